This is an optimization exercise on Yosys and OpenROAD, whose aim is small area, not a production implementation.
Only simulation tests tie the RTL to the original design; equivalence was not proved.
Runs are listed by start time; runs that overlapped did not see each other's results, and the first one shown may already differ from the original design.
Not every run is shown, and edits may drop behaviour that the tests do not exercise.
The clock cells of runs 6 to 11 come from the design's own scripts or RTL, not from TritonCTS.
The clock port is modelled as an ideal driver, which makes a skipped or thinned clock tree look cheaper than it is; a real chip needs a root buffer or a tree.
No activity file was given, so power comes from the tool's default toggle rates.

**design/flow/design.v**
```verilog
module fifo
#(
    parameter int fifo_depth = 4,
    parameter int fifo_width = 32
)
(
    input logic                    clk,
    input logic                    reset,
    input logic                    push,
    input logic                    pop,
    input logic [fifo_width-1:0]   data_in,
    output logic                   fifo_full,
    output logic                   fifo_empty,
    output logic [fifo_width-1:0]  data_out
);
    logic [fifo_width-1:0] myfifo [fifo_depth-1:0];
    logic [2:0] wr_ptr;
    logic [2:0] rd_ptr;
    logic bit_comp;
    logic [fifo_width-1:0] register1;
    logic [fifo_width-1:0] register2;
    logic [fifo_width-1:0] register3;
    logic [fifo_width-1:0] register4;
    logic d_mux_out1;
    logic d_mux_out2;
    logic d_mux_out3;
    logic d_mux_out4;
    logic clr_wr;
    logic clr_rd;
    always_comb begin
        case (rd_ptr[1:0])
            2'd0: data_out = register1;
            2'd1: data_out = register2;
            2'd2: data_out = register3;
            2'd3: data_out = register4;
            default: data_out = '0;  
        endcase
    end
    always_comb begin
        case (wr_ptr[1:0])
            2'd0: {d_mux_out1, d_mux_out2, d_mux_out3, d_mux_out4} = {push && !fifo_full, 3'b0};
            2'd1: {d_mux_out1, d_mux_out2, d_mux_out3, d_mux_out4} = {1'b0, push && !fifo_full, 2'b0};
            2'd2: {d_mux_out1, d_mux_out2, d_mux_out3, d_mux_out4} = {2'b0, push && !fifo_full, 1'b0};
            2'd3: {d_mux_out1, d_mux_out2, d_mux_out3, d_mux_out4} = {3'b0, push && !fifo_full};
            default: {d_mux_out1, d_mux_out2, d_mux_out3, d_mux_out4} = 4'b0;  
        endcase
    end
    always_ff @(posedge clk or posedge reset) begin
        if (reset) begin
            register1 <= '0;
        end else if (d_mux_out1) begin
            register1 <= data_in;
        end
    end
    always_ff @(posedge clk or posedge reset) begin
        if (reset) begin
            register2 <= '0;
        end else if (d_mux_out2) begin
            register2 <= data_in;
        end
    end
    always_ff @(posedge clk or posedge reset) begin
        if (reset) begin
            register3 <= '0;
        end else if (d_mux_out3) begin
            register3 <= data_in;
        end
    end
    always_ff @(posedge clk or posedge reset) begin
        if (reset) begin
            register4 <= '0;
        end else if (d_mux_out4) begin
            register4 <= data_in;
        end
    end
    always_ff @(posedge clk or posedge reset) begin
        if (reset) begin
            wr_ptr <= '0;
        end else if (push && !fifo_full) begin
            wr_ptr <= wr_ptr + 1;
        end
    end
    always_ff @(posedge clk or posedge reset) begin
        if (reset) begin
            rd_ptr <= '0;
        end else if (pop && !fifo_empty) begin
            rd_ptr <= rd_ptr + 1;
        end    
    end
    always_comb begin
        bit_comp = wr_ptr[2] ^ rd_ptr[2];
    end
    always_comb begin
        fifo_full = bit_comp && (wr_ptr[1:0] == rd_ptr[1:0]);
        fifo_empty = !bit_comp && (wr_ptr[1:0] == rd_ptr[1:0]);
    end
endmodule
```
**design/flow/run.sh**
```bash
#!/bin/bash
# synth_recipe.tcl (not shown) runs the flow's synth.tcl, then flattens the netlist and writes it again
# the make line also repeats each setting of config.mk as NAME=value (left out here)
make -C /OpenROAD-flow-scripts/flow DESIGN_CONFIG=/design/flow/config.mk WORK_HOME=/design/flow/orfs CLKGATE_MAP_FILE= SYNTH_SCRIPT=/design/flow/synth_recipe.tcl finish
```
**design/flow/config.mk**
```make
export PLATFORM = sky130hd
export DESIGN_NAME = fifo
export DESIGN_NICKNAME = fifo
export VERILOG_FILES = /design/flow/design.v
export SDC_FILE = /design/flow/constraint.sdc
export NUM_CORES = 4
export LEC_CHECK = 0
export CAP_MARGIN = 20
export CORE_MARGIN = 2
export CORE_UTILIZATION = 40
export SLEW_MARGIN = 20
```
**design/flow/constraint.sdc**
```tcl
create_clock -name core_clock -period 5.0 [get_ports {clk}]
set_input_delay 1.0000 -clock core_clock [delete_from_list [all_inputs] [get_ports {clk}]]
set_output_delay 1.0000 -clock core_clock [all_outputs]
set_load 0.01 [all_outputs]
```
==> results of run 1 <==
## stage by stage
stage	instance area (um^2)	worst slack (ns)	hold slack [ns]
after CTS	7530	0.928	0.490
after global placement	6960	1.40	0.467
after detailed placement	6960	1.36	0.477
final	7530	0.959	0.486
after global routing	7530	0.743	0.499
after floorplan	6070	0.417	0.457
## path summary, 6_finish.rpt
check	from	to	slack, ns	cells past startpoint
worst max-delay path	rd_ptr[1]	data_out[21]	0.96	6
worst min-delay path	register4[31]	register4[31]	0.49	1
worst max register to register	wr_ptr[0]	register4[5]	2.39	4
worst min register to register	register4[31]	register4[31]	0.49	1
max in group asynchronous	reset	register1[7]	2.84	3
min in group asynchronous	reset	register1[21]	1.15	2
## registers in the layout, summed over array words and instances (netlist names)
name / cells
rd_ptr: 3
register1: 32
register2: 32
register3: 32
register4: 32
wr_ptr: 3
## cell families (layout without fill, tap and decap cells)
group,after synthesis,in the layout,share of synthesized area
xor+xnor,9,9,0.0142
simple gates,8,8,0.00577
buf+inv,63,146,0.0457
fa+ha+maj,8,8,0.0165
flops,134,134,0.552
mux,162,162,0.294
compound gates,41,41,0.0721
other cells,0,1,0
## power by group
part           total (W)  internal, W  switching (W)
clock            0.00119     0.000699       0.000487
sequential       0.00197      0.00165       0.000316
combinational    0.00261      0.00143        0.00118
total            0.00576      0.00378        0.00198
## synth_stat cells, types with 2 or more instances
library cell and number:
dfrtp_1 134, mux2_2 118, inv_1 37, a222oi_1 32
mux2i_1 32, clkbuf_1 12, mux2_1 12, ha_1 8
buf_2 6, xnor2_1 6, nand2_1 4, buf_4 3
buf_6 3, a31oi_2 2, buf_1 2, nor2_1 2
o31ai_1 2, xor2_1 2
## cell type report
cell class,instances,area (um^2),share of cell area
sequential,134,3350,0.445
multi-input combinational,228,2470,0.327
timing repair buffer,77,763,0.101
clock buffer,18,439,0.0583
tap,188,235,0.0312
inverter,37,144,0.0191
clock inverter,14,128,0.0169
antenna,1,2.50,0.000332
## routing by layer
| metal | vias up | wire [um] |
|---|---|---|
| met4 | 0 | 191 |
| met1 | 1948 | 5790 |
| met3 | 12 | 613 |
| met2 | 77 | 6840 |
| li1 | 1711 | - |
| met5 | - | 0 |
## critical path, delay by kind of cell, from the launching register on
family	cells	cell delay, ns
muxes	1	0.18
adders and majority gates	1	0.83
AOI/OAI and AO/OA	1	0.13
DFF	1	0.46
buffers and inverters	3	1.02
## layout by cell type (no fill, tap or decap), types with 7 or more instances in the layout
cell type	instances
clkbuf_16	17
inv_1	36
clkdlybuf4s50_1	69
a222oi_1	32
mux2_1	12
mux2_2	118
dfrtp_1	134
buf_4	7
mux2i_1	32
==> results.cfg, run 1 <==
[cts]
postCtsSetupBuffers = 0
cts.clk_slew.worst_paths_ns = 0.06
cts_root_buffer = clkbuf_16
cts.htree.levels = 4
cts_tree = yes
ctsHoldBuffers = 0
insertion_delay_ns = 0.42
clk_path_buf_depth = 2
cts-resized-gates = 0
cts_buffers = 17
cts_sinks = 134

[setup_path]
critPathLaunchType = flop
arrival_ns = 3.04
required_ns = 4.00
critPathSlowestCell = ha_1
critPathMaxStageDelay_ns = 0.83
cp_cell_sequence = inv_1 -> ha_1 -> buf_4 -> a222oi_1 -> mux2i_1 -> clkdlybuf4s50_1
critical_path_class = reg2out
worstPathMaxFanout = 22
end_kind = output pin

[sta]
setup_viol = 0
final-hold-violation-count = 0
clock_skew_ns = 0.00775
rsz0062_at_grt = false
slew_viol_final = 0
setup_tns_ns = 0
worst_slew_pin_slew_ns = 1.01
min_period_ns = 4.04
slew_headroom = 0.325
period_share = 0.808
fmax_mhz = 247

[routing]
viasPerCell = 5.38
drc = 0
wl_per_cell_um = 19.3
dr.pass1.iters = 6
vias = 3748
finalWirelength_um = 13400
detail-route-antenna-nets = 0
drt_iter0_markers = 242

[floorplanning]
die_w_um = 127
die_area_um2 = 16200
die_h_um = 127
floorplan.initialDensity = 0.404
rows = 45
boundaryPins = 70
placeableCoreArea_um2 = 15000

[finish]
final_cells = 697
fin_nets = 539
drive_above_1_share = 0.327
final_core_util = 0.501
fill_cells = 1297
area_growth_pct = 24.0

[global_route]
use_met3 = 0.0465
grt_util_met1 = 0.230
grt_pass1_wl_um = 22400
grt.total_usage = 0.181
grt_overflow = 0
busiest_layer = met2
antenna_found_initial = 1
grt_max_degree = 103
grt_pass1_vias = 4094
globalRouteMet2Util = 0.304

[min_path]
worstHoldPathType = reg2reg

[synthesis]
synth_fp_nets = 469
ys_seq_area_frac = 0.552
synth-edff-count = 0
synth_top_area_frac = 0.552
yosys.cell_types.count = 26
ys.flop_type = dfrtp_1
synth_warnings = 1
synth.avg_cell_area_um2 = 14.3
synth.ff_latch_count = 134
yosys.area.top_type = dfrtp_1
syn-cell-area_um2 = 6070
syn_inst = 425
async_reset_ff_frac = 1.00
yosys-top-cells-area = dfrtp_1 55%, mux2_2 22%, a222oi_1 5.3%

[placed_design]
placedCellCount = 664
globalplace.congestion = 0.762
dp_hpwl_um = 8360
portBuffers = 69

[power]
powerDensity_nw_per_um2 = 765
p_total_w = 0.00576
ir_drop_mv = 0.334
leakagePower_nw = 3.20

[job]
maxCapViolations = 0

[outcome]
status = no timing/DRC/antenna violations
==> run 2, diff against run 1 <==
==> design/flow/design.v (replaced) <==
module fifo
#(
    parameter int fifo_depth = 4,
    parameter int fifo_width = 32
)
(
    input logic                    clk,
    input logic                    reset,
    input logic                    push,
    input logic                    pop,
    input logic [fifo_width-1:0]   data_in,
    output logic                   fifo_full,
    output logic                   fifo_empty,
    output logic [fifo_width-1:0]  data_out
);
    logic [fifo_width-1:0] mem0, mem1, mem2, mem3;
    logic [1:0] sel;
    logic       empty_q;
    logic do_push, do_pop;
    assign fifo_empty = empty_q;
    assign fifo_full  = !empty_q && (sel == 2'd3);
    assign do_push = push && !fifo_full;
    assign do_pop  = pop && !empty_q;
    always_ff @(posedge clk) begin
        if (do_push) begin
            mem0 <= data_in;
            mem1 <= mem0;
            mem2 <= mem1;
            mem3 <= mem2;
        end
    end
    always_ff @(posedge clk or posedge reset) begin
        if (reset) begin
            sel     <= 2'd3;
            empty_q <= 1'b1;
        end else begin
            if (do_push && !do_pop) begin
                sel     <= sel + 2'd1;
                empty_q <= 1'b0;
            end else if (do_pop && !do_push) begin
                sel     <= sel - 2'd1;
                empty_q <= (sel == 2'd0);
            end
        end
    end
    always_comb begin
        case (sel)
            2'd0: data_out = mem0;
            2'd1: data_out = mem1;
            2'd2: data_out = mem2;
            default: data_out = mem3;
        endcase
    end
endmodule
==> run 2 against run 1 <==
Compared with the run above:
- count of clock-buffer cells in the layout rose by 5
- first-iteration DRC count rose by 29%
- utilization rose by 2.0 points
- critical path type unchanged
- design area fell by 17%
- register-to-register slack improved by 0.05 ns
- largest cell class unchanged
- critical endpoint is now data_out[13]
- combinational power fell by 48%
- synthesized cell count fell by 39%
- clock power fell by 9%
- cell count fell by 28%
- sequential cell count fell by 3
==> results.cfg, run 2 <==
[outcome]
status = no timing/DRC/antenna violations

[setup_path]
crit_path_start = sel[0]
r2r_start = sel[0]
worstPathMaxFanout = 28
critPathSlowestCell = ha_2
worst-path-stages = 4
reg2reg_depth = 4
end_kind = output pin
critPathLaunchType = flop
critPathMaxStageDelay_ns = 0.82
required_ns = 4.00
critical-path-top-delay-family = buffers and inverters
timing.critical_path.buf_inv = 2
arrival_ns = 2.88
cp_cell_sequence = ha_2 -> buf_4 -> mux2i_1 -> clkdlybuf4s50_1
critical_path_class = reg2out

[floorplanning]
rows = 40
die_w_um = 115
placeableCoreArea_um2 = 12000
die_h_um = 115
die_area_um2 = 13200
floorplan.initialDensity = 0.409
boundaryPins = 70

[sta]
rsz0062_at_grt = false
slew_viol_final = 0
final-hold-violation-count = 0
min_period_ns = 3.88
setup_tns_ns = 0
worst_slew_pin_slew_ns = 0.947
setup_viol = 0
clock_skew_ns = 0.00677
period_share = 0.775
fmax_mhz = 258
slew_headroom = 0.368

[global_route]
grt_pass1_vias = 2573
grt_overflow = 0
grt.total_usage = 0.147
grt_pass1_wl_um = 14300
grt_max_degree = 65
antenna_found_initial = 0

[cts]
cts-resized-gates = 0
cts_root_buffer = clkbuf_16
insertion_delay_ns = 0.41
ctsHoldBuffers = 0
clk_path_buf_depth = 2
cts_sinks = 131
cts_buffers = 17
postCtsSetupBuffers = 0
cts.htree.levels = 4
cts_tree = yes
cts.clk_slew.worst_paths_ns = 0.05

[routing]
top_layer = met4
finalWirelength_um = 8790
drc = 0
drt_iter0_markers = 312
met3_length_um = 684
wl_per_cell_um = 17.6
detail-route-antenna-nets = 0
wl_met1_um = 4050
viasPerCell = 5.20
dr_wl_met2_um = 3960
dr.pass1.iters = 7
vias = 2597

[min_path]
worstHoldPathType = reg2reg
min_path_cells = 0
holdCritStartpoint = mem1[2]

[finish]
layout_commonest_cell = edfxtp_1
diodes = 0
fill_cells = 1020
area_growth_pct = 27.4
drive_above_1_share = 0.0909
final_cell_mix = 128 x edfxtp_1, 69 x clkdlybuf4s50_1, 35 x inv_1, 32 x a222oi_1, 32 x mux2i_1
fin_nets = 380

[power]
powerDensity_nw_per_um2 = 654
p_total_w = 0.00409
leakagePower_nw = 2.24
ir_drop_mv = 0.256

[synthesis]
async_reset_ff_frac = 0.0229
yosys.area.top_type = edfxtp_1
synth.ff_latch_count = 131
synth-edff-count = 128
synth_warnings = 1
yosys.cell_types.count = 14
syn_inst = 259
synth.most_common_cell = edfxtp_1
synth_fp_nets = 300
ys_top_cells_by_count = 128 x edfxtp_1, 35 x inv_1, 32 x a222oi_1, 32 x mux2i_1, 10 x buf_2
yosys-top-cells-area = edfxtp_1 78%, a222oi_1 6.5%, mux2i_1 6.5%
ys.flop_type = edfxtp_1
synth.avg_cell_area_um2 = 19.0
synth_top_area_frac = 0.782
syn-cell-area_um2 = 4910
ys_seq_area_frac = 0.799

[job]
maxCapViolations = 0

[placed_design]
portBuffers = 69
globalplace.congestion = 0.725
dp_hpwl_um = 5120
[run 2: area by class of cell]
class                      count  area [um^2]  share of cell area
multi-input combinational     79          773               0.124
inverter                      35          131              0.0210
clock inverter                 9         63.8              0.0102
tap                          147          184              0.0294
sequential                   131         3920               0.627
clock buffer                  23          448              0.0716
timing repair buffer          75          736               0.118
[run 2: kinds of logic after synthesis]
family                     synth area share
and+or+nand+nor                     0.00662
DFF                                   0.799
xor gates and xnor gates            0.00357
adders and majority gates            0.0127
muxes                                0.0652
buffers and inverters                0.0461
AOI/OAI and AO/OA                    0.0672
[run 2: worst register-to-register path, delay by kind of cell (launching register included)]
kind                       cells  cell delay [ns]
and+or+nand+nor                2             0.43
buffers and inverters          1             0.36
adders and majority gates      1             0.82
DFF                            1             0.56
[run 2: worst paths after layout]
check                               endpoint  slack (ns)
worst max-delay path            data_out[13]        1.12
worst min-delay path                 mem2[2]        0.44
worst max register to register      mem2[29]        2.44
worst min register to register       mem2[2]        0.44
max in group asynchronous             sel[0]        4.00
min in group asynchronous             sel[1]        0.98
[run 2: layer usage]
metal,track usage,vias up
met5,0,-
li1,-,1200
met2,0.205,114
met1,0.210,1276
met4,0.0578,0
met3,0.0554,7
[run 2: report_power, final]
group / total, W / internal (W) / switching, W
Sequential: 0.00165 / 0.00154 / 0.000106
Clock: 0.00108 / 0.000671 / 0.000408
Combinational: 0.00137 / 0.000684 / 0.000684
Total: 0.00409 / 0.00290 / 0.00120
[run 2: per-stage QoR]
stage | hold WS, ns | std cells | util | setup WS, ns | cell area, um^2
detailed placement | 0.433 | 467 | 0.478 | 1.51 | 5750
CTS | 0.449 | 499 | 0.521 | 1.07 | 6260
floorplan | 0.426 | 259 | - | 1.19 | 4920
finish | 0.443 | 499 | 0.521 | 1.12 | 6260
global placement | 0.429 | 467 | 0.478 | 1.54 | 5750
global route | 0.460 | 499 | 0.521 | 0.934 | 6260
==> run 3, diff against run 2 <==
==> design/flow/flow/run.sh (new file) <==
#!/bin/bash
# Own layout flow: the standard synthesis and layout, with smaller
# cells for the port buffers and the clock tree, and no dummy clock loads.
set -euo pipefail
WORK=$(pwd)

bash standard.sh synth > "$WORK/make_synth.log" 2>&1

bash standard.sh \
  "BUFFER_PORTS_ARGS=-buffer_cell sky130_fd_sc_hd__buf_1" \
  "CTS_ARGS=-sink_clustering_enable -repair_clock_nets -dont_use_dummy_load -buf_list {sky130_fd_sc_hd__clkbuf_4 sky130_fd_sc_hd__clkbuf_2}" \
  finish > "$WORK/make_finish.log" 2>&1
==> design/flow/standard.sh (new file) <==
#!/bin/bash
# synth_recipe.tcl (not shown) runs the flow's synth.tcl, then flattens the netlist and writes it again
# the make line also repeats each setting of config.mk as NAME=value (left out here)
make -C /OpenROAD-flow-scripts/flow DESIGN_CONFIG=/design/flow/config.mk WORK_HOME=/design/flow/orfs CLKGATE_MAP_FILE= SYNTH_SCRIPT=/design/flow/synth_recipe.tcl "${@:-finish}"
removed: design/flow/run.sh
==> run 3 against run 2 <==
Compared with the run above:
- sequential power barely moved
- synthesized cell count did not move
- fmax rose by 11%
- area after synthesis did not move
- sequential cell count did not move
- via count fell by 2.3%
- first-iteration DRC count rose by 2.9%
- critical endpoint is now data_out[21]
==> results.cfg, run 3 <==
[min_path]
worstHoldPathType = reg2reg

[floorplanning]
rows = 40
boundaryPins = 70
floorplan.initialDensity = 0.409
die_h_um = 115
die_w_um = 115
die_area_um2 = 13200
placeableCoreArea_um2 = 12000

[routing]
drt_iter0_markers = 321
wl_per_cell_um = 18.3
detail-route-antenna-nets = 0
finalWirelength_um = 8830
viasPerCell = 5.25
drc = 0
dr.pass1.iters = 7
vias = 2538

[outcome]
status = no timing/DRC/antenna violations

[synthesis]
async_reset_ff_frac = 0.0229
syn_inst = 259
yosys-top-cells-area = edfxtp_1 78%, a222oi_1 6.5%, mux2i_1 6.5%
yosys.area.top_type = edfxtp_1
synth.avg_cell_area_um2 = 19.0
ys_seq_area_frac = 0.799
synth.ff_latch_count = 131
ys.flop_type = edfxtp_1
ys_top_cells_by_count = 128 x edfxtp_1, 35 x inv_1, 32 x a222oi_1, 32 x mux2i_1, 10 x buf_2
yosys.cell_types.count = 14
synth_warnings = 1
syn-cell-area_um2 = 4910
synth_top_area_frac = 0.782
synth-edff-count = 128
synth.most_common_cell = edfxtp_1
synth_fp_nets = 300

[setup_path]
critPathMaxStageDelay_ns = 0.58
required_ns = 4.00
arrival_ns = 2.48
worst-path-stages = 6
endpoint = data_out[21]
critical_path_class = reg2out
r2r_slack_ns = 2.12
timing.critical_path.buf_inv = 3
critPathLaunchType = flop
worstPathMaxFanout = 27
crit_path_start = sel[1]
reg2reg_depth = 7
r2r_start = sel[0]
cp_cell_sequence = inv_1 -> ha_1 -> buf_4 -> a222oi_1 -> mux2i_1 -> buf_1
critical-path-top-delay-family = flip-flops
end_kind = output pin
critPathSlowestCell = dfstp_2
r2r_end = empty_q

[global_route]
grt_overflow = 0
grt_pass1_wl_um = 13700
grt.total_usage = 0.142
antenna_found_initial = 1
grt_max_degree = 69
grt_pass1_vias = 2537

[power]
leakagePower_nw = 1.88
sw_frac_of_total = 0.347
powerDensity_nw_per_um2 = 585
ir_drop_mv = 0.206
p_clk_frac = 0.147
p_switching_w = 0.00111
internal-power_w = 0.00208
p_seq_frac = 0.516
combPwrFrac = 0.336

[sta]
setup_viol = 0
final-hold-violation-count = 0
rsz0062_at_grt = false
setup_tns_ns = 0
clock_skew_ns = 0.0290
period_share = 0.696
min_period_ns = 3.48
slew_headroom = 0.433
slew_viol_final = 0
fmax_mhz = 287
worst_slew_pin_slew_ns = 0.851

[cts]
cts_sinks = 131
cts_tree = yes
clk_path_buf_depth = 2
cts_buffers = 17
cts-resized-gates = 0
cts.htree.levels = 4
insertion_delay_ns = 0.52
cts.clk_slew.worst_paths_ns = 0.10
ctsHoldBuffers = 0
cts_root_buffer = clkbuf_4
postCtsSetupBuffers = 0

[finish]
design_area_um2 = 5440
fin_nets = 378
drive_above_1_share = 0.0806
final_cell_mix = 128 x edfxtp_1, 69 x buf_1, 35 x inv_1, 32 x a222oi_1, 32 x mux2i_1
layout_commonest_cell = edfxtp_1
final_core_util = 0.453
area_growth_pct = 10.8
final_cells = 483

[placed_design]
placedCellCount = 465
dp_hpwl_um = 4720
portBuffers = 69
globalplace.congestion = 0.663
dpl_cell_area_um2 = 5310

[job]
maxCapViolations = 0
run 3: cell counts after synthesis:
No cell type changed its count.
run 3: kinds of logic after synthesis:
logic type | synth area share
flops | 0.799
simple gates | 0.00662
mux | 0.0652
buf+inv | 0.0461
xor+xnor | 0.00357
compound gates | 0.0672
fa+ha+maj | 0.0127
run 3: through the flow:
step           power (W)  worst slack, ns  hold WS, ns
6_report         0.00319             1.52        0.428
5_1_grt          0.00339             1.39        0.441
4_1_cts          0.00325             1.49        0.428
3_5_place_dp     0.00277             2.06        0.435
3_3_place_gp     0.00273             1.80        0.429
2_1_floorplan    0.00240             1.19        0.426
run 3: worst min-delay path by stage:
stage,start,depth (start not counted),endpoint
final,mem0[21],0,mem1[21]
after global routing,mem0[21],0,mem1[21]
after CTS,mem0[21],0,mem1[21]
after detailed placement,mem0[20],0,mem1[20]
after global placement,mem1[23],0,mem2[23]
after floorplan,mem0[0],0,mem1[0]
run 3: final cells by class:
cell class                 count  area, um^2
antenna                        1        2.50
clock buffer                  17         128
fill                        1097        6570
inverter                      35         131
multi-input combinational     79         786
sequential                   131        3920
tap                          147         184
timing repair buffer          73         289
run 3: worst register-to-register path, cell delays in order (launching register included):
cell	delay, ns
dfstp_2	0.59
ha_4	0.60
nor2b_1	0.34
nor2b_4	0.06
buf_4	0.36
ha_1	0.50
nand2b_1	0.16
o21ai_0	0.19
run 3: per-layer routing:
layer / wire [um] / track usage / vias to the layer above
li1: - / - / 1179
met1: 4090 / 0.198 / 1249
met2: 3980 / 0.200 / 103
met3: 660 / 0.0548 / 7
met4: 108 / 0.0627 / 0
met5: 0 / 0 / -
run 3: power by group through the flow:
| stage | Sequential, W | Combinational [W] | Clock [W] |
|---|---|---|---|
| detailed placement | 0.00167 | 0.00110 | 0 |
| global route | 0.00168 | 0.00117 | 0.000538 |
| floorplan | 0.00164 | 0.000764 | 0 |
| CTS | 0.00165 | 0.00110 | 0.000496 |
| global placement | 0.00165 | 0.00109 | 0 |
| finish | 0.00164 | 0.00107 | 0.000470 |
==> run 4, diff against run 3 <==
==> design/flow/design.v (replaced) <==
module fifo
#(
    parameter int fifo_depth = 4,
    parameter int fifo_width = 32
)
(
    input logic                    clk,
    input logic                    reset,
    input logic                    push,
    input logic                    pop,
    input logic [fifo_width-1:0]   data_in,
    output logic                   fifo_full,
    output logic                   fifo_empty,
    output logic [fifo_width-1:0]  data_out
);
    logic [fifo_width-1:0] mem0, mem1, mem2, mem3;
    logic [1:0] nsel;
    logic       nonempty;
    logic [3:0] rsel;
    logic do_push, do_pop;
    assign fifo_empty = !nonempty;
    assign fifo_full  = nonempty && (nsel == 2'd0);
    assign do_push = push && !fifo_full;
    assign do_pop  = pop && nonempty;
    always_ff @(posedge clk) begin
        if (do_push) begin
            mem0 <= data_in;
            mem1 <= mem0;
            mem2 <= mem1;
            mem3 <= mem2;
        end
    end
    always_ff @(posedge clk or posedge reset) begin
        if (reset) begin
            nsel     <= 2'd0;
            nonempty <= 1'b0;
        end else begin
            if (do_push && !do_pop) begin
                nsel     <= nsel - 2'd1;
                nonempty <= 1'b1;
            end else if (do_pop && !do_push) begin
                nsel     <= nsel + 2'd1;
                nonempty <= (nsel != 2'd3);
            end
        end
    end
    assign rsel[0] = (nsel == 2'd3);
    assign rsel[1] = (nsel == 2'd2);
    assign rsel[2] = (nsel == 2'd1);
    assign rsel[3] = (nsel == 2'd0);
    for (genvar i = 0; i < fifo_width; i++) begin : g_rd
        fifo_rdbit u_rd (
            .sel(rsel),
            .d({mem3[i], mem2[i], mem1[i], mem0[i]}),
            .q(data_out[i])
        );
    end
endmodule
module fifo_rdbit (
    input  logic [3:0] sel,
    input  logic [3:0] d,
    output logic       q
);
    logic n3, n1;
    fifo_aoi3  u_a (.s(sel[2:0]), .d(d[2:0]), .y(n3));
    fifo_nand2 u_b (.a(sel[3]), .b(d[3]), .y(n1));
    fifo_nand2 u_c (.a(n3), .b(n1), .y(q));
endmodule
module fifo_aoi3 (
    input  logic [2:0] s,
    input  logic [2:0] d,
    output logic       y
);
    assign y = ~|(s & d);
endmodule
module fifo_nand2 (
    input  logic a,
    input  logic b,
    output logic y
);
    assign y = ~(a & b);
endmodule
--- a/design/flow/config.mk
+++ b/design/flow/config.mk
@@ -9,3 +9,5 @@
 export CORE_MARGIN = 2
 export CORE_UTILIZATION = 40
 export SLEW_MARGIN = 20
+export SYNTH_HIERARCHICAL = 1
+export SYNTH_MINIMUM_KEEP_SIZE = 0
==> run 4 against run 3 <==
Compared with the run above:
- still clean
- register-to-register slack gained 0.08 ns
- count of clock-buffer cells in the layout is the same
- utilization grew 0.97 points
- combinational power is essentially flat
- non-clock buffer count grew 1
- clock skew shrank 0.010 ns
- routed wire length shrank 5.1%
==> results.cfg, run 4 <==
[outcome]
status = no timing/DRC/antenna violations

[routing]
drt_iter0_markers = 300
dr.pass1.iters = 7
detail-route-antenna-nets = 0
drc = 0
wl_per_cell_um = 17.4
vias = 2503
finalWirelength_um = 8390
viasPerCell = 5.18

[sta]
period_share = 0.661
clock_skew_ns = 0.0189
slew_headroom = 0.527
fmax_mhz = 302
final-hold-violation-count = 0
setup_tns_ns = 0
rsz0062_at_grt = false
slew_viol_final = 0
worst_slew_pin_slew_ns = 0.710
setup_viol = 0
min_period_ns = 3.31

[global_route]
grt.total_usage = 0.142
antenna_found_initial = 0
grt_pass1_vias = 2552
grt_overflow = 0
grt_max_degree = 131
grt_pass1_wl_um = 13400

[synthesis]
ys_top_cells_by_count = 128 x edfxtp_1, 67 x nand2_1, 32 x a222oi_1
synth-edff-count = 128
yosys.area.top_type = edfxtp_1
async_reset_ff_frac = 0.0229
synth_fp_nets = 291
syn_inst = 249
syn-cell-area_um2 = 4640
ys_seq_area_frac = 0.845
synth.most_common_cell = edfxtp_1
synth_warnings = 7
synth.avg_cell_area_um2 = 18.6
yosys-top-cells-area = edfxtp_1 83%, a222oi_1 6.9%, nand2_1 5.4%
yosys.cell_types.count = 14
ys.flop_type = edfxtp_1
synth_top_area_frac = 0.828
synth.ff_latch_count = 131

[finish]
final_cell_mix = 128 x edfxtp_1, 69 x buf_1, 67 x nand2_1, 32 x a222oi_1, 17 x clkbuf_4
fill_cells = 1020
layout_commonest_cell = edfxtp_1
drive_above_1_share = 0.0706
area_growth_pct = 13.4
design_area_um2 = 5260
fin_nets = 384
diodes = 0

[floorplanning]
die_area_um2 = 12500
placeableCoreArea_um2 = 11400
floorplan.initialDensity = 0.408
rows = 39
die_w_um = 112
boundaryPins = 70
die_h_um = 112

[setup_path]
cp_cell_sequence = ha_1 -> buf_4 -> a222oi_1 -> nand2_1 -> buf_1
critical_path_class = reg2out
timing.critical_path.buf_inv = 2
required_ns = 4.00
critPathSlowestCell = dfrtp_1
worstPathMaxFanout = 20
critPathMaxStageDelay_ns = 0.43
critical-path-top-delay-family = buffers and inverters
critPathLaunchType = flop
reg2reg_depth = 9
arrival_ns = 2.31
r2r_start = nsel[0]
r2r_slack_ns = 2.20
end_kind = output pin
r2r_end = nsel[0]

[cts]
postCtsSetupBuffers = 0
cts_sinks = 131
insertion_delay_ns = 0.50
cts-resized-gates = 0
ctsHoldBuffers = 0
cts_buffers = 17
cts_tree = yes
cts_root_buffer = clkbuf_4
clk_path_buf_depth = 2
cts.htree.levels = 4
cts.clk_slew.worst_paths_ns = 0.09

[power]
ir_drop_mv = 0.236
leakagePower_nw = 1.81
powerDensity_nw_per_um2 = 616

[placed_design]
portBuffers = 69
dpl_cell_area_um2 = 5130
globalplace.congestion = 0.727
dp_hpwl_um = 4920

[min_path]
worstHoldPathType = in2async

[job]
maxCapViolations = 0
==> run 4: changes by cell type after synthesis, sizes merged, moves of 3 or more <==
cell,delta
inv,-31
buf,-14
dfrtp,+3
dfstp,-3
mux2i,-32
nand2,+65
==> run 4: cells by family (layout without fill, tap and decap cells) <==
group	Yosys count	count (layout)	synth area share
xor gates and xnor gates	1	1	0.00189
adders and majority gates	6	6	0.0162
DFF	131	131	0.845
buffers and inverters	4	95	0.00324
AOI/OAI and AO/OA	35	35	0.0736
and+or+nand+nor	72	72	0.0604
==> run 4: per-module statistics from Yosys (local to each module, per instance), excerpt <==
| module | area [um^2] | cells inside | flops+latches |
|---|---|---|---|
| fifo | 4080 | 153 | 131 |
| fifo_aoi3 | 10.0 | 1 | 0 |
| fifo_nand2 | 3.75 | 1 | 0 |
==> run 4: stage by stage <==
stage | std cells | total power, W | hold slack (ns) | utilization | worst slack [ns]
after floorplan | 249 | 0.00240 | 0.425 | - | 0.868
after global placement | 466 | 0.00281 | 0.428 | 0.452 | 2.20
after detailed placement | 466 | 0.00284 | 0.435 | 0.452 | 2.11
after CTS | 483 | 0.00331 | 0.292 | 0.463 | 1.61
after global routing | 483 | 0.00348 | 0.289 | 0.463 | 1.48
final | 483 | 0.00324 | 0.342 | 0.463 | 1.69
==> run 4: worst max path at each step <==
stage / from / cells after the start / slack, ns / endpoint
global placement: nsel[0] / 9 / 2.20 / nsel[0]
CTS: nsel[0] / 5 / 1.61 / data_out[24]
finish: nsel[0] / 5 / 1.69 / data_out[24]
detailed placement: nsel[0] / 9 / 2.11 / nsel[0]
floorplan: nsel[0] / 7 / 0.87 / nsel[0]
global route: nsel[0] / 6 / 1.48 / data_out[18]
==> run 4: per-layer routing <==
| layer | wire length, um | global-route usage | share of wire | vias up |
|---|---|---|---|---|
| li1 | - | - | - | 1199 |
| met1 | 3580 | 0.189 | 0.43 | 1209 |
| met2 | 4130 | 0.213 | 0.49 | 91 |
| met3 | 600 | 0.0533 | 0.072 | 4 |
| met4 | 73 | 0.0593 | 0.0087 | 0 |
| met5 | 0 | 0 | 0 | - |
==> run 4: power by group <==
group / switching (W) / internal (W)
clock network: 0.000303 / 0.000155
registers: 0.000121 / 0.00162
logic: 0.000704 / 0.000339
total: 0.00113 / 0.00211
==> run 4: final cells by class <==
| type | count | area [um^2] | share of cell area |
|---|---|---|---|
| clock buffer | 17 | 128 | 0.0243 |
| inverter | 4 | 15.0 | 0.00285 |
| multi-input combinational | 114 | 713 | 0.136 |
| sequential | 131 | 3920 | 0.745 |
| tap | 143 | 179 | 0.0340 |
| timing repair buffer | 74 | 309 | 0.0587 |
==> run 5, diff against run 4 <==
--- a/design/flow/design.v
+++ b/design/flow/design.v
@@ -30,18 +30,17 @@
             mem3 <= mem2;
         end
     end
+    logic chg, up;
+    assign chg = do_push ^ do_pop;
+    assign up  = do_pop;
     always_ff @(posedge clk or posedge reset) begin
         if (reset) begin
             nsel     <= 2'd0;
             nonempty <= 1'b0;
-        end else begin
-            if (do_push && !do_pop) begin
-                nsel     <= nsel - 2'd1;
-                nonempty <= 1'b1;
-            end else if (do_pop && !do_push) begin
-                nsel     <= nsel + 2'd1;
-                nonempty <= (nsel != 2'd3);
-            end
+        end else if (chg) begin
+            nsel[0]  <= !nsel[0];
+            nsel[1]  <= nsel[1] ^ (up ~^ nsel[0]);
+            nonempty <= !(up && nsel == 2'd3);
         end
     end
     assign rsel[0] = (nsel == 2'd3);
==> run 5 against run 4 <==
Compared with the run above:
- design area down 0.67%
- sequential share of layout area up 0.50 points
- worst setup slack worse by 0.14 ns
- sequential cell count unchanged
- global-route usage up 0.20 points
- non-clock buffer count down 2
- critical endpoint is now data_out[3]
- largest power group unchanged
==> results.cfg, run 5 <==
[routing]
drt_iter0_markers = 445
finalWirelength_um = 8590
drc = 0
vias = 2600
dr.pass1.iters = 6
detail-route-antenna-nets = 0
wl_per_cell_um = 17.8
viasPerCell = 5.39

[floorplanning]
floorplan.initialDensity = 0.408
placeableCoreArea_um2 = 11400
die_area_um2 = 12500
boundaryPins = 70
die_h_um = 112
rows = 39
die_w_um = 112

[finish]
fill_cells = 1024
layout_commonest_cell = edfxtp_1
area_growth_pct = 12.8
drive_above_1_share = 0.0767
final_cell_mix = 128 x edfxtp_1, 69 x buf_1, 65 x nand2_1, 32 x a222oi_1, 17 x clkbuf_4
diodes = 0
fin_nets = 377

[cts]
clk_path_buf_depth = 2
cts-resized-gates = 0
cts_tree = yes
cts.clk_slew.worst_paths_ns = 0.11
cts.htree.levels = 4
ctsHoldBuffers = 0
insertion_delay_ns = 0.48
cts_sinks = 131
cts_root_buffer = clkbuf_4
postCtsSetupBuffers = 0
cts_buffers = 17

[global_route]
grt_pass1_wl_um = 13800
antenna_found_initial = 0
grt.total_usage = 0.144
grt_pass1_vias = 2577
grt_overflow = 0
grt_max_degree = 69

[synthesis]
yosys-top-cells-area = edfxtp_1 83%, a222oi_1 6.9%, nand2_1 5.3%
syn_inst = 252
synth.ff_latch_count = 131
synth-edff-count = 128
yosys.cell_types.count = 22
yosys.area.top_type = edfxtp_1
ys.flop_type = edfxtp_1
ys_seq_area_frac = 0.846
synth_fp_nets = 288
syn-cell-area_um2 = 4630
synth_top_area_frac = 0.829
ys_top_cells_by_count = 128 x edfxtp_1, 65 x nand2_1, 32 x a222oi_1
synth.avg_cell_area_um2 = 18.4
synth.most_common_cell = edfxtp_1
async_reset_ff_frac = 0.0229
synth_warnings = 7

[placed_design]
dp_hpwl_um = 4820
globalplace.congestion = 0.685
portBuffers = 69

[power]
p_clk_frac = 0.147
p_seq_frac = 0.552
internal-power_w = 0.00204
combPwrFrac = 0.302
leakagePower_nw = 1.76
p_switching_w = 0.00109
sw_frac_of_total = 0.348
powerDensity_nw_per_um2 = 600
ir_drop_mv = 0.527

[sta]
rsz0062_at_grt = false
holdWs_ns = 0.344
setup_tns_ns = 0
setup_viol = 0
slew_viol_final = 0
period_share = 0.690
worst_slew_pin_slew_ns = 0.922
slew_headroom = 0.384
final-hold-violation-count = 0
clock_skew_ns = 0.0334
fmax_mhz = 290
min_period_ns = 3.45

[setup_path]
required_ns = 4.00
critPathLaunchType = flop
r2r_end = mem3[11]
end_kind = output pin
reg2reg_depth = 3
r2r_start = nsel[1]
critical_path_class = reg2out
arrival_ns = 2.45
worstPathMaxFanout = 32
r2r_slack_ns = 2.98

[job]
maxCapViolations = 0

[min_path]
worstHoldPathType = in2async

[outcome]
status = no timing/DRC/antenna violations
==> run 5: cell count changes in the layout (fill, tap and decap cells not counted), moves of 2 or more <==
cell,change
nor2_4,+2
o211ai_1,+2
a21oi_1,+2
nand2_1,-2
ha_1,-6
==> run 5: worst max path at each step <==
stage,slack (ns),end,startpoint,cells past startpoint
after floorplan,0.23,mem0[0],push,1
after global placement,2.16,data_out[16],nsel[0],5
after detailed placement,2.10,data_out[19],nsel[0],5
after CTS,1.53,data_out[19],nsel[0],5
after global routing,1.34,data_out[3],nsel[0],5
final,1.55,data_out[3],nsel[0],5
==> run 5: through the flow <==
stage / setup WS (ns) / area, um^2 / cells / power, W / utilization
after floorplan: 0.225 / 4640 / 252 / 0.00234 / -
after global placement: 2.16 / 5100 / 465 / 0.00269 / 0.449
after detailed placement: 2.10 / 5100 / 465 / 0.00272 / 0.449
after CTS: 1.53 / 5230 / 482 / 0.00318 / 0.460
after global routing: 1.34 / 5230 / 482 / 0.00336 / 0.460
final: 1.55 / 5230 / 482 / 0.00313 / 0.460
==> run 5: worst max-delay path: stages, from the launching register on <==
cell and delay, ns:
dfrtp_1 0.54, inv_1 0.16, nor2_4 0.72, a222oi_1 0.20, nand2_1 0.16, buf_1 0.18
==> run 5: cell type report <==
cell class,instances,area (um^2),area share
Tap cell,143,179,0.0342
Multi-Input combinational cell,115,706,0.135
Timing Repair Buffer,72,282,0.0539
Clock buffer,17,128,0.0244
Inverter,4,15.0,0.00287
Sequential cell,131,3920,0.750
==> run 5: per-layer routing <==
metal,vias up,track usage,share of wire
li1,1203,-,-
met1,1271,0.214,0.46
met2,121,0.201,0.45
met3,5,0.0555,0.084
met4,0,0.0370,0.0069
met5,-,0,0
==> run 5: logic make-up (layout without fill, tap and decap cells) <==
kind of cell / count (synthesis) / in the layout / synth area share
compound gates: 40 / 40 / 0.0807
xor+xnor: 1 / 1 / 0.00189
buf+inv: 6 / 93 / 0.00729
flops: 131 / 131 / 0.846
simple gates: 74 / 74 / 0.0645
==> run 5: per-module statistics from Yosys, one instance, submodules excluded, excerpt <==
module / flip-flops and latches / cells inside / area, um^2
fifo: 131 / 156 / 4070
fifo_aoi3: 0 / 1 / 10.0
fifo_nand2: 0 / 1 / 3.75
==> run 5: power by group through the flow <==
stage,clock (W),sequential [W],combinational (W)
after floorplan,0,0.00172,0.000620
final,0.000459,0.00173,0.000946
after global routing,0.000534,0.00176,0.00106
after CTS,0.000482,0.00173,0.000969
after detailed placement,0,0.00175,0.000966
after global placement,0,0.00173,0.000960
==> run 6, diff against run 5 <==
==> design/flow/flow/run.sh (replaced) <==
#!/bin/bash
# Own layout flow: the standard synthesis and layout, with the smallest
# buffer on the ports and a hand-built clock tree (flow/mcts.tcl) in place
# of TritonCTS.
set -euo pipefail
WORK=$(pwd)

bash standard.sh synth > "$WORK/make_synth.log" 2>&1

export MCTS_LEAVES=${MCTS_LEAVES:-4}
export MCTS_LEAF_CELL=${MCTS_LEAF_CELL:-sky130_fd_sc_hd__clkbuf_16}
export MCTS_ROOT_CELL=${MCTS_ROOT_CELL:-}
bash standard.sh \
  "BUFFER_PORTS_ARGS=-buffer_cell sky130_fd_sc_hd__buf_1" \
  "PRE_CTS_TCL=$WORK/flow/mcts.tcl" \
  finish > "$WORK/make_finish.log" 2>&1
==> design/flow/flow/mcts.tcl (new file) <==
proc mcts_split {items k} {
  # items: list of {iterm x y}; split into k groups of near-equal size
  if {$k <= 1 || [llength $items] < 2} { return [list $items] }
  set xs [lmap i $items {lindex $i 1}]; set ys [lmap i $items {lindex $i 2}]
  set w [expr {[tcl::mathfunc::max {*}$xs] - [tcl::mathfunc::min {*}$xs]}]
  set h [expr {[tcl::mathfunc::max {*}$ys] - [tcl::mathfunc::min {*}$ys]}]
  set ix [expr {$w >= $h ? 1 : 2}]
  set s [lsort -integer -index $ix $items]
  set k1 [expr {$k / 2}]
  set m [expr {int(round([llength $s] * double($k1) / $k))}]
  return [concat [mcts_split [lrange $s 0 [expr {$m-1}]] $k1] \
                 [mcts_split [lrange $s $m end] [expr {$k-$k1}]]]
}

proc manual_cts {clkname depth leafcell rootcell} {
  set db [ord::get_db]
  set block [ord::get_db_block]
  set net [[$block findBTerm $clkname] getNet]
  set items {}
  foreach it [$net getITerms] {
    set inst [$it getInst]
    set loc [$inst getLocation]
    set m [$inst getMaster]
    set cx [expr {[lindex $loc 0] + [$m getWidth]/2}]
    set cy [expr {[lindex $loc 1] + [$m getHeight]/2}]
    lappend items [list $it $cx $cy]
  }
  set groups [mcts_split $items $depth]
  set srcnet $net
  if {$rootcell ne ""} {
    # root buffer at the centre of all sinks
    set xs [lmap i $items {lindex $i 1}]; set ys [lmap i $items {lindex $i 2}]
    set rx [expr {int(([tcl::mathfunc::max {*}$xs] + [tcl::mathfunc::min {*}$xs])/2)}]
    set ry [expr {int(([tcl::mathfunc::max {*}$ys] + [tcl::mathfunc::min {*}$ys])/2)}]
    set rb [odb::dbInst_create $block [$db findMaster $rootcell] "clkbuf_root"]
    $rb setLocation $rx $ry
    $rb setPlacementStatus PLACED
    set rnet [odb::dbNet_create $block "clknet_root"]
    $rnet setSigType CLOCK
    [$rb findITerm A] connect $net
    [$rb findITerm X] connect $rnet
    set srcnet $rnet
  }
  set n 0
  foreach g $groups {
    set xs [lmap i $g {lindex $i 1}]; set ys [lmap i $g {lindex $i 2}]
    set gx [expr {int(([tcl::mathfunc::max {*}$xs] + [tcl::mathfunc::min {*}$xs])/2)}]
    set gy [expr {int(([tcl::mathfunc::max {*}$ys] + [tcl::mathfunc::min {*}$ys])/2)}]
    set b [odb::dbInst_create $block [$db findMaster $leafcell] "clkbuf_leaf_$n"]
    $b setLocation $gx $gy
    $b setPlacementStatus PLACED
    set nn [odb::dbNet_create $block "clknet_leaf_$n"]
    $nn setSigType CLOCK
    [$b findITerm A] connect $srcnet
    [$b findITerm X] connect $nn
    foreach i $g {
      set it [lindex $i 0]
      $it disconnect
      $it connect $nn
    }
    incr n
  }
  puts "manual_cts: [llength $groups] leaf buffers ($leafcell), root $rootcell"
}

# This file is sourced inside a proc, so its settings are set as globals.
# The clock port's name, from the SDC.
set ::mcts_clk_port [get_full_name [lindex [get_property [lindex [all_clocks] 0] sources] 0]]
set ::mcts_leaves $::env(MCTS_LEAVES)
set ::mcts_leaf_cell $::env(MCTS_LEAF_CELL)
set ::mcts_root_cell [expr {[info exists ::env(MCTS_ROOT_CELL)] ? $::env(MCTS_ROOT_CELL) : ""}]

rename ::clock_tree_synthesis ::tritoncts_clock_tree_synthesis
proc ::clock_tree_synthesis {args} {
  manual_cts $::mcts_clk_port $::mcts_leaves $::mcts_leaf_cell $::mcts_root_cell
  set_propagated_clock [all_clocks]
}
==> run 6 against run 5 <==
Compared with the run above:
- still clean on timing, DRC and antenna
- utilization is 0.24 points lower
- via count shrank 3.8%
- die area is the same
- global-route usage fell by 1.4 points
- critical endpoint unchanged
- largest cell class unchanged
- largest power group unchanged
==> results.cfg, run 6 <==
[synthesis]
synth_fp_nets = 288
syn_inst = 252
yosys.area.top_type = edfxtp_1
synth.ff_latch_count = 131
yosys.cell_types.count = 22
ys_seq_area_frac = 0.846
synth.avg_cell_area_um2 = 18.4
async_reset_ff_frac = 0.0229
synth_warnings = 7
synth_top_area_frac = 0.829
ys_top_cells_by_count = 128 x edfxtp_1, 65 x nand2_1, 32 x a222oi_1
syn-cell-area_um2 = 4630
synth-edff-count = 128
ys.flop_type = edfxtp_1
synth.most_common_cell = edfxtp_1
yosys-top-cells-area = edfxtp_1 83%, a222oi_1 6.9%, nand2_1 5.3%

[sta]
min_period_ns = 3.14
slew_viol_final = 0
worst_slew_pin_slew_ns = 0.928
slew_headroom = 0.380
fmax_mhz = 319
rsz0062_at_grt = false
period_share = 0.628
final-hold-violation-count = 0
clock_skew_ns = 0.00720
holdWs_ns = 0.461
setup_viol = 0
setup_tns_ns = 0

[global_route]
grt_pass1_vias = 2453
grt_max_degree = 69
antenna_found_initial = 0
grt_pass1_wl_um = 13400
grt_overflow = 0
grt.total_usage = 0.130

[cts]
cts.clk_slew.worst_paths_ns = 0.12
cts-resized-gates = 0
ctsHoldBuffers = 0
postCtsSetupBuffers = 0
insertion_delay_ns = 0.17

[setup_path]
required_ns = 4.00
crit_path_start = nsel[0]
cp_cell_sequence = inv_1 -> nor2_4 -> a222oi_1 -> nand2_1 -> buf_1
critPathMaxStageDelay_ns = 0.72
critical_path_class = reg2out
end_kind = output pin
worstPathMaxFanout = 32
critPathLaunchType = flop
arrival_ns = 2.14
r2r_end = mem2[14]
reg2reg_depth = 3
r2r_start = nsel[1]
r2r_slack_ns = 3.00
critPathSlowestCell = nor2_4

[routing]
finalWirelength_um = 8410
met3_length_um = 762
drt_iter0_markers = 401
wl_met1_um = 3820
dr_wl_met2_um = 3780
dr.pass1.iters = 9
viasPerCell = 5.33
wl_per_cell_um = 17.9
top_layer = met4
vias = 2502
detail-route-antenna-nets = 0
drc = 0

[finish]
diodes = 0
final_cell_mix = 128 x edfxtp_1, 69 x buf_1, 65 x nand2_1, 32 x a222oi_1
layout_commonest_cell = edfxtp_1
final_core_util = 0.457
drive_above_1_share = 0.0399
fin_nets = 364
area_growth_pct = 12.2

[floorplanning]
die_h_um = 112
placeableCoreArea_um2 = 11400
floorplan.initialDensity = 0.408
die_w_um = 112
boundaryPins = 70
rows = 39
die_area_um2 = 12500

[power]
leakagePower_nw = 1.73
powerDensity_nw_per_um2 = 592
ir_drop_mv = 0.523

[placed_design]
dp_hpwl_um = 4820
globalplace.congestion = 0.685
portBuffers = 69

[job]
maxCapViolations = 0

[outcome]
status = no timing/DRC/antenna violations

[min_path]
worstHoldPathType = reg2reg
min_path_cells = 0
holdCritStartpoint = mem1[11]
whs_endpoint = mem2[11]
==> run 6: worst max path at each step <==
| stage | endpoint | slack (ns) | cells after the start |
|---|---|---|---|
| 2_1_floorplan | mem0[0] | 0.23 | 1 |
| 3_3_place_gp | data_out[16] | 2.16 | 5 |
| 3_5_place_dp | data_out[19] | 2.10 | 5 |
| 4_1_cts | data_out[19] | 1.88 | 5 |
| 5_1_grt | data_out[3] | 1.70 | 5 |
| 6_report | data_out[3] | 1.86 | 5 |
==> run 6: cell type report <==
class                      instances  area, um^2
fill                            1012        6170
sequential                       131        3920
multi-input combinational        115         706
timing repair buffer              72         282
tap                              143         179
buffer                             4         100
inverter                           4        15.0
==> run 6: metrics by stage <==
| stage | area [um^2] | cells | worst slack, ns | power (W) |
|---|---|---|---|---|
| after floorplan | 4640 | 252 | 0.225 | 0.00234 |
| after global placement | 5100 | 465 | 2.16 | 0.00269 |
| after detailed placement | 5100 | 465 | 2.10 | 0.00272 |
| after CTS | 5200 | 469 | 1.88 | 0.00312 |
| after global routing | 5200 | 469 | 1.70 | 0.00328 |
| final | 5200 | 469 | 1.86 | 0.00308 |
==> run 6: critical path, delay by kind of cell, from the launching register on <==
family	cells	cell delay [ns]
compound gates	1	0.20
flops	1	0.54
buf+inv	2	0.33
simple gates	2	0.88
==> run 6: cell families (layout without fill, tap and decap cells) <==
family,Yosys count,in the layout,share of synthesized area
compound gates,40,40,0.0807
xor+xnor,1,1,0.00189
buf+inv,6,80,0.00729
flops,131,131,0.846
simple gates,74,74,0.0645
==> run 6: modules after synthesis (local to each module, per instance), excerpt <==
module	flip-flops and latches	copies in the design	cells
fifo_nand2	0	64	1
fifo	131	1	156
fifo_aoi3	0	32	1
==> run 6: per-layer routing <==
| layer | global-route usage | up-vias |
|---|---|---|
| met4 | 0.00741 | 0 |
| met3 | 0.0196 | 2 |
| li1 | - | 1178 |
| met5 | 0 | - |
| met1 | 0.213 | 1201 |
| met2 | 0.194 | 121 |
==> run 6: report_power, final <==
part / switching (W) / total [W] / internal [W] / leakage (nW)
sequential: 0.000132 / 0.00173 / 0.00160 / 1.25
clock: 0.000252 / 0.000401 / 0.000150 / 0.0493
combinational: 0.000658 / 0.000947 / 0.000289 / 0.433
total: 0.00104 / 0.00308 / 0.00204 / 1.73
==> run 7, diff against run 6 <==
--- a/design/flow/flow/run.sh
+++ b/design/flow/flow/run.sh
@@ -1,7 +1,8 @@
 #!/bin/bash
 # Own layout flow: the standard synthesis and layout, with the smallest
 # buffer on the ports and a hand-built clock tree (flow/mcts.tcl) in place
-# of TritonCTS.
+# of TritonCTS, and smaller drive strengths where the loads allow
+# (flow/downsize.tcl).
 set -euo pipefail
 WORK=$(pwd)
 
@@ -13,4 +14,5 @@
 bash standard.sh \
   "BUFFER_PORTS_ARGS=-buffer_cell sky130_fd_sc_hd__buf_1" \
   "PRE_CTS_TCL=$WORK/flow/mcts.tcl" \
+  "POST_CTS_TCL=$WORK/flow/downsize.tcl" \
   finish > "$WORK/make_finish.log" 2>&1
==> design/flow/flow/downsize.tcl (new file) <==
# Sourced as POST_CTS_TCL: after CTS and its timing repair, downsize
# combinational cells: for each instance, try the smaller cells of
# the same function (smallest first) and keep the first that leaves no
# max-slew, max-capacitance or max-fanout violation and keeps setup and hold
# slack at or above the given floors. Registers are left as they are.
proc ds_violations {} {
  set n 0
  incr n [sta::max_slew_violation_count]
  incr n [sta::max_capacitance_violation_count]
  return $n
}

proc downsize_cells {setup_floor hold_floor} {
  estimate_parasitics -placement
  set saved 0.0
  set changed 0
  foreach inst [get_cells *] {
    set cell [get_property $inst ref_name]
    if {[regexp {tap|fill|decap} $cell]} { continue }
    set lc [get_lib_cells */$cell]
    if {[regexp {__(e?df|sdf|sedf|dl)} $cell]} { continue }
    if {[string match "*clkbuf*" $cell] || [string match "*tap*" $cell] || [string match "*fill*" $cell]} { continue }
    # the same function in other drive strengths: same name but the suffix
    set fam [regsub {_[0-9]+$} $cell ""]
    set equivs [get_lib_cells */${fam}_*]
    set area0 [get_property $lc area]
    set cands {}
    foreach e $equivs {
      set a [get_property $e area]
      if {![regexp "^${fam}_\[0-9\]+\$" [get_name $e]]} { continue }
      if {$a < $area0 && ![regexp {lpflow|probe} [get_name $e]]} { lappend cands [list $e $a] }
    }
    if {$cands eq ""} { continue }
    set cands [lsort -real -index 1 $cands]
    set base_viol [ds_violations]
    foreach c $cands {
      set e [lindex $c 0]
      replace_cell $inst [get_name $e]
      set ok 1
      if {[ds_violations] > $base_viol} { set ok 0 }
      if {$ok && [sta::worst_slack_cmd max] < $setup_floor} { set ok 0 }
      if {$ok && [sta::worst_slack_cmd min] < $hold_floor} { set ok 0 }
      if {$ok} {
        set saved [expr {$saved + $area0 - [lindex $c 1]}]
        incr changed
        puts "downsize: [get_full_name $inst] $cell -> [get_name $e]"
        break
      }
      replace_cell $inst $cell
    }
  }
  puts "downsize: $changed cells, [format %.2f $saved] um2 saved"
}

downsize_cells 0.3e-9 0.05e-9
==> run 7 against run 6 <==
Compared with the run above:
- first-iteration DRC count shrank 7.2%
- area after synthesis unchanged
- combinational power decreased by 0.5%
- largest power group unchanged
==> results.cfg, run 7 <==
[outcome]
status = no timing/DRC/antenna violations

[floorplanning]
placeableCoreArea_um2 = 11400
boundaryPins = 70
die_area_um2 = 12500
rows = 39
die_w_um = 112
die_h_um = 112
floorplan.initialDensity = 0.408

[finish]
diodes = 0
drive_above_1_share = 0.0337
fin_nets = 364
area_growth_pct = 12.0
final_cell_mix = 128 x edfxtp_1, 69 x buf_1, 65 x nand2_1, 32 x a222oi_1
design_area_um2 = 5190
layout_commonest_cell = edfxtp_1

[synthesis]
synth.ff_latch_count = 131
synth.avg_cell_area_um2 = 18.4
async_reset_ff_frac = 0.0229
yosys.cell_types.count = 22
ys_top_cells_by_count = 128 x edfxtp_1, 65 x nand2_1, 32 x a222oi_1
synth_top_area_frac = 0.829
synth_fp_nets = 288
yosys.area.top_type = edfxtp_1
syn-cell-area_um2 = 4630
syn_inst = 252
synth_warnings = 7
synth.most_common_cell = edfxtp_1
yosys-top-cells-area = edfxtp_1 83%, a222oi_1 6.9%, nand2_1 5.3%
synth-edff-count = 128
ys_seq_area_frac = 0.846
ys.flop_type = edfxtp_1

[global_route]
globalRouteMet2Util = 0.195
busiest_layer = met1
use_met3 = 0.0196
grt_overflow = 0
grt_pass1_vias = 2459
antenna_found_initial = 0
grt_util_met1 = 0.213
grt.total_usage = 0.130
grt_max_degree = 69
grt_pass1_wl_um = 13400

[power]
powerDensity_nw_per_um2 = 593
ir_drop_mv = 0.522
p_total_w = 0.00308
leakagePower_nw = 1.72

[setup_path]
timing.critical_path.buf_inv = 2
arrival_ns = 2.16
cp_cell_sequence = inv_1 -> nor2_4 -> a222oi_1 -> nand2_1 -> buf_1
critPathMaxStageDelay_ns = 0.75
critPathSlowestCell = nor2_4
end_kind = output pin
critPathLaunchType = flop
critical-path-top-delay-family = simple AND/OR/NAND/NOR gates
critical_path_class = reg2out
worstPathMaxFanout = 32
required_ns = 4.00

[sta]
min_period_ns = 3.16
worst_slew_pin_slew_ns = 0.954
slew_headroom = 0.362
fmax_mhz = 316
setup_viol = 0
clock_skew_ns = 0.00744
setup_tns_ns = 0
period_share = 0.633
rsz0062_at_grt = false
final-hold-violation-count = 0
slew_viol_final = 0

[placed_design]
dpl_cell_area_um2 = 5100
globalplace.congestion = 0.685
dp_hpwl_um = 4820
portBuffers = 69

[cts]
insertion_delay_ns = 0.17
cts.clk_slew.worst_paths_ns = 0.12

[routing]
drt_iter0_markers = 372
wl_per_cell_um = 18.0
drc = 0
dr.pass1.iters = 8
detail-route-antenna-nets = 0
viasPerCell = 5.40
vias = 2532
finalWirelength_um = 8440

[job]
maxCapViolations = 0

[min_path]
worstHoldPathType = reg2reg
[run 7: cell counts after synthesis]
No cell type changed its count.
[run 7: worst paths after layout]
kind | slack [ns] | end | depth (start not counted) | startpoint
setup reg to reg | 2.96 | mem1[20] | 3 | nsel[1]
max in group asynchronous | 4.21 | nonempty | 2 | reset
setup / recovery | 1.84 | data_out[3] | 5 | nsel[0]
min in group asynchronous | 0.65 | nsel[1] | 2 | reset
hold / removal | 0.46 | mem2[11] | 0 | mem1[11]
hold reg to reg | 0.46 | mem2[11] | 0 | mem1[11]
[run 7: stage by stage]
| step | setup WS (ns) | cells | hold slack, ns | utilization |
|---|---|---|---|---|
| floorplan | 0.225 | 252 | 0.425 | - |
| global placement | 2.16 | 465 | 0.429 | 0.449 |
| detailed placement | 2.10 | 465 | 0.433 | 0.449 |
| global route | 1.70 | 469 | 0.471 | 0.456 |
| finish | 1.84 | 469 | 0.461 | 0.456 |
[run 7: cell type report]
| cell class | count | area (um^2) |
|---|---|---|
| flip-flops and latches | 131 | 3920 |
| inverters | 4 | 15.0 |
| multi-input cells | 115 | 697 |
| repair buffers | 72 | 279 |
| well taps | 143 | 179 |
| plain buffers | 4 | 100 |
| fillers | 1014 | 6180 |
[run 7: logic make-up after synthesis]
kind of cell | share of synthesized area
simple gates | 0.0645
flops | 0.846
compound gates | 0.0807
xor+xnor | 0.00189
buf+inv | 0.00729
[run 7: Yosys stat by module (local to each module, per instance), excerpt]
module / flops+latches / times used / area, um^2
fifo: 131 / 1 / 4070
fifo_nand2: 0 / 64 / 3.75
fifo_aoi3: 0 / 32 / 10.0
[run 7: where the power goes]
part	internal, W	switching, W	total, W
registers	0.00160	0.000132	0.00173
clock network	0.000150	0.000256	0.000405
logic	0.000285	0.000657	0.000942
total	0.00203	0.00105	0.00308
[run 7: per-layer routing]
| layer | vias up | routed length [um] | share of wire |
|---|---|---|---|
| met4 | 0 | 48 | 0.0057 |
| met1 | 1226 | 3920 | 0.46 |
| met2 | 127 | 3730 | 0.44 |
| met5 | - | 0 | 0 |
| met3 | 2 | 742 | 0.088 |
| li1 | 1177 | - | - |
==> run 8, diff against run 7 <==
--- a/design/flow/design.v
+++ b/design/flow/design.v
@@ -17,10 +17,16 @@
     logic [1:0] nsel;
     logic       nonempty;
     logic [3:0] rsel;
-    logic do_push, do_pop;
+    logic do_push, do_pop, do_push_n;
+    logic chg, up;
+    fifo_and2  u_rsel0 (.a(nsel[1]),  .b(nsel[0]),  .y(rsel[0]));
+    fifo_and2b u_rsel1 (.a_n(nsel[0]), .b(nsel[1]), .y(rsel[1]));
+    fifo_and2b u_rsel2 (.a_n(nsel[1]), .b(nsel[0]), .y(rsel[2]));
+    fifo_nor2  u_rsel3 (.a(nsel[1]),  .b(nsel[0]),  .y(rsel[3]));
     assign fifo_empty = !nonempty;
-    assign fifo_full  = nonempty && (nsel == 2'd0);
-    assign do_push = push && !fifo_full;
+    assign fifo_full  = nonempty && rsel[3];
+    assign do_push_n = !push || fifo_full;
+    fifo_inv u_push (.a(do_push_n), .y(do_push));
     assign do_pop  = pop && nonempty;
     always_ff @(posedge clk) begin
         if (do_push) begin
@@ -30,7 +36,6 @@
             mem3 <= mem2;
         end
     end
-    logic chg, up;
     assign chg = do_push ^ do_pop;
     assign up  = do_pop;
     always_ff @(posedge clk or posedge reset) begin
@@ -40,13 +45,9 @@
         end else if (chg) begin
             nsel[0]  <= !nsel[0];
             nsel[1]  <= nsel[1] ^ (up ~^ nsel[0]);
-            nonempty <= !(up && nsel == 2'd3);
+            nonempty <= !(up && rsel[0]);
         end
     end
-    assign rsel[0] = (nsel == 2'd3);
-    assign rsel[1] = (nsel == 2'd2);
-    assign rsel[2] = (nsel == 2'd1);
-    assign rsel[3] = (nsel == 2'd0);
     for (genvar i = 0; i < fifo_width; i++) begin : g_rd
         fifo_rdbit u_rd (
             .sel(rsel),
@@ -79,3 +80,30 @@
 );
     assign y = ~(a & b);
 endmodule
+module fifo_and2 (
+    input  logic a,
+    input  logic b,
+    output logic y
+);
+    assign y = a & b;
+endmodule
+module fifo_and2b (
+    input  logic a_n,
+    input  logic b,
+    output logic y
+);
+    assign y = !a_n & b;
+endmodule
+module fifo_nor2 (
+    input  logic a,
+    input  logic b,
+    output logic y
+);
+    assign y = !(a | b);
+endmodule
+module fifo_inv (
+    input  logic a,
+    output logic y
+);
+    assign y = !a;
+endmodule
==> run 8 against run 7 <==
Compared with the run above:
- via count shrank 3.9%
- combinational power grew 5.7%
- clock skew grew 0.0038 ns
- die area shrank 0.57%
- utilization grew 0.17 points
- still clean
- register-to-register slack lost 1.1 ns
- critical path depth is the same
- first-iteration DRC count shrank 13%
- synthesized cell count shrank 2.8%
- design area is essentially flat
- sequential share of layout area is essentially flat
==> results.cfg, run 8 <==
[setup_path]
required_ns = 4.00
end_kind = output pin
worstPathMaxFanout = 19
critical_path_class = reg2out
arrival_ns = 2.69
critPathLaunchType = flop
r2r_slack_ns = 1.90

[finish]
seqCellArea_um2 = 3920
layout_commonest_cell = edfxtp_1
fin_nets = 359
final_cell_mix = 128 x edfxtp_1, 70 x buf_1, 66 x nand2_1, 32 x a222oi_1, 4 x clkbuf_16
area_growth_pct = 12.6
fill_cells = 999
diodes = 0
drive_above_1_share = 0.0312
final_cells = 464
multi_input_area_um2 = 679

[routing]
viasPerCell = 5.24
wl_per_cell_um = 16.9
vias = 2432
drc = 0
finalWirelength_um = 7860
detail-route-antenna-nets = 0
dr.pass1.iters = 5
drt_iter0_markers = 324

[synthesis]
ys_top_cells_by_count = 128 x edfxtp_1, 66 x nand2_1, 32 x a222oi_1
ys.flop_type = edfxtp_1
synth.area.mux_share = 0
synth_compound_area_frac = 0.0744
synth.most_common_cell = edfxtp_1
synth.avg_cell_area_um2 = 18.8
yosys.area.top_type = edfxtp_1
synth.ff_latch_count = 131
synth_top_family_by_area = compound AO/OA/AOI/OAI gates
synth_fp_nets = 281
yosys-top-cells-area = edfxtp_1 83%, a222oi_1 7.0%, nand2_1 5.4%
async_reset_ff_frac = 0.0229
syn-cell-area_um2 = 4610
yosys.area_share.simple = 0.0668
synth_top_area_frac = 0.834
synth-adder-area-share = 0
synth-edff-count = 128
yosys.cell_types.count = 15
syn_inst = 245
synth_xor_xnor_area_share = 0.00570
ys_seq_area_frac = 0.851
synth_warnings = 7

[global_route]
grt_max_degree = 86
grt_overflow = 0
grt_pass1_vias = 2301
antenna_found_initial = 0
grt.total_usage = 0.121
grt_pass1_wl_um = 12500

[sta]
clock_skew_ns = 0.0113
setup_tns_ns = 0
period_share = 0.738
worst_slew_pin_slew_ns = 1.03
rsz0062_at_grt = false
slew_viol_final = 0
setup_viol = 0
fmax_mhz = 271
holdWs_ns = 0.462
min_period_ns = 3.69
slew_headroom = 0.315
final-hold-violation-count = 0

[outcome]
status = no timing/DRC/antenna violations

[power]
sw_frac_of_total = 0.336
leakagePower_nw = 1.74
p_switching_w = 0.00104
powerDensity_nw_per_um2 = 599
p_clk_frac = 0.127
combPwrFrac = 0.321
p_seq_frac = 0.552
p_total_w = 0.00310
internal-power_w = 0.00206
ir_drop_mv = 0.271

[floorplanning]
placeableCoreArea_um2 = 11300
die_area_um2 = 12400
die_w_um = 111
die_h_um = 111
rows = 39
floorplan.initialDensity = 0.407
boundaryPins = 70

[cts]
cts.clk_slew.worst_paths_ns = 0.12
insertion_delay_ns = 0.17

[placed_design]
placedCellCount = 459
globalplace.congestion = 0.703
portBuffers = 69
dp_hpwl_um = 4600

[job]
maxCapViolations = 0

[min_path]
worstHoldPathType = reg2reg
==> run 8: modules after synthesis (local to each module, per instance), a selection <==
module	cells inside	area, um^2	flops+latches
fifo	144	4010	131
fifo_nand2	1	3.75	0
fifo_nor2	1	3.75	0
fifo_and2	1	6.26	0
fifo_and2b	1	13.8	0
fifo_aoi3	1	10.0	0
fifo_inv	1	3.75	0
==> run 8: final cells by class <==
class / instances / share of cell area
Buffer: 4 / 0.0193
Tap cell: 143 / 0.0345
Timing Repair Buffer: 72 / 0.0569
Sequential cell: 131 / 0.756
Inverter: 3 / 0.00265
Multi-Input combinational cell: 111 / 0.131
==> run 8: worst paths after layout <==
kind                          from      endpoint  depth (start not counted)
max in group asynchronous    reset      nonempty                          2
min                        mem1[1]       mem2[1]                          0
min reg2reg                mem1[1]       mem2[1]                          0
max                        nsel[0]  data_out[30]                          5
max reg2reg                nsel[0]      mem2[24]                          6
min in group asynchronous    reset       nsel[0]                          2
==> run 8: cells by family (layout without fill, tap and decap cells) <==
group / after synthesis / count (layout)
AOI/OAI and AO/OA: 35 / 35
xor gates and xnor gates: 3 / 3
buffers and inverters: 3 / 79
DFF: 131 / 131
and+or+nand+nor: 73 / 73
==> run 8: power by group through the flow <==
stage	Combinational (W)	Clock, W	Sequential, W
detailed placement	0.00101	0	0.00174
floorplan	0.000645	0	0.00172
finish	0.000996	0.000395	0.00171
global route	0.00112	0.000446	0.00175
global placement	0.00101	0	0.00173
==> run 8: metrics by stage <==
step	utilization	area (um^2)	setup WS [ns]
after floorplan	-	4610	0.480
after global placement	0.448	5070	2.03
after detailed placement	0.448	5070	1.99
after global routing	0.458	5190	1.05
final	0.458	5190	1.31
==> run 8: critical path, stage by stage, from the launching register on <==
cell and delay [ns]:
dfrtp_1 0.54, and2_1 0.61, buf_1 0.76, a222oi_1 0.29, nand2_1 0.14, buf_1 0.16
==> run 8: routing by layer <==
layer / track usage / wire length [um]
met1: 0.202 / 3850
met2: 0.178 / 3500
met3: 0.0153 / 450
met4: 0.00741 / 61
met5: 0 / 0
==> run 9, diff against run 8 <==
--- a/design/flow/flow/downsize.tcl
+++ b/design/flow/flow/downsize.tcl
@@ -1,8 +1,10 @@
 # Sourced as POST_CTS_TCL: after CTS and its timing repair, downsize
 # combinational cells: for each instance, try the smaller cells of
 # the same function (smallest first) and keep the first that leaves no
-# max-slew, max-capacitance or max-fanout violation and keeps setup and hold
-# slack at or above the given floors. Registers are left as they are.
+# max-slew or max-capacitance violation, keeps the worst slew and load at
+# least the given headroom below their limits (or no closer than before),
+# and keeps setup and hold slack at or above the given floors. Registers
+# and clock buffers are left as they are.
 proc ds_violations {} {
   set n 0
   incr n [sta::max_slew_violation_count]
@@ -10,7 +12,12 @@
   return $n
 }
 
-proc downsize_cells {setup_floor hold_floor} {
+# Worst ratio of slack to limit over the max-slew and max-capacitance checks.
+proc ds_headroom {} {
+  return [expr {min([sta::max_slew_check_slack_limit], [sta::max_capacitance_check_slack_limit])}]
+}
+
+proc downsize_cells {setup_floor hold_floor headroom} {
   estimate_parasitics -placement
   set saved 0.0
   set changed 0
@@ -19,7 +26,7 @@
     if {[regexp {tap|fill|decap} $cell]} { continue }
     set lc [get_lib_cells */$cell]
     if {[regexp {__(e?df|sdf|sedf|dl)} $cell]} { continue }
-    if {[string match "*clkbuf*" $cell] || [string match "*tap*" $cell] || [string match "*fill*" $cell]} { continue }
+    if {[string match "*clkbuf*" $cell]} { continue }
     # the same function in other drive strengths: same name but the suffix
     set fam [regsub {_[0-9]+$} $cell ""]
     set equivs [get_lib_cells */${fam}_*]
@@ -33,11 +40,13 @@
     if {$cands eq ""} { continue }
     set cands [lsort -real -index 1 $cands]
     set base_viol [ds_violations]
+    set base_room [expr {min($headroom, [ds_headroom])}]
     foreach c $cands {
       set e [lindex $c 0]
       replace_cell $inst [get_name $e]
       set ok 1
       if {[ds_violations] > $base_viol} { set ok 0 }
+      if {$ok && [ds_headroom] < $base_room} { set ok 0 }
       if {$ok && [sta::worst_slack_cmd max] < $setup_floor} { set ok 0 }
       if {$ok && [sta::worst_slack_cmd min] < $hold_floor} { set ok 0 }
       if {$ok} {
@@ -52,4 +61,4 @@
   puts "downsize: $changed cells, [format %.2f $saved] um2 saved"
 }
 
-downsize_cells 0.3e-9 0.05e-9
+downsize_cells 0.3e-9 0.05e-9 0.3
==> run 9 against run 8 <==
Compared with the run above:
- still clean
- clock power is 1% higher
- power down 0.12%
- routed wire length rose by 0.62%
- critical path depth unchanged
- clock skew down 0.0019 ns
- sequential cell count stayed put
- fmax shrank 0.32%
- first-iteration DRC count down 2.8%
- via count decreased by 1.3%
- worst setup slack worse by 0.012 ns
- critical endpoint unchanged
- largest power group unchanged
==> results.cfg, run 9 <==
[global_route]
grt.total_usage = 0.121
antenna_found_initial = 0
grt_pass1_vias = 2301
grt_pass1_wl_um = 12500
grt_max_degree = 86
grt_overflow = 0

[sta]
clock_skew_ns = 0.00938
period_share = 0.740
min_period_ns = 3.70
worst_slack_ns = 1.30
fmax_mhz = 270
slew_headroom = 0.311
holdWs_ns = 0.463
rsz0062_at_grt = false
setup_tns_ns = 0
final-hold-violation-count = 0
worst_slew_pin_slew_ns = 1.03
setup_viol = 0
slew_viol_final = 0

[finish]
seqCellArea_um2 = 3920
fin_nets = 358
diodes = 0
final_cell_mix = 128 x edfxtp_1, 70 x buf_1, 66 x nand2_1, 32 x a222oi_1, 4 x clkbuf_16
area_growth_pct = 12.0
multi_input_area_um2 = 679
drive_above_1_share = 0.0281
fill_cells = 1003
layout_commonest_cell = edfxtp_1

[cts]
insertion_delay_ns = 0.17
cts.clk_slew.worst_paths_ns = 0.12

[setup_path]
worstPathMaxFanout = 19
critPathLaunchType = flop
crit_path_start = nsel[0]
r2r_start = nsel[0]
end_kind = output pin
arrival_ns = 2.70
required_ns = 4.00
critical_path_class = reg2out

[power]
ir_drop_mv = 0.388
p_total_w = 0.00310
leakagePower_nw = 1.72
powerDensity_nw_per_um2 = 601

[floorplanning]
boundaryPins = 70
die_w_um = 111
placeableCoreArea_um2 = 11300
die_h_um = 111
rows = 39
floorplan.initialDensity = 0.407
die_area_um2 = 12400

[routing]
drt_iter0_markers = 315
viasPerCell = 5.18
dr.pass1.iters = 7
detail-route-antenna-nets = 0
finalWirelength_um = 7910
vias = 2400
wl_per_cell_um = 17.1
drc = 0

[synthesis]
async_reset_ff_frac = 0.0229
syn_inst = 245
yosys-top-cells-area = edfxtp_1 83%, a222oi_1 7.0%, nand2_1 5.4%
synth.ff_latch_count = 131
synth_fp_nets = 281
ys_seq_area_frac = 0.851
yosys.area.top_type = edfxtp_1
synth-edff-count = 128
ys_top_cells_by_count = 128 x edfxtp_1, 66 x nand2_1, 32 x a222oi_1
syn-cell-area_um2 = 4610
synth_warnings = 7
synth.most_common_cell = edfxtp_1
synth.avg_cell_area_um2 = 18.8
ys.flop_type = edfxtp_1
synth_top_area_frac = 0.834
yosys.cell_types.count = 15

[placed_design]
dp_hpwl_um = 4600
globalplace.congestion = 0.703
place_ws_ns = 1.99
portBuffers = 69

[job]
maxCapViolations = 0

[min_path]
holdCritStartpoint = mem1[25]
worstHoldPathType = reg2reg

[outcome]
status = no timing/DRC/antenna violations
==> run 9: cell counts after synthesis <==
No cell type changed its count.
==> run 9: cell families (layout without fill, tap and decap cells) <==
group,after synthesis,after routing,synth area share
compound gates,35,35,0.0744
simple gates,73,73,0.0668
flops,131,131,0.851
xor+xnor,3,3,0.00570
buf+inv,3,78,0.00244
==> run 9: cell type report <==
class | count | share of cell area
Sequential cell | 131 | 0.759
Buffer | 4 | 0.0194
Timing Repair Buffer | 71 | 0.0524
Tap cell | 143 | 0.0347
Multi-Input combinational cell | 111 | 0.132
Inverter | 3 | 0.00267
==> run 9: modules after synthesis, one instance, submodules excluded, excerpt <==
| module | cell area [um^2] | times used | cells inside |
|---|---|---|---|
| fifo | 4010 | 1 | 144 |
| fifo_nor2 | 3.75 | 1 | 1 |
| fifo_and2 | 6.26 | 1 | 1 |
| fifo_nand2 | 3.75 | 64 | 1 |
| fifo_aoi3 | 10.0 | 32 | 1 |
| fifo_inv | 3.75 | 1 | 1 |
| fifo_and2b | 13.8 | 2 | 1 |
==> run 9: metrics by stage <==
step,utilization,cells,instance area (um^2)
after floorplan,-,245,4610
after global placement,0.448,459,5070
after detailed placement,0.448,459,5070
after global routing,0.456,463,5160
final,0.456,463,5160
==> run 9: final timing paths <==
kind / end / slack [ns] / cells past startpoint
max: data_out[30] / 1.30 / 5
min in group asynchronous: nsel[0] / 0.65 / 2
max reg2reg: mem3[25] / 2.00 / 5
min: mem2[25] / 0.46 / 0
max in group asynchronous: nonempty / 4.22 / 2
min reg2reg: mem2[25] / 0.46 / 0
==> run 9: power breakdown <==
group | switching (W) | internal (W) | leakage, nW
clock | 0.000251 | 0.000150 | 0.0493
sequential | 0.000130 | 0.00159 | 1.26
combinational | 0.000668 | 0.000316 | 0.411
total | 0.00105 | 0.00205 | 1.72
==> run 9: per-layer routing <==
layer  track usage  part of all wire  vias up  routed length [um]
met5             0                 0        -                   0
met3        0.0153             0.062        4                 488
met1         0.202              0.49     1167                3860
li1              -                 -     1152                   -
met2         0.178              0.44       77                3510
met4       0.00741            0.0077        0                  61
==> run 9: worst max-delay path, cell delays in order, from the launching register on <==
cell	delay, ns
dfrtp_1	0.54
and2_1	0.62
buf_1	0.78
a222oi_1	0.29
nand2_1	0.14
buf_1	0.16
==> run 10, diff against run 9 <==
==> design/flow/design.v (replaced) <==
module fifo
#(
    parameter int fifo_depth = 4,
    parameter int fifo_width = 32
)
(
    input logic                    clk,
    input logic                    reset,
    input logic                    push,
    input logic                    pop,
    input logic [fifo_width-1:0]   data_in,
    output logic                   fifo_full,
    output logic                   fifo_empty,
    output logic [fifo_width-1:0]  data_out
);
    logic [fifo_width-1:0] mem0, mem1, mem2, mem3;
    logic [1:0] nsel;
    logic       nonempty;
    logic [3:0] rsel_n;
    logic do_push, do_pop, do_push_n;
    logic chg, up;
    fifo_nand2  u_rsel0 (.a(nsel[1]),   .b(nsel[0]), .y(rsel_n[0]));
    fifo_nand2b u_rsel1 (.a_n(nsel[0]), .b(nsel[1]), .y(rsel_n[1]));
    fifo_nand2b u_rsel2 (.a_n(nsel[1]), .b(nsel[0]), .y(rsel_n[2]));
    fifo_or2    u_rsel3 (.a(nsel[1]),   .b(nsel[0]), .y(rsel_n[3]));
    assign fifo_empty = !nonempty;
    assign fifo_full  = nonempty && !rsel_n[3];
    assign do_push_n = !push || fifo_full;
    fifo_inv u_push (.a(do_push_n), .y(do_push));
    assign do_pop  = pop && nonempty;
    always_ff @(posedge clk) begin
        if (do_push) begin
            mem0 <= data_in;
            mem1 <= mem0;
            mem2 <= mem1;
            mem3 <= mem2;
        end
    end
    assign chg = do_push ^ do_pop;
    assign up  = do_pop;
    always_ff @(posedge clk or posedge reset) begin
        if (reset) begin
            nsel     <= 2'd0;
            nonempty <= 1'b0;
        end else if (chg) begin
            nsel[0]  <= !nsel[0];
            nsel[1]  <= nsel[1] ^ (up ~^ nsel[0]);
            nonempty <= !(up && !rsel_n[0]);
        end
    end
    for (genvar i = 0; i < fifo_width; i++) begin : g_rd
        fifo_rdbit u_rd (
            .sel_n(rsel_n),
            .d({mem3[i], mem2[i], mem1[i], mem0[i]}),
            .q(data_out[i])
        );
    end
endmodule
module fifo_rdbit (
    input  logic [3:0] sel_n,
    input  logic [3:0] d,
    output logic       q
);
    logic y01, y23;
    fifo_oai22 u_a (.a1(d[0]), .a2(sel_n[0]), .b1(d[1]), .b2(sel_n[1]), .y(y01));
    fifo_oai22 u_b (.a1(d[2]), .a2(sel_n[2]), .b1(d[3]), .b2(sel_n[3]), .y(y23));
    fifo_nor2  u_c (.a(y01), .b(y23), .y(q));
endmodule
module fifo_oai22 (
    input  logic a1,
    input  logic a2,
    input  logic b1,
    input  logic b2,
    output logic y
);
    assign y = !((a1 | a2) & (b1 | b2));
endmodule
module fifo_nor2 (
    input  logic a,
    input  logic b,
    output logic y
);
    assign y = !(a | b);
endmodule
module fifo_nand2 (
    input  logic a,
    input  logic b,
    output logic y
);
    assign y = !(a & b);
endmodule
module fifo_nand2b (
    input  logic a_n,
    input  logic b,
    output logic y
);
    assign y = a_n | !b;
endmodule
module fifo_or2 (
    input  logic a,
    input  logic b,
    output logic y
);
    assign y = a | b;
endmodule
module fifo_inv (
    input  logic a,
    output logic y
);
    assign y = !a;
endmodule
==> run 10 against run 9 <==
Compared with the run above:
- still clean on timing, DRC and antenna
- area after synthesis fell by 1.2%
- register-to-register slack got worse by 0.31 ns
- die area fell by 1.2%
- synthesized cell count did not move
- sequential power barely moved
- first-iteration DRC count fell by 73%
- global-route usage rose by 0.097 points
- critical path type is now reg2reg
==> results.cfg, run 10 <==
[outcome]
status = no timing/DRC/antenna violations

[setup_path]
critPathSlowestCell = clkinv_2
r2r_end = mem2[8]
critPathMaxStageDelay_ns = 0.78
endpoint = mem2[8]
reg2reg_depth = 4
r2r_start = nsel[0]
critPathLaunchType = flop
r2r_slack_ns = 1.69
required_ns = 4.82
end_kind = flop
arrival_ns = 3.13
cp_cell_sequence = or2_2 -> o21ai_1 -> clkinv_2 -> buf_4
worstPathMaxFanout = 73
critical_path_class = reg2reg
crit_path_start = nsel[0]

[power]
ir_drop_mv = 0.231
p_seq_frac = 0.554
p_clk_frac = 0.128
sw_frac_of_total = 0.339
powerDensity_nw_per_um2 = 608
leakagePower_nw = 1.61
internal-power_w = 0.00205
p_switching_w = 0.00105
combPwrFrac = 0.318

[finish]
fill_cells = 979
area_growth_pct = 12.0
diodes = 0
final_core_util = 0.464
drive_above_1_share = 0.0344
final_cell_mix = 128 x edfxtp_1, 69 x buf_1, 64 x o22ai_1, 33 x nor2_1, 4 x clkbuf_16
fin_nets = 358
layout_commonest_cell = edfxtp_1

[min_path]
worstHoldPathType = reg2reg

[job]
maxCapViolations = 0

[floorplanning]
die_area_um2 = 12200
boundaryPins = 70
floorplan.initialDensity = 0.414
die_w_um = 111
die_h_um = 111
rows = 38
placeableCoreArea_um2 = 11000

[sta]
setup_tns_ns = 0
final-hold-violation-count = 0
worst_slew_pin_slew_ns = 0.996
min_period_ns = 3.31
setup_viol = 0
worst_slack_ns = 1.69
slew_headroom = 0.336
rsz0062_at_grt = false
clock_skew_ns = 0.0121
fmax_mhz = 302
holdWs_ns = 0.463
period_share = 0.662
slew_viol_final = 0

[synthesis]
ys_seq_area_frac = 0.861
yosys-top-cells-area = edfxtp_1 84%, o22ai_1 8.8%, nor2_1 2.7%
yosys.area.top_type = edfxtp_1
yosys.cell_types.count = 16
synth_top_area_frac = 0.845
synth-edff-count = 128
synth.ff_latch_count = 131
synth_warnings = 7
async_reset_ff_frac = 0.0229
ys.flop_type = edfxtp_1
synth.avg_cell_area_um2 = 18.6
ys_top_cells_by_count = 128 x edfxtp_1, 64 x o22ai_1, 33 x nor2_1
syn-cell-area_um2 = 4550
synth_fp_nets = 281
synth.most_common_cell = edfxtp_1
syn_inst = 245

[placed_design]
globalplace.congestion = 0.721
dp_hpwl_um = 4770
portBuffers = 69
place_ws_ns = 2.24

[routing]
vias = 2398
drc = 0
finalWirelength_um = 7990
detail-route-antenna-nets = 0
dr.pass1.iters = 6
wl_per_cell_um = 17.4
viasPerCell = 5.21
drt_iter0_markers = 85

[cts]
cts.clk_slew.worst_paths_ns = 0.12
insertion_delay_ns = 0.18

[global_route]
grt_overflow = 0
grt_max_degree = 74
grt_pass1_vias = 2414
antenna_found_initial = 0
grt.total_usage = 0.121
grt_pass1_wl_um = 12600
==> run 10: cell types whose count changed after synthesis, sizes merged <==
cell / delta
a222oi: -32
nand2b: +2
nor2: +32
o22ai: +64
o21ai: +1
nor2b: -2
or2: +1
nand2: -64
and2: -2
==> run 10: worst max-delay path, delay by kind of cell (launching register included) <==
| family | cells | cell delay [ns] |
|---|---|---|
| compound gates | 1 | 0.28 |
| buf+inv | 2 | 1.49 |
| flops | 1 | 0.47 |
| simple gates | 1 | 0.63 |
==> run 10: worst min path at each step <==
stage | startpoint | slack, ns | cells after the start | end
after floorplan | mem1[0] | 0.43 | 0 | mem2[0]
final | mem1[29] | 0.46 | 0 | mem2[29]
after global placement | mem2[23] | 0.43 | 0 | mem3[23]
after detailed placement | mem1[29] | 0.43 | 0 | mem2[29]
after global routing | mem1[29] | 0.47 | 0 | mem2[29]
==> run 10: kinds of logic after synthesis <==
group	share of synthesized area
AO/OA/AOI/OAI	0.0940
XOR/XNOR	0.00578
buffers and inverters	0.00247
flip-flops	0.861
AND/OR/NAND/NOR	0.0366
==> run 10: area by class of cell <==
| class | instances | area (um^2) | area share |
|---|---|---|---|
| Buffer | 4 | 100 | 0.0196 |
| Inverter | 3 | 12.5 | 0.00245 |
| Timing Repair Buffer | 71 | 272 | 0.0533 |
| Tap cell | 140 | 175 | 0.0344 |
| Sequential cell | 131 | 3920 | 0.769 |
| Multi-Input combinational cell | 111 | 621 | 0.122 |
==> run 10: per-module statistics from Yosys (local to each module, per instance), a selection <==
module | cells | flip-flops and latches | copies in the design
fifo | 144 | 131 | 1
fifo_inv | 1 | 0 | 1
fifo_or2 | 1 | 0 | 1
fifo_nand2b | 1 | 0 | 2
fifo_nand2 | 1 | 0 | 1
fifo_nor2 | 1 | 0 | 32
fifo_oai22 | 1 | 0 | 64
==> run 10: metal layers <==
layer,vias to the layer above,wire length (um),part of all wire,GRT usage
met5,-,0,0,0
met4,0,70,0.0088,0.00917
met3,7,356,0.045,0.0159
met2,50,3740,0.47,0.197
met1,1187,3820,0.48,0.186
li1,1154,-,-,-
==> run 10: per-stage QoR <==
step / instances / power [W] / instance area (um^2)
finish: 460 / 0.00310 / 5100
global route: 460 / 0.00329 / 5100
detailed placement: 456 / 0.00277 / 5020
global placement: 456 / 0.00274 / 5020
floorplan: 245 / 0.00237 / 4550
==> run 10: power groups by stage <==
stage / Combinational, W / Clock, W / Sequential, W
after global placement: 0.00102 / 0 / 0.00172
after global routing: 0.00110 / 0.000442 / 0.00175
final: 0.000984 / 0.000398 / 0.00172
after detailed placement: 0.00103 / 0 / 0.00174
after floorplan: 0.000647 / 0 / 0.00172
==> run 11, diff against run 10 <==
--- a/design/flow/design.v
+++ b/design/flow/design.v
@@ -18,7 +18,6 @@
     logic       nonempty;
     logic [3:0] rsel_n;
     logic do_push, do_pop, do_push_n;
-    logic chg, up;
     fifo_nand2  u_rsel0 (.a(nsel[1]),   .b(nsel[0]), .y(rsel_n[0]));
     fifo_nand2b u_rsel1 (.a_n(nsel[0]), .b(nsel[1]), .y(rsel_n[1]));
     fifo_nand2b u_rsel2 (.a_n(nsel[1]), .b(nsel[0]), .y(rsel_n[2]));
@@ -36,16 +35,16 @@
             mem3 <= mem2;
         end
     end
-    assign chg = do_push ^ do_pop;
-    assign up  = do_pop;
     always_ff @(posedge clk or posedge reset) begin
         if (reset) begin
             nsel     <= 2'd0;
             nonempty <= 1'b0;
-        end else if (chg) begin
-            nsel[0]  <= !nsel[0];
-            nsel[1]  <= nsel[1] ^ (up ~^ nsel[0]);
-            nonempty <= !(up && !rsel_n[0]);
+        end else if (do_push && !do_pop) begin
+            nsel     <= nsel - 2'd1;
+            nonempty <= 1'b1;
+        end else if (do_pop && !do_push) begin
+            nsel     <= nsel + 2'd1;
+            nonempty <= rsel_n[0];
         end
     end
     for (genvar i = 0; i < fifo_width; i++) begin : g_rd
==> run 11 against run 10 <==
Compared with the run above:
- sequential cell count unchanged
- first-iteration DRC count is 82% higher
- utilization up 0.18 points
- sequential power about the same
==> results.cfg, run 11 <==
[outcome]
status = no timing/DRC/antenna violations

[power]
ir_drop_mv = 0.213
p_switching_w = 0.00105
internal-power_w = 0.00204
powerDensity_nw_per_um2 = 607
p_seq_frac = 0.549
combPwrFrac = 0.324
p_clk_frac = 0.128
leakagePower_nw = 1.61
sw_frac_of_total = 0.340

[sta]
setup_tns_ns = 0
slew_headroom = 0.357
period_share = 0.769
min_period_ns = 3.85
setup_viol = 0
worst_slew_pin_slew_ns = 0.965
fmax_mhz = 260
slew_viol_final = 0
final-hold-violation-count = 0
rsz0062_at_grt = false
worst_slack_ns = 1.15
clock_skew_ns = 0.00846

[floorplanning]
floorplan.initialDensity = 0.415
boundaryPins = 70
die_area_um2 = 12200
rows = 38
placeableCoreArea_um2 = 10900
die_h_um = 111
die_w_um = 111

[global_route]
grt_pass1_vias = 2356
grt_max_degree = 53
grt_overflow = 0
grt_pass1_wl_um = 12400
grt.total_usage = 0.120
antenna_found_initial = 0

[synthesis]
synth_fp_nets = 281
synth.most_common_cell = edfxtp_1
yosys-top-cells-area = edfxtp_1 85%, o22ai_1 8.8%, nor2_1 2.8%
yosys.cell_types.count = 14
ys_seq_area_frac = 0.864
syn_inst = 244
async_reset_ff_frac = 0.0229
synth-edff-count = 128
yosys.area.top_type = edfxtp_1
synth_top_area_frac = 0.847
synth_warnings = 7
synth.avg_cell_area_um2 = 18.6
ys.flop_type = edfxtp_1
syn-cell-area_um2 = 4540
ys_top_cells_by_count = 128 x edfxtp_1, 64 x o22ai_1, 34 x nor2_1
synth.ff_latch_count = 131

[routing]
wl_per_cell_um = 17.0
drt_iter0_markers = 155
dr.pass1.iters = 4
viasPerCell = 5.25
finalWirelength_um = 7800
drc = 0
vias = 2413
detail-route-antenna-nets = 0

[finish]
final_cells = 460
fin_nets = 359
final_cell_mix = 128 x edfxtp_1, 70 x buf_1, 64 x o22ai_1, 34 x nor2_1, 4 x clkbuf_16
area_growth_pct = 12.3
layout_commonest_cell = edfxtp_1
diodes = 0
drive_above_1_share = 0.0313

[setup_path]
worstPathMaxFanout = 45
critPathLaunchType = flop
crit_path_start = nsel[0]
worst-path-stages = 5
critPathSlowestCell = buf_2
r2r_start = nsel[0]
r2r_end = mem0[1]
cp_cell_sequence = or2_1 -> buf_1 -> o21ai_0 -> inv_2 -> buf_2
arrival_ns = 3.65
critical-path-top-delay-family = buffers and inverters
r2r_slack_ns = 1.15
critical_path_class = reg2reg
reg2reg_depth = 5
required_ns = 4.81
timing.critical_path.buf_inv = 3
end_kind = flop
critPathMaxStageDelay_ns = 0.87
endpoint = mem0[1]

[placed_design]
dp_hpwl_um = 4680
place_ws_ns = 2.00
placedCellCount = 456
globalplace.congestion = 0.720
portBuffers = 69

[min_path]
worstHoldPathType = reg2reg
min_path_cells = 0

[cts]
insertion_delay_ns = 0.17
cts.clk_slew.worst_paths_ns = 0.11

[job]
maxCapViolations = 0
run 11: changes by cell type after synthesis:
cell	change
a21o_2	-1
nand2b_1	-1
nor2_1	+1
a21oi_2	-1
inv_1	+1
nor3_1	+1
o21ai_0	+1
o21ai_1	-1
ha_1	+1
inv_2	-1
and4b_1	-1
run 11: how the worst min path moves through the flow:
stage,from,end,slack [ns]
after global routing,mem1[18],mem2[18],0.47
final,mem2[3],mem3[3],0.46
after detailed placement,mem1[17],mem2[17],0.43
after floorplan,mem1[0],mem2[0],0.43
after global placement,mem1[9],mem2[9],0.43
run 11: metrics by stage:
stage                     hold slack, ns  total power [W]  area, um^2  utilization
after global routing               0.468          0.00329        5100        0.466
after floorplan                    0.427          0.00236        4540            -
after detailed placement           0.433          0.00276        5000        0.458
final                              0.462          0.00309        5100        0.466
after global placement             0.428          0.00273        5000        0.457
run 11: routing by layer:
layer,track usage,share of wire
met1,0.180,0.47
met2,0.198,0.47
met3,0.0154,0.045
met4,0.00750,0.0068
met5,0,0
run 11: power groups by stage:
stage / combinational [W] / clock [W] / sequential [W]
after global placement: 0.00103 / 0 / 0.00171
after global routing: 0.00112 / 0.000438 / 0.00173
after detailed placement: 0.00103 / 0 / 0.00172
after floorplan: 0.000652 / 0 / 0.00171
final: 0.00100 / 0.000396 / 0.00170
run 11: cells by family (layout without fill, tap and decap cells):
logic type,count (synthesis),after routing,synth area share
flip-flops,131,131,0.864
XOR/XNOR,3,3,0.00579
AND/OR/NAND/NOR,40,40,0.0350
buffers and inverters,3,79,0.00248
AO/OA/AOI/OAI,66,66,0.0904
adder cells (fa/ha/maj),1,1,0.00276
run 11: per-module statistics from Yosys, one instance, submodules excluded, excerpt:
module | cell area (um^2) | flops+latches | copies in the design | cells inside
fifo_oai22 | 6.26 | 0 | 64 | 1
fifo_or2 | 6.26 | 0 | 1 | 1
fifo_nor2 | 3.75 | 0 | 32 | 1
fifo_inv | 3.75 | 0 | 1 | 1
fifo_nand2b | 6.26 | 0 | 2 | 1
fifo | 3990 | 131 | 1 | 143
fifo_nand2 | 3.75 | 0 | 1 | 1
run 11: area by class of cell:
class / count / area (um^2)
multi-input combinational: 110 / 616
inverter: 3 / 11.3
timing repair buffer: 72 / 275
fill: 971 / 5840
sequential: 131 / 3920
tap: 140 / 175
buffer: 4 / 100

==> afterwards: timing with drivers on the ports <==
The results above use ideal ports. As a check the final layouts listed here were re-extracted and re-timed, cells and wires unchanged. Step 1 (the two cells are an assumption about what drives the block):
set clk [get_ports {clk}]
set_driving_cell -lib_cell sky130_fd_sc_hd__clkbuf_16 $clk
set_driving_cell -lib_cell sky130_fd_sc_hd__buf_2 [delete_from_list [all_inputs] $clk]
Step 2 moves the port delays by t, midway between the first and last clock arrival at a register: inputs arrive t later, outputs are due t later. That takes back most of the time a late clock gives input paths. Slacks: ideal / step 1 / step 2; pairs: ideal / step 1.
| run | shift t [ns] | slack for setup (ns) | slew at the worst register clock pin (ns) | pins driven straight from the clock port |
|---|---|---|---|---|
| run 1 | 0.462 | 0.959 / 0.916 / 1.377 | 0.06 / 0.06 | 1 |
| run 2 | 0.439 | 1.124 / 1.088 / 1.527 | 0.05 / 0.05 | 1 |
| run 3 | 0.536 | 1.518 / 1.486 / 2.021 | 0.11 / 0.11 | 1 |
| run 4 | 0.520 | 1.694 / 1.663 / 2.184 | 0.10 / 0.10 | 1 |
| run 5 | 0.495 | 1.551 / 1.520 / 2.015 | 0.11 / 0.11 | 1 |
| run 6 | 0.249 | 1.860 / 1.783 / 2.032 | 0.12 / 0.12 | 4 |
| run 7 | 0.251 | 1.836 / 1.758 / 2.008 | 0.12 / 0.12 | 4 |
| run 8 | 0.245 | 1.310 / 1.233 / 1.479 | 0.12 / 0.12 | 4 |
| run 9 | 0.246 | 1.298 / 1.221 / 1.468 | 0.12 / 0.12 | 4 |
| run 10 | 0.251 | 1.689 / 1.689 / 1.689 | 0.12 / 0.12 | 4 |
| run 11 | 0.248 | 1.154 / 1.154 / 1.154 | 0.11 / 0.11 | 4 |
After both steps every run listed still meets setup and hold.
